Source: an optimization exercise on an open RTL-to-GDS flow (aim: small area and a short achievable clock period). Production flows keep margins and buffers that such runs may drop.
In this exercise RTL edits were held to simulation tests only and were not proved equivalent to the original.
Runs are listed by start time; runs that overlapped did not see each other's results, and the first one shown may already differ from the original design.
Not every run is shown, and edits may drop behaviour that the tests do not exercise.

===== flow/run.sh =====
#!/bin/bash
# synth_recipe.tcl (not shown) runs the flow's synth.tcl, then flattens the netlist and writes it again
# the make line also repeats each setting of config.mk as NAME=value (left out here)
make -C /OpenROAD-flow-scripts/flow DESIGN_CONFIG=/design/flow/config.mk WORK_HOME=/design/flow/orfs CLKGATE_MAP_FILE= SYNTH_SCRIPT=/design/flow/synth_recipe.tcl finish

===== flow/config.mk =====
export PLATFORM = sky130hd
export DESIGN_NAME = NoC
export DESIGN_NICKNAME = NoC
export VERILOG_FILES = /design/flow/design.v
export SDC_FILE = /design/flow/constraint.sdc
export NUM_CORES = 8
export LEC_CHECK = 0
export CAP_MARGIN = 30
export CORE_MARGIN = 2
export CORE_UTILIZATION = 35
export PLACE_DENSITY = 0.45
export SLEW_MARGIN = 30

===== flow/constraint.sdc =====
create_clock -name core_clock -period 12.0 [get_ports {clk}]
set_input_delay 2.4000 -clock core_clock [delete_from_list [all_inputs] [get_ports {clk}]]
set_output_delay 2.4000 -clock core_clock [all_outputs]
set_load 0.01 [all_outputs]

===== flow/design.v =====
module NoC (
    input wire clk,
    input wire rst,
    input wire [3:0] in_west,
    input wire [3:0] in_south,
    input wire [3:0] in_east,
    input wire [3:0] in_north,
    input wire [1:0] west_sel,
    input wire [1:0] south_sel,
    input wire [1:0] east_sel,
    input wire [1:0] north_sel,
    input wire in_west_valid,
    input wire in_south_valid,
    input wire in_east_valid,
    input wire in_north_valid,
    input wire in_west_vc,
    input wire in_south_vc,
    input wire in_east_vc,
    input wire in_north_vc,
    output wire [3:0] out_west,
    output wire [3:0] out_south,
    output wire [3:0] out_east,
    output wire [3:0] out_north,
    output wire out_west_valid,
    output wire out_south_valid,
    output wire out_east_valid,
    output wire out_north_valid,
    output wire out_west_vc,
    output wire out_south_vc,
    output wire out_east_vc,
    output wire out_north_vc
);
    wire [3:0] s_in    [0:3];
    wire       s_valid [0:3];
    wire       s_vc    [0:3];
    wire [1:0] s_sel   [0:3];
    assign s_in[0] = in_west;  assign s_valid[0] = in_west_valid;  assign s_vc[0] = in_west_vc;  assign s_sel[0] = west_sel;
    assign s_in[1] = in_south; assign s_valid[1] = in_south_valid; assign s_vc[1] = in_south_vc; assign s_sel[1] = south_sel;
    assign s_in[2] = in_east;  assign s_valid[2] = in_east_valid;  assign s_vc[2] = in_east_vc;  assign s_sel[2] = east_sel;
    assign s_in[3] = in_north; assign s_valid[3] = in_north_valid; assign s_vc[3] = in_north_vc; assign s_sel[3] = north_sel;
    wire [63:0] de_data  [0:11];
    wire        de_valid [0:11];
    wire        de_vc    [0:11];
    wire [64:0] se_data  [0:11];
    wire        se_valid [0:11];
    wire        se_vc    [0:11];
    wire [3:0]  so_data  [0:11];
    wire        so_valid [0:11];
    wire        so_vc    [0:11];
    genvar e;
    generate
        for (e = 0; e < 12; e = e + 1) begin : edge_port
            Deserializer des (
                .clk(clk), .rst(rst),
                .data_in(s_in[e/3]), .valid_in(s_valid[e/3] && s_sel[e/3] == (e%3)), .vc_in(s_vc[e/3]),
                .data_out(de_data[e]), .valid_out(de_valid[e]), .vc_out(de_vc[e])
            );
            Serializer ser (
                .clk(clk), .rst(rst),
                .data_in(se_data[e][63:0]), .valid_in(se_valid[e]), .vc_in(se_vc[e]),
                .data_out(so_data[e]), .valid_out(so_valid[e]), .vc_out(so_vc[e])
            );
        end
    endgenerate
    wire [3:0] o_data  [0:3];
    wire       o_valid [0:3];
    wire       o_vc    [0:3];
    genvar s;
    generate
        for (s = 0; s < 4; s = s + 1) begin : side_out
            assign o_data[s]  = (s_sel[s] == 2'd0) ? so_data[s*3]  : (s_sel[s] == 2'd1) ? so_data[s*3+1]  :
                                (s_sel[s] == 2'd2) ? so_data[s*3+2]  : 4'b0;
            assign o_valid[s] = (s_sel[s] == 2'd0) ? so_valid[s*3] : (s_sel[s] == 2'd1) ? so_valid[s*3+1] :
                                (s_sel[s] == 2'd2) ? so_valid[s*3+2] : 1'b0;
            assign o_vc[s]    = (s_sel[s] == 2'd0) ? so_vc[s*3]    : (s_sel[s] == 2'd1) ? so_vc[s*3+1]    :
                                (s_sel[s] == 2'd2) ? so_vc[s*3+2]    : 1'b0;
        end
    endgenerate
    assign out_west  = o_data[0]; assign out_west_valid  = o_valid[0]; assign out_west_vc  = o_vc[0];
    assign out_south = o_data[1]; assign out_south_valid = o_valid[1]; assign out_south_vc = o_vc[1];
    assign out_east  = o_data[2]; assign out_east_valid  = o_valid[2]; assign out_east_vc  = o_vc[2];
    assign out_north = o_data[3]; assign out_north_valid = o_valid[3]; assign out_north_vc = o_vc[3];
    reg [2:0] lcred;
    always @(posedge clk or posedge rst) begin
        if (rst) lcred <= 3'd4;
        else lcred <= lcred + 3'd1;
    end
    wire lavail = (lcred != 3'd0);
    wire [259:0] r_in_data   [0:8];
    wire [3:0]   r_in_valid  [0:8];
    wire [3:0]   r_in_vc     [0:8];
    wire [7:0]   r_cred_in   [0:8];
    wire [259:0] r_out_data  [0:8];
    wire [3:0]   r_out_valid [0:8];
    wire [3:0]   r_out_vc    [0:8];
    wire [7:0]   r_cred_out  [0:8];
    genvar x, y;
    generate
        for (x = 1; x <= 3; x = x + 1) begin : col
            for (y = 1; y <= 3; y = y + 1) begin : row
                localparam integer R = (x-1)*3 + (y-1);
                Router #(.X(x), .Y(y)) router (
                    .clk(clk), .rst(rst),
                    .in_data(r_in_data[R]), .in_valid(r_in_valid[R]), .in_vc(r_in_vc[R]),
                    .cred_in(r_cred_in[R]), .lavail(lavail),
                    .out_data(r_out_data[R]), .out_valid(r_out_valid[R]), .out_vc(r_out_vc[R]),
                    .cred_out(r_cred_out[R])
                );
                if (y < 3) begin : n_in
                    assign r_in_data[R][0*65 +: 65] = r_out_data[R+1][2*65 +: 65];
                    assign r_in_valid[R][0] = r_out_valid[R+1][2];
                    assign r_in_vc[R][0]    = r_out_vc[R+1][2];
                    assign r_cred_in[R][1:0] = r_cred_out[R+1][5:4];
                end else begin : n_edge
                    assign r_in_data[R][0*65 +: 65] = {|de_data[9+x-1], de_data[9+x-1]};
                    assign r_in_valid[R][0] = de_valid[9+x-1];
                    assign r_in_vc[R][0]    = de_vc[9+x-1];
                    assign r_cred_in[R][1:0] = 2'b11;
                    assign se_data[9+x-1]  = r_out_data[R][0*65 +: 65];
                    assign se_valid[9+x-1] = r_out_valid[R][0];
                    assign se_vc[9+x-1]    = r_out_vc[R][0];
                end
                if (x < 3) begin : e_in
                    assign r_in_data[R][1*65 +: 65] = r_out_data[R+3][3*65 +: 65];
                    assign r_in_valid[R][1] = r_out_valid[R+3][3];
                    assign r_in_vc[R][1]    = r_out_vc[R+3][3];
                    assign r_cred_in[R][3:2] = r_cred_out[R+3][7:6];
                end else begin : e_edge
                    assign r_in_data[R][1*65 +: 65] = {|de_data[6+y-1], de_data[6+y-1]};
                    assign r_in_valid[R][1] = de_valid[6+y-1];
                    assign r_in_vc[R][1]    = de_vc[6+y-1];
                    assign r_cred_in[R][3:2] = 2'b11;
                    assign se_data[6+y-1]  = r_out_data[R][1*65 +: 65];
                    assign se_valid[6+y-1] = r_out_valid[R][1];
                    assign se_vc[6+y-1]    = r_out_vc[R][1];
                end
                if (y > 1) begin : s_in
                    assign r_in_data[R][2*65 +: 65] = r_out_data[R-1][0*65 +: 65];
                    assign r_in_valid[R][2] = r_out_valid[R-1][0];
                    assign r_in_vc[R][2]    = r_out_vc[R-1][0];
                    assign r_cred_in[R][5:4] = r_cred_out[R-1][1:0];
                end else begin : s_edge
                    assign r_in_data[R][2*65 +: 65] = {|de_data[3+x-1], de_data[3+x-1]};
                    assign r_in_valid[R][2] = de_valid[3+x-1];
                    assign r_in_vc[R][2]    = de_vc[3+x-1];
                    assign r_cred_in[R][5:4] = 2'b11;
                    assign se_data[3+x-1]  = r_out_data[R][2*65 +: 65];
                    assign se_valid[3+x-1] = r_out_valid[R][2];
                    assign se_vc[3+x-1]    = r_out_vc[R][2];
                end
                if (x > 1) begin : w_in
                    assign r_in_data[R][3*65 +: 65] = r_out_data[R-3][1*65 +: 65];
                    assign r_in_valid[R][3] = r_out_valid[R-3][1];
                    assign r_in_vc[R][3]    = r_out_vc[R-3][1];
                    assign r_cred_in[R][7:6] = r_cred_out[R-3][3:2];
                end else begin : w_edge
                    assign r_in_data[R][3*65 +: 65] = {|de_data[0+y-1], de_data[0+y-1]};
                    assign r_in_valid[R][3] = de_valid[0+y-1];
                    assign r_in_vc[R][3]    = de_vc[0+y-1];
                    assign r_cred_in[R][7:6] = 2'b11;
                    assign se_data[0+y-1]  = r_out_data[R][3*65 +: 65];
                    assign se_valid[0+y-1] = r_out_valid[R][3];
                    assign se_vc[0+y-1]    = r_out_vc[R][3];
                end
            end
        end
    endgenerate
endmodule
module Router #(
    parameter X = 1,
    parameter Y = 1
) (
    input  wire         clk,
    input  wire         rst,
    input  wire [259:0] in_data,     
    input  wire [3:0]   in_valid,
    input  wire [3:0]   in_vc,
    input  wire [7:0]   cred_in,     
    input  wire         lavail,      
    output wire [259:0] out_data,
    output wire [3:0]   out_valid,
    output wire [3:0]   out_vc,
    output wire [7:0]   cred_out     
);
    wire [15:0] rc_hdr [0:3];
    wire [64:0] cbs    [0:3];
    wire [3:0]  rc_nz, rc_valid, rc_vc, req, sa_vc, cgrant;
    wire [1:0]  vgrant [0:3];
    genvar p;
    generate
        for (p = 0; p < 4; p = p + 1) begin : ib
            Buffer buffer (
                .clk(clk), .rst(rst),
                .din(in_data[p*65 +: 65]), .dvalid(in_valid[p]), .dvc(in_vc[p]),
                .vgrant(vgrant[p]), .cgrant(cgrant[p]),
                .notfull(cred_out[2*p +: 2]),
                .rc_hdr(rc_hdr[p]), .rc_nz(rc_nz[p]), .rc_valid(rc_valid[p]), .rc_vc(rc_vc[p]),
                .req(req[p]), .sa_vc(sa_vc[p]), .cbs(cbs[p])
            );
        end
    endgenerate
    reg  [2:0] cred [0:7];
    wire [9:0] av;
    genvar d;
    generate
        for (d = 0; d < 8; d = d + 1) begin : cr
            assign av[d] = (cred[d] != 3'd0);
        end
    endgenerate
    assign av[9:8] = {lavail, lavail};
    function [3:0] rcomp;
        input [2:0] dy, dx;
        input [9:0] a;
        reg [2:0] prim, sec, port;
        reg [1:0] pa;
        begin
            if (dx == X && dy == Y) begin prim = 3'd4; sec = 3'd4; end
            else if (dx < X) begin
                prim = 3'd3;
                sec = (dy > Y) ? 3'd0 : (dy < Y) ? 3'd2 : 3'd3;
            end
            else if (dy > Y) begin prim = 3'd0; sec = 3'd0; end
            else if (dy < Y) begin prim = 3'd2; sec = 3'd2; end
            else begin prim = 3'd1; sec = 3'd1; end
            port = (a[2*prim +: 2] != 2'b00) ? prim : sec;
            pa = a[2*port +: 2];
            rcomp = {port, ~pa[0] & pa[1]};
        end
    endfunction
    reg  [31:0] tbl;             
    wire [3:0]  comp  [0:3];
    wire [3:0]  route [0:3];
    wire [2:0]  port  [0:3];
    wire [3:0]  rvc;
    wire [3:0]  is_head;
    generate
        for (p = 0; p < 4; p = p + 1) begin : rc
            assign is_head[p] = (rc_hdr[p][9:7] == 3'b000);
            assign comp[p]  = rcomp(rc_hdr[p][15:13], rc_hdr[p][12:10], av);
            assign route[p] = is_head[p] ? comp[p] : tbl[rc_hdr[p][2:0]*4 +: 4];
            assign port[p]  = route[p][3:1];
            assign rvc[p]   = route[p][0];
        end
    endgenerate
    integer k;
    always @(posedge clk or posedge rst) begin
        if (rst) tbl <= 32'b0;
        else begin
            for (k = 0; k < 4; k = k + 1)
                if (is_head[k] && rc_nz[k]) tbl[rc_hdr[k][2:0]*4 +: 4] <= comp[k];
        end
    end
    function [3:0] rr;
        input [1:0] last;
        input [3:0] r;
        integer j;
        reg [1:0] idx;
        reg found;
        begin
            rr = 4'b0; found = 1'b0;
            for (j = 1; j <= 4; j = j + 1) begin
                idx = last + j[1:0];
                if (!found && r[idx]) begin rr[idx] = 1'b1; found = 1'b1; end
            end
        end
    endfunction
    function [1:0] enc4;
        input [3:0] oh;
        begin
            enc4 = {oh[3] | oh[2], oh[3] | oh[1]};
        end
    endfunction
    reg  [1:0] vlast [0:4];
    wire [3:0] vwin  [0:4];
    wire [3:0] vwon;
    wire [3:0] g;
    genvar o;
    generate
        for (o = 0; o < 5; o = o + 1) begin : va
            wire [3:0] r;
            for (p = 0; p < 4; p = p + 1) begin : rq
                assign r[p] = rc_valid[p] && (port[p] == o);
            end
            assign vwin[o] = rr(vlast[o], r);
        end
        for (p = 0; p < 4; p = p + 1) begin : vg
            assign vwon[p] = vwin[0][p] | vwin[1][p] | vwin[2][p] | vwin[3][p] | vwin[4][p];
            assign g[p] = vwon[p] & av[{port[p], rvc[p]}];
            wire gv = req[p] ? sa_vc[p] : rc_vc[p];
            assign vgrant[p] = g[p] ? (gv ? 2'b10 : 2'b01) : 2'b00;
        end
    endgenerate
    always @(posedge clk or posedge rst) begin
        if (rst) begin
            for (k = 0; k < 5; k = k + 1) vlast[k] <= 2'd0;
            for (k = 0; k < 8; k = k + 1) cred[k] <= 3'd4;
        end else begin
            for (k = 0; k < 5; k = k + 1)
                if ((vwin[k] & g) != 4'b0) vlast[k] <= enc4(vwin[k]);
            for (k = 0; k < 8; k = k + 1)
                cred[k] <= cred[k] + {2'b0, cred_in[k]} - {2'b0, vgrant[k/2][k%2]};
        end
    end
    reg  [1:0] clast [0:4];
    reg  [4:0] lk;
    reg  [6:0] lid   [0:4];
    wire [3:0] cwin  [0:4];
    wire [2:0] wtype [0:4];
    wire [6:0] wid   [0:4];
    generate
        for (o = 0; o < 5; o = o + 1) begin : sa
            wire [3:0] r;
            for (p = 0; p < 4; p = p + 1) begin : rq
                assign r[p] = req[p] && (port[p] == o) &&
                              (!lk[o] || cbs[p][54:48] == lid[o]);
            end
            assign cwin[o] = rr(clast[o], r);
            assign wtype[o] = ({3{cwin[o][0]}} & cbs[0][57:55]) | ({3{cwin[o][1]}} & cbs[1][57:55]) |
                              ({3{cwin[o][2]}} & cbs[2][57:55]) | ({3{cwin[o][3]}} & cbs[3][57:55]);
            assign wid[o]   = ({7{cwin[o][0]}} & cbs[0][54:48]) | ({7{cwin[o][1]}} & cbs[1][54:48]) |
                              ({7{cwin[o][2]}} & cbs[2][54:48]) | ({7{cwin[o][3]}} & cbs[3][54:48]);
        end
        for (p = 0; p < 4; p = p + 1) begin : sg
            assign cgrant[p] = cwin[0][p] | cwin[1][p] | cwin[2][p] | cwin[3][p] | cwin[4][p];
        end
        for (o = 0; o < 4; o = o + 1) begin : xb
            assign out_data[o*65 +: 65] = ({65{cwin[o][0]}} & cbs[0]) | ({65{cwin[o][1]}} & cbs[1]) |
                                          ({65{cwin[o][2]}} & cbs[2]) | ({65{cwin[o][3]}} & cbs[3]);
            assign out_valid[o] = cwin[o] != 4'b0;
            assign out_vc[o]    = (cwin[o] & sa_vc) != 4'b0;
        end
    endgenerate
    always @(posedge clk or posedge rst) begin
        if (rst) begin
            lk <= 5'b0;
            for (k = 0; k < 5; k = k + 1) begin
                clast[k] <= 2'd0;
                lid[k] <= 7'd0;
            end
        end else begin
            for (k = 0; k < 5; k = k + 1) begin
                if (cwin[k] != 4'b0) begin
                    clast[k] <= enc4(cwin[k]);
                    if (!lk[k]) begin
                        if (wtype[k] == 3'b000) begin
                            lk[k] <= 1'b1;
                            lid[k] <= wid[k];
                        end
                    end else if (wtype[k] == 3'b010) begin
                        lk[k] <= 1'b0;
                    end
                end
            end
        end
    end
endmodule
module Buffer (
    input  wire        clk,
    input  wire        rst,
    input  wire [64:0] din,
    input  wire        dvalid,
    input  wire        dvc,
    input  wire [1:0]  vgrant,     
    input  wire        cgrant,     
    output wire [1:0]  notfull,
    output wire [15:0] rc_hdr,     
    output wire        rc_nz,      
    output wire        rc_valid,
    output wire        rc_vc,
    output wire        req,        
    output wire        sa_vc,
    output wire [64:0] cbs
);
    reg [64:0] m0 [0:3];
    reg [64:0] m1 [0:3];
    reg [1:0] hd0, tl0, hd1, tl1;
    reg [2:0] n0, n1;
    reg last, gr0, gr1, cl0, cl1;
    wire e0 = (n0 == 3'd0);
    wire e1 = (n1 == 3'd0);
    wire f0 = n0[2];
    wire f1 = n1[2];
    assign notfull = {~f1, ~f0};
    wire [64:0] h0 = m0[hd0];
    wire [64:0] h1 = m1[hd1];
    wire a0 = gr0 & ~e0;
    wire a1 = gr1 & ~e1;
    wire s0 = ~e0 & (e1 | last);
    wire s1 = ~e1 & (e0 | ~last);
    assign rc_hdr   = s0 ? h0[63:48] : h1[63:48];
    assign rc_nz    = s0 ? h0[64] : (s1 & h1[64]);
    assign rc_valid = ~e0 | ~e1;
    assign rc_vc    = ~s0;
    assign req      = a0 | a1;
    assign sa_vc    = ~a0;
    assign cbs      = a0 ? h0 : h1;
    wire dq0 = cgrant & a0;
    wire dq1 = cgrant & a1;
    wire eq0 = dvalid & ~dvc & ~f0;
    wire eq1 = dvalid &  dvc & ~f1;
    always @(posedge clk) begin
        if (eq0) m0[tl0] <= din;
        if (eq1) m1[tl1] <= din;
    end
    always @(posedge clk or posedge rst) begin
        if (rst) begin
            hd0 <= 2'd0; tl0 <= 2'd0; n0 <= 3'd0;
            hd1 <= 2'd0; tl1 <= 2'd0; n1 <= 3'd0;
            last <= 1'b0;
            gr0 <= 1'b0; gr1 <= 1'b0; cl0 <= 1'b0; cl1 <= 1'b0;
        end else begin
            if (eq0) tl0 <= tl0 + 2'd1;
            if (dq0) hd0 <= hd0 + 2'd1;
            n0 <= n0 + {2'b0, eq0} - {2'b0, dq0};
            if (eq1) tl1 <= tl1 + 2'd1;
            if (dq1) hd1 <= hd1 + 2'd1;
            n1 <= n1 + {2'b0, eq1} - {2'b0, dq1};
            gr0 <= vgrant[0] | (gr0 & ~cl0);
            cl0 <= ~vgrant[0] & dq0 & (h0[57:55] == 3'b010);
            gr1 <= vgrant[1] | (gr1 & ~cl1);
            cl1 <= ~vgrant[1] & dq1 & (h1[57:55] == 3'b010);
            if (cgrant) last <= sa_vc;
        end
    end
endmodule
module Serializer (
    input  wire        clk,
    input  wire        rst,
    input  wire [63:0] data_in,
    input  wire        valid_in,
    input  wire        vc_in,
    output wire [3:0]  data_out,
    output reg         valid_out,
    output wire        vc_out
);
    reg [63:0] s0, s1, s2, s3;
    reg [59:0] s4lo;
    reg [3:0]  s4hi;
    reg [3:0]  vcs;
    reg        vc4;
    reg [2:0]  tx, tl, fc;
    reg [3:0]  count;
    wire [2:0] hd = (tx == 3'd4) ? 3'd0 : tx + 3'd1;
    wire do_enq = valid_in && !fc[2];
    wire do_deq = (count == 4'd0) && (fc != 3'd0);
    always @(posedge clk) begin
        if (do_enq) begin
            case (tl)
                3'd0: begin s0 <= data_in; vcs[0] <= vc_in; end
                3'd1: begin s1 <= data_in; vcs[1] <= vc_in; end
                3'd2: begin s2 <= data_in; vcs[2] <= vc_in; end
                3'd3: begin s3 <= data_in; vcs[3] <= vc_in; end
                default: s4lo <= data_in[59:0];
            endcase
        end
    end
    always @(posedge clk or posedge rst) begin
        if (rst) begin
            s4hi <= 4'b0;
            vc4  <= 1'b0;
        end else if (do_enq && tl == 3'd4) begin
            s4hi <= data_in[63:60];
            vc4  <= vc_in;
        end
    end
    always @(posedge clk or posedge rst) begin
        if (rst) begin
            tx <= 3'd4; tl <= 3'd0; fc <= 3'd0; count <= 4'd0; valid_out <= 1'b0;
        end else begin
            valid_out <= do_deq || (count != 4'd0);
            if (do_deq) begin
                tx <= hd;
                count <= 4'd1;
            end else if (count != 4'd0) begin
                count <= count + 4'd1;
            end
            if (do_enq) tl <= (tl == 3'd4) ? 3'd0 : tl + 3'd1;
            case ({do_enq, do_deq})
                2'b10: fc <= fc + 3'd1;
                2'b01: fc <= fc - 3'd1;
                default: ;
            endcase
        end
    end
    wire [63:0] s4 = {s4hi, s4lo};
    reg  [63:0] cur;
    reg         cvc;
    always @(*) begin
        case (tx)
            3'd0: begin cur = s0; cvc = vcs[0]; end
            3'd1: begin cur = s1; cvc = vcs[1]; end
            3'd2: begin cur = s2; cvc = vcs[2]; end
            3'd3: begin cur = s3; cvc = vcs[3]; end
            default: begin cur = s4; cvc = vc4; end
        endcase
    end
    wire [3:0] nib = count - 4'd1;
    assign data_out = cur[nib*4 +: 4];
    assign vc_out = cvc;
endmodule
module Deserializer (
    input  wire        clk,
    input  wire        rst,
    input  wire [3:0]  data_in,
    input  wire        valid_in,
    input  wire        vc_in,
    output reg  [63:0] data_out,
    output reg         valid_out,
    output reg         vc_out
);
    reg [3:0] count;
    always @(posedge clk or posedge rst) begin
        if (rst) begin
            data_out  <= 64'b0;
            count     <= 4'b0;
            valid_out <= 1'b0;
            vc_out    <= 1'b0;
        end else begin
            valid_out <= valid_in && (count == 4'd15);
            if (valid_in) data_out[count*4 +: 4] <= data_in;
            if (valid_in && count == 4'd0) vc_out <= vc_in;
            if (valid_in || count != 4'd0) count <= count + 4'd1;
        end
    end
endmodule

==> flow_summary.yaml, run 1 <==
sta:
  slew_violations: 0
  rsz0062_at_grt: "no"
  slew_headroom: 0.141
  finalCritPeriodShare: 0.858
  fin_setup_tns_ns: 0
  max_freq_mhz: 97.1
  fin_crit_ns: 10.30
  hold_viol: 0
  fin_skew_ns: 0.180
  setup-violations-final: 0
  worst_slack_ns: 1.70
  tightest_slew_ns: 1.28
  whs_ns: 0.377
synth:
  synth_edf_count: 22600
  synth-seq-area-share: 0.667
  synth_area_mm2: 1.12
  synth_warnings: 85
  synth_area_leaders: "edfxtp_1, mux4_2, dfrtp_1"
  syn_avg_cell_area_um2: 15.9
  ys_types: 122
  syn_inst: 70600
  synth_top_area_cell: "edfxtp_1"
  synth_ff_type: "edfxtp_1"
  synth_top_area_share: 0.604
  syn-num-nets: 72400
  synth_seq_cells: 25400
  async_flop_share: 0.110
clocking:
  ctsResizeCount: 0
  htreeDepth: 8
  clock_path_buffers: 6
  path_clk_slew_ns: 0.06
  clock_latency_ns: 1.81
  clockRootBuffer: "clkbuf_16"
  cts_buffers: 2807
  clock_sinks: 25400
  cts_tree: "yes"
  cts_hold_buf: 0
  post_cts_buffers: 0
critical_path:
  arrival_ns: 7.90
  path_class: "flop to output port"
  rr_startpoint: "col[2].row[2].router.ib[3].buffer.n0[2]"
  worst_setup_path_start_kind: "flop"
  cp_max_fo: 52
  crit_required_ns: 9.60
  critPathMaxStageDelay_ns: 0.71
  r2r_cells: 18
  crit_chain: "buf_4 -> inv_1 -> buf_4 -> ha_1 -> buf_4 -> mux4_2 -> mux4_2 -> a21oi_1 -> nand3_1 -> o311ai_0 -> nand2_1 -> clkdlybuf4s50_1"
  crit_path_frequent_cell: "buf_4"
  worst_path_max_delay_cell: "a21oi_1"
  end_kind: "output port"
  r2r_slack_ns: 1.94
  r2r_end: "col[1].row[2].router.ib[1].buffer.m0[2][63]"
floorplan:
  start_util: 0.351
  coreArea_mm2: 3.20
  die_area_mm2: 3.22
  die_h_mm: 1.79
  ios: 58
  core.rowCount: 657
  die_w_mm: 1.79
drt:
  drc: 0
  drt_iter0_drc: 93500
  vias: 711000
  routed-wl-met2_mm: 2020
  routed_wl_mm: 4640
  first_pass_iters: 13
  wl_per_cell_um: 39.3
  vias_per_cell: 6.03
  highest_layer: "met5"
  ant_nets: 0
  dr_wl_met3_mm: 394
  wl_met1_mm: 1940
run:
  max_cap_viol_count: 0
placement:
  hpwl_mm: 3340
  place.gp.congestion: 0.991
  pre_cts_ws_ns: 2.09
  port_buffers: 57
run_status:
  status: "finished clean"
min_path:
  worstHoldPathType: "flop to flop"
  min_path_cells: 1
  hold_start: "col[1].row[3].router.ib[2].buffer.cl0"
  hold_end: "col[1].row[3].router.ib[2].buffer.gr0"
layout:
  utilization: 0.404
  final_nets: 74700
  drive_above_1_share: 0.213
  area_growth_pct: 15.3
global_route:
  grt_pass1_wl_mm: 6200
  antenna_found_initial: 419
  grt_overflow: 0
  grt_pass1_vias: 681000
  grt_max_degree: 128
  grtUsageTotal: 0.278
==> layout by cell type, fill, tap and decap left out, types with 989 or more instances in the layout <==
cell type	instances
edfxtp_1	22600
mux2i_1	1611
xnor2_1	1453
a21oi_1	1731
inv_1	1989
mux4_2	4926
o22ai_1	1287
a221o_1	989
o21ai_0	1374
a22oi_1	1636
mux2_2	1116
clkbuf_16	2826
ha_1	1595
dfrtp_1	2545
nand2_1	6200
nor2_1	2070
buf_4	3336
==> kinds of logic after synthesis <==
kind of cell,count (synthesis),synth area share
xor+xnor,2283,0.0178
compound gates,13500,0.0889
simple gates,13600,0.0569
flops,25400,0.667
buf+inv,6113,0.0208
mux,8107,0.129
fa+ha+maj,1742,0.0203
==> sequential cells by signal, summed over array words and instances, names as in the netlist, 90 cells and up <==
| signal | cells |
|---|---|
| edge_port.ser.s0 | 768 |
| edge_port.ser.s3 | 768 |
| edge_port.des.data_out | 768 |
| col.row.router.cred | 216 |
| col.row.router.ib.buffer.m0 | 9360 |
| edge_port.ser.s1 | 768 |
| col.row.router.tbl | 288 |
| col.row.router.ib.buffer.m1 | 9360 |
| col.row.router.ib.buffer.n0 | 108 |
| edge_port.ser.s2 | 768 |
| col.row.router.lid | 315 |
| col.row.router.vlast | 90 |
| edge_port.ser.s4lo | 720 |
| col.row.router.ib.buffer.n1 | 108 |
| col.row.router.clast | 90 |
==> worst max path at each step <==
| stage | cells after the start | start | endpoint |
|---|---|---|---|
| floorplan | 1 | rst | col[1].row[1].router.clast[0][0] |
| global placement | 19 | col[2].row[2].router.ib[1].buffer.hd0[0] | col[1].row[2].router.ib[1].buffer.m0[2][58] |
| detailed placement | 21 | col[2].row[2].router.ib[1].buffer.hd0[1] | col[1].row[2].router.ib[1].buffer.m0[2][63] |
| CTS | 12 | edge_port[5].ser.count[0] | out_south[1] |
| global route | 20 | col[2].row[2].router.ib[1].buffer.hd1[0] | col[1].row[2].router.ib[1].buffer.m0[2][53] |
| finish | 12 | edge_port[5].ser.count[0] | out_south[1] |
==> metal layers <==
layer  global-route usage  vias to the layer above
li1                     -                   290000
met4                0.136                       68
met5                    0                        -
met2                0.416                    33400
met1                0.385                   380000
met3               0.0613                     7421
==> cells in the mapped netlist, types with 130 or more instances <==
cell type,instances
a211o_1,193
a211oi_1,608
a21oi_1,1759
a221o_1,1072
a221oi_1,725
a222oi_1,189
a22o_1,203
a22oi_1,1636
a31oi_1,197
a32oi_1,130
and2_1,511
and3_1,385
buf_1,1266
buf_2,216
clkbuf_1,2568
dfrtp_1,2714
edfxtp_1,22600
fa_1,132
ha_1,1610
inv_1,1990
mux2_2,1116
mux2i_1,2026
mux4_2,4926
nand2_1,6211
nand2b_1,269
nand3_1,757
nand4_1,446
nor2_1,2096
nor2b_1,279
nor3_1,840
nor3b_1,194
nor4_1,578
o211ai_1,721
o21ai_0,1508
o221ai_1,1288
o22a_1,225
o22ai_1,1299
o31ai_1,171
or3_1,292
xnor2_1,1458
xor2_1,825
==> through the flow <==
stage | cell area, um2 | std cells
3_5_place_dp | 1200000 | 113000
6_report | 1290000 | 118000
4_1_cts | 1290000 | 118000
2_1_floorplan | 1120000 | 70600
5_1_grt | 1290000 | 118000
3_3_place_gp | 1200000 | 112000
==> layout make-up <==
type | count | area, um2
multi-input cells | 39200 | 364000
well taps | 42500 | 53200
clock inverters | 1434 | 15100
clock buffers | 3739 | 75600
fillers | 291000 | 1910000
flip-flops and latches | 25400 | 748000
inverters | 2032 | 7630
diodes | 251 | 628
repair buffers | 3577 | 28700
==> worst max-delay path: cells and delay by family, from the launching register on <==
family | cells | cell delay [ns]
flip-flops | 1 | 0.34
AO/OA/AOI/OAI | 2 | 0.93
buffers and inverters | 5 | 2.84
multiplexers | 2 | 0.91
adder cells (fa/ha/maj) | 1 | 0.31
AND/OR/NAND/NOR | 2 | 0.75
Power of run 1 is left out: the tool's default activity adds up to more than one toggle a clock period on the data nets, which glitch-free logic cannot reach.
==> run 2, diff against run 1 <==
--- a/flow/design.v
+++ b/flow/design.v
@@ -210,19 +210,26 @@
     assign av[9:8] = {lavail, lavail};
-    function [3:0] rcomp;
+    function [5:0] rcomp;
         input [2:0] dy, dx;
         input [9:0] a;
-        reg [2:0] prim, sec, port;
+        reg lx, gx, ly, gy, ey, aw;
+        reg [4:0] oh;
         reg [1:0] pa;
         begin
-            if (dx == X && dy == Y) begin prim = 3'd4; sec = 3'd4; end
-            else if (dx < X) begin
-                prim = 3'd3;
-                sec = (dy > Y) ? 3'd0 : (dy < Y) ? 3'd2 : 3'd3;
-            end
-            else if (dy > Y) begin prim = 3'd0; sec = 3'd0; end
-            else if (dy < Y) begin prim = 3'd2; sec = 3'd2; end
-            else begin prim = 3'd1; sec = 3'd1; end
-            port = (a[2*prim +: 2] != 2'b00) ? prim : sec;
-            pa = a[2*port +: 2];
-            rcomp = {port, ~pa[0] & pa[1]};
+            lx = dx < X; gx = dx > X;
+            ly = dy < Y; gy = dy > Y; ey = (dy == Y);
+            aw = a[6] | a[7];
+            oh[3] = lx & (aw | ey);
+            oh[0] = gy & ~(lx & aw);
+            oh[2] = ly & ~(lx & aw);
+            oh[1] = gx & ey;
+            oh[4] = ~lx & ~gx & ey;
+            pa = ({2{oh[0]}} & a[1:0]) | ({2{oh[1]}} & a[3:2]) | ({2{oh[2]}} & a[5:4]) |
+                 ({2{oh[3]}} & a[7:6]) | ({2{oh[4]}} & a[9:8]);
+            rcomp = {oh, ~pa[0] & pa[1]};
+        end
+    endfunction
+    function [2:0] enc5;
+        input [4:0] oh;
+        begin
+            enc5 = {oh[4], oh[3] | oh[2], oh[3] | oh[1]};
         end
@@ -230,7 +237,7 @@
     reg  [31:0] tbl;             
-    wire [3:0]  comp  [0:3];
-    wire [3:0]  route [0:3];
-    wire [2:0]  port  [0:3];
+    wire [5:0]  comp  [0:3];
+    wire [4:0]  poh   [0:3];     
     wire [3:0]  rvc;
     wire [3:0]  is_head;
+    wire [3:0]  tent  [0:3];
     generate
@@ -239,5 +246,7 @@
             assign comp[p]  = rcomp(rc_hdr[p][15:13], rc_hdr[p][12:10], av);
-            assign route[p] = is_head[p] ? comp[p] : tbl[rc_hdr[p][2:0]*4 +: 4];
-            assign port[p]  = route[p][3:1];
-            assign rvc[p]   = route[p][0];
+            assign tent[p]  = tbl[rc_hdr[p][2:0]*4 +: 4];
+            assign poh[p]   = is_head[p] ? comp[p][5:1] :
+                              {tent[p][3:1] == 3'd4, tent[p][3:1] == 3'd3, tent[p][3:1] == 3'd2,
+                               tent[p][3:1] == 3'd1, tent[p][3:1] == 3'd0};
+            assign rvc[p]   = is_head[p] ? comp[p][0] : tent[p][0];
         end
@@ -249,3 +258,3 @@
             for (k = 0; k < 4; k = k + 1)
-                if (is_head[k] && rc_nz[k]) tbl[rc_hdr[k][2:0]*4 +: 4] <= comp[k];
+                if (is_head[k] && rc_nz[k]) tbl[rc_hdr[k][2:0]*4 +: 4] <= {enc5(comp[k][5:1]), comp[k][0]};
         end
@@ -253,22 +262,14 @@
     function [3:0] rr;
-        input [1:0] last;
+        input [3:0] l;       
         input [3:0] r;
-        integer j;
-        reg [1:0] idx;
-        reg found;
-        begin
-            rr = 4'b0; found = 1'b0;
-            for (j = 1; j <= 4; j = j + 1) begin
-                idx = last + j[1:0];
-                if (!found && r[idx]) begin rr[idx] = 1'b1; found = 1'b1; end
-            end
-        end
-    endfunction
-    function [1:0] enc4;
-        input [3:0] oh;
+        integer i;
         begin
-            enc4 = {oh[3] | oh[2], oh[3] | oh[1]};
+            for (i = 0; i < 4; i = i + 1)
+                rr[i] = r[i] & (l[(i+3)%4] |
+                                (l[(i+2)%4] & ~r[(i+3)%4]) |
+                                (l[(i+1)%4] & ~r[(i+2)%4] & ~r[(i+3)%4]) |
+                                (l[i] & ~r[(i+1)%4] & ~r[(i+2)%4] & ~r[(i+3)%4]));
         end
     endfunction
-    reg  [1:0] vlast [0:4];
+    reg  [3:0] vlast [0:4];
     wire [3:0] vwin  [0:4];
@@ -281,3 +282,3 @@
             for (p = 0; p < 4; p = p + 1) begin : rq
-                assign r[p] = rc_valid[p] && (port[p] == o);
+                assign r[p] = rc_valid[p] & poh[p][o];
             end
@@ -287,3 +288,3 @@
             assign vwon[p] = vwin[0][p] | vwin[1][p] | vwin[2][p] | vwin[3][p] | vwin[4][p];
-            assign g[p] = vwon[p] & av[{port[p], rvc[p]}];
+            assign g[p] = vwon[p] & |(poh[p] & (rvc[p] ? {av[9], av[7], av[5], av[3], av[1]} : {av[8], av[6], av[4], av[2], av[0]}));
             wire gv = req[p] ? sa_vc[p] : rc_vc[p];
@@ -294,3 +295,3 @@
         if (rst) begin
-            for (k = 0; k < 5; k = k + 1) vlast[k] <= 2'd0;
+            for (k = 0; k < 5; k = k + 1) vlast[k] <= 4'b0001;
             for (k = 0; k < 8; k = k + 1) cred[k] <= 3'd4;
@@ -298,3 +299,3 @@
             for (k = 0; k < 5; k = k + 1)
-                if ((vwin[k] & g) != 4'b0) vlast[k] <= enc4(vwin[k]);
+                if ((vwin[k] & g) != 4'b0) vlast[k] <= vwin[k];
             for (k = 0; k < 8; k = k + 1)
@@ -303,3 +304,3 @@
     end
-    reg  [1:0] clast [0:4];
+    reg  [3:0] clast [0:4];
     reg  [4:0] lk;
@@ -313,3 +314,3 @@
             for (p = 0; p < 4; p = p + 1) begin : rq
-                assign r[p] = req[p] && (port[p] == o) &&
+                assign r[p] = req[p] & poh[p][o] &
                               (!lk[o] || cbs[p][54:48] == lid[o]);
@@ -336,3 +337,3 @@
             for (k = 0; k < 5; k = k + 1) begin
-                clast[k] <= 2'd0;
+                clast[k] <= 4'b0001;
                 lid[k] <= 7'd0;
@@ -342,3 +343,3 @@
                 if (cwin[k] != 4'b0) begin
-                    clast[k] <= enc4(cwin[k]);
+                    clast[k] <= cwin[k];
                     if (!lk[k]) begin
@@ -373,21 +374,20 @@
 );
-    reg [64:0] m0 [0:3];
-    reg [64:0] m1 [0:3];
-    reg [1:0] hd0, tl0, hd1, tl1;
-    reg [2:0] n0, n1;
+    wire [16:0] dh = {din[64], din[63:48]};
+    wire [47:0] dp = din[47:0];
+    reg [16:0] H0 [0:3];
+    reg [16:0] H1 [0:3];
+    reg [47:0] P0 [0:3];
+    reg [47:0] P1 [0:3];
+    reg [3:0] t0, t1;           
+    reg [3:0] hp0, tp0, hp1, tp1;   
     reg last, gr0, gr1, cl0, cl1;
-    wire e0 = (n0 == 3'd0);
-    wire e1 = (n1 == 3'd0);
-    wire f0 = n0[2];
-    wire f1 = n1[2];
-    assign notfull = {~f1, ~f0};
-    wire [64:0] h0 = m0[hd0];
-    wire [64:0] h1 = m1[hd1];
-    wire a0 = gr0 & ~e0;
-    wire a1 = gr1 & ~e1;
-    wire s0 = ~e0 & (e1 | last);
-    wire s1 = ~e1 & (e0 | ~last);
-    assign rc_hdr   = s0 ? h0[63:48] : h1[63:48];
-    assign rc_nz    = s0 ? h0[64] : (s1 & h1[64]);
-    assign rc_valid = ~e0 | ~e1;
+    wire ne0 = t0[0];
+    wire ne1 = t1[0];
+    assign notfull = {~t1[3], ~t0[3]};
+    wire a0 = gr0 & ne0;
+    wire a1 = gr1 & ne1;
+    wire s0 = ne0 & (~ne1 | last);
+    assign rc_hdr   = s0 ? H0[0][15:0] : H1[0][15:0];
+    assign rc_nz    = s0 ? H0[0][16] : (ne1 & H1[0][16]);
+    assign rc_valid = ne0 | ne1;
     assign rc_vc    = ~s0;
@@ -395,10 +395,24 @@
     assign sa_vc    = ~a0;
-    assign cbs      = a0 ? h0 : h1;
+    wire [3:0] ps0 = hp0 & {4{a0}};
+    wire [3:0] ps1 = hp1 & {4{~a0}};
+    wire [47:0] pay = ({48{ps0[0]}} & P0[0]) | ({48{ps0[1]}} & P0[1]) |
+                      ({48{ps0[2]}} & P0[2]) | ({48{ps0[3]}} & P0[3]) |
+                      ({48{ps1[0]}} & P1[0]) | ({48{ps1[1]}} & P1[1]) |
+                      ({48{ps1[2]}} & P1[2]) | ({48{ps1[3]}} & P1[3]);
+    wire [16:0] hh = a0 ? H0[0] : H1[0];
+    assign cbs = {hh, pay};
     wire dq0 = cgrant & a0;
     wire dq1 = cgrant & a1;
-    wire eq0 = dvalid & ~dvc & ~f0;
-    wire eq1 = dvalid &  dvc & ~f1;
+    wire eq0 = dvalid & ~dvc & ~t0[3];
+    wire eq1 = dvalid &  dvc & ~t1[3];
+    integer i;
     always @(posedge clk) begin
-        if (eq0) m0[tl0] <= din;
-        if (eq1) m1[tl1] <= din;
+        for (i = 0; i < 4; i = i + 1) begin
+            if (dq0 || (eq0 && !t0[i] && (i == 0 || t0[i > 0 ? i - 1 : 0])))
+                H0[i] <= (dq0 && i < 3 && t0[i < 3 ? i + 1 : 3]) ? H0[i < 3 ? i + 1 : 3] : dh;
+            if (dq1 || (eq1 && !t1[i] && (i == 0 || t1[i > 0 ? i - 1 : 0])))
+                H1[i] <= (dq1 && i < 3 && t1[i < 3 ? i + 1 : 3]) ? H1[i < 3 ? i + 1 : 3] : dh;
+            if (eq0 && tp0[i]) P0[i] <= dp;
+            if (eq1 && tp1[i]) P1[i] <= dp;
+        end
     end
@@ -406,4 +420,4 @@
         if (rst) begin
-            hd0 <= 2'd0; tl0 <= 2'd0; n0 <= 3'd0;
-            hd1 <= 2'd0; tl1 <= 2'd0; n1 <= 3'd0;
+            t0 <= 4'b0; t1 <= 4'b0;
+            hp0 <= 4'b0001; tp0 <= 4'b0001; hp1 <= 4'b0001; tp1 <= 4'b0001;
             last <= 1'b0;
@@ -411,12 +425,20 @@
         end else begin
-            if (eq0) tl0 <= tl0 + 2'd1;
-            if (dq0) hd0 <= hd0 + 2'd1;
-            n0 <= n0 + {2'b0, eq0} - {2'b0, dq0};
-            if (eq1) tl1 <= tl1 + 2'd1;
-            if (dq1) hd1 <= hd1 + 2'd1;
-            n1 <= n1 + {2'b0, eq1} - {2'b0, dq1};
+            case ({eq0, dq0})
+                2'b10: t0 <= {t0[2:0], 1'b1};
+                2'b01: t0 <= {1'b0, t0[3:1]};
+                default: ;
+            endcase
+            case ({eq1, dq1})
+                2'b10: t1 <= {t1[2:0], 1'b1};
+                2'b01: t1 <= {1'b0, t1[3:1]};
+                default: ;
+            endcase
+            if (eq0) tp0 <= {tp0[2:0], tp0[3]};
+            if (dq0) hp0 <= {hp0[2:0], hp0[3]};
+            if (eq1) tp1 <= {tp1[2:0], tp1[3]};
+            if (dq1) hp1 <= {hp1[2:0], hp1[3]};
             gr0 <= vgrant[0] | (gr0 & ~cl0);
-            cl0 <= ~vgrant[0] & dq0 & (h0[57:55] == 3'b010);
+            cl0 <= ~vgrant[0] & dq0 & (H0[0][9:7] == 3'b010);
             gr1 <= vgrant[1] | (gr1 & ~cl1);
-            cl1 <= ~vgrant[1] & dq1 & (h1[57:55] == 3'b010);
+            cl1 <= ~vgrant[1] & dq1 & (H1[0][9:7] == 3'b010);
             if (cgrant) last <= sa_vc;
@@ -431,48 +453,50 @@
     input  wire        vc_in,
-    output wire [3:0]  data_out,
+    output reg  [3:0]  data_out,
     output reg         valid_out,
-    output wire        vc_out
+    output reg         vc_out
 );
-    reg [63:0] s0, s1, s2, s3;
-    reg [59:0] s4lo;
-    reg [3:0]  s4hi;
-    reg [3:0]  vcs;
-    reg        vc4;
-    reg [2:0]  tx, tl, fc;
+    reg [63:0] s [0:4];
+    reg [4:0]  vcs;
+    reg [4:0]  hd, tl;           
+    wire [4:0] tx = {hd[0], hd[4:1]};    
+    reg [2:0]  fc;
     reg [3:0]  count;
-    wire [2:0] hd = (tx == 3'd4) ? 3'd0 : tx + 3'd1;
+    wire sending = (count != 4'd0);
     wire do_enq = valid_in && !fc[2];
-    wire do_deq = (count == 4'd0) && (fc != 3'd0);
+    wire do_deq = !sending && (fc != 3'd0);
+    integer i;
     always @(posedge clk) begin
-        if (do_enq) begin
-            case (tl)
-                3'd0: begin s0 <= data_in; vcs[0] <= vc_in; end
-                3'd1: begin s1 <= data_in; vcs[1] <= vc_in; end
-                3'd2: begin s2 <= data_in; vcs[2] <= vc_in; end
-                3'd3: begin s3 <= data_in; vcs[3] <= vc_in; end
-                default: s4lo <= data_in[59:0];
-            endcase
-        end
+        for (i = 0; i < 5; i = i + 1)
+            if (do_enq && tl[i]) begin
+                s[i]   <= data_in;
+                vcs[i] <= vc_in;
+            end
     end
-    always @(posedge clk or posedge rst) begin
-        if (rst) begin
-            s4hi <= 4'b0;
-            vc4  <= 1'b0;
-        end else if (do_enq && tl == 3'd4) begin
-            s4hi <= data_in[63:60];
-            vc4  <= vc_in;
+    reg  [63:0] cur;
+    reg         nvc;
+    always @(*) begin
+        cur = 64'b0;
+        nvc = 1'b0;
+        for (i = 0; i < 5; i = i + 1) begin
+            cur = cur | ({64{hd[i] & do_deq | tx[i] & ~do_deq}} & s[i]);
+            nvc = nvc | (hd[i] & vcs[i]);
         end
     end
+    wire [3:0] nib = cur[count*4 +: 4];
     always @(posedge clk or posedge rst) begin
         if (rst) begin
-            tx <= 3'd4; tl <= 3'd0; fc <= 3'd0; count <= 4'd0; valid_out <= 1'b0;
+            hd <= 5'b00001; tl <= 5'b00001;
+            fc <= 3'd0; count <= 4'd0;
+            data_out <= 4'b0; valid_out <= 1'b0; vc_out <= 1'b0;
         end else begin
-            valid_out <= do_deq || (count != 4'd0);
+            valid_out <= do_deq || sending;
+            if (do_deq || sending) data_out <= nib;
             if (do_deq) begin
-                tx <= hd;
+                hd <= {hd[3:0], hd[4]};
+                vc_out <= nvc;
                 count <= 4'd1;
-            end else if (count != 4'd0) begin
+            end else if (sending) begin
                 count <= count + 4'd1;
             end
-            if (do_enq) tl <= (tl == 3'd4) ? 3'd0 : tl + 3'd1;
+            if (do_enq) tl <= {tl[3:0], tl[4]};
             case ({do_enq, do_deq})
@@ -484,17 +508,2 @@
     end
-    wire [63:0] s4 = {s4hi, s4lo};
-    reg  [63:0] cur;
-    reg         cvc;
-    always @(*) begin
-        case (tx)
-            3'd0: begin cur = s0; cvc = vcs[0]; end
-            3'd1: begin cur = s1; cvc = vcs[1]; end
-            3'd2: begin cur = s2; cvc = vcs[2]; end
-            3'd3: begin cur = s3; cvc = vcs[3]; end
-            default: begin cur = s4; cvc = vc4; end
-        endcase
-    end
-    wire [3:0] nib = count - 4'd1;
-    assign data_out = cur[nib*4 +: 4];
-    assign vc_out = cvc;
 endmodule
--- a/flow/config.mk
+++ b/flow/config.mk
@@ -11,2 +11,3 @@
 export PLACE_DENSITY = 0.45
+export SETUP_SLACK_MARGIN = 5
 export SLEW_MARGIN = 30
==> flow_summary.yaml, run 2 <==
run_status:
  status: "finished clean"
synth:
  synth-seq-area-share: 0.683
  syn_inst: 77700
  synth_top_area_cell: "edfxtp_1"
  synth_warnings: 90
  async_flop_share: 0.130
  synth_common_cells: "edfxtp_1, a22oi_1, mux2_2, nand2_1, clkbuf_1"
  synth_area_leaders: "edfxtp_1, dfrtp_1, a22oi_1"
  ys_types: 151
  yosysMostFrequentCell: "edfxtp_1"
  synth_area_mm2: 1.12
  synth_ff_type: "edfxtp_1"
  synth_edf_count: 22600
  syn_avg_cell_area_um2: 14.4
  synth_seq_cells: 26000
  syn-num-nets: 78300
  synth_top_area_share: 0.607
placement:
  port_buffers: 57
  placedInstanceArea_mm2: 1.18
  hpwl_mm: 3200
  place.gp.congestion: 0.988
clocking:
  clock_path_buffers: 6
  cts_tree: "yes"
  clock_sinks: 26000
  clock_latency_ns: 1.92
  clockRootBuffer: "clkbuf_16"
  cts_buffers: 2873
  htreeDepth: 8
  path_clk_slew_ns: 0.07
layout:
  area_growth_pct: 14.1
  final_nets: 79300
  drive_above_1_share: 0.181
  reg_top3: "col.row.router.ib.buffer.P0 x6912, col.row.router.ib.buffer.P1 x6912, edge_port.ser.s x3840"
  mostFrequentLayoutCells: "edfxtp_1, a22oi_1, mux2_2, nand2_1, dfrtp_1"
  fin_area_mm2: 1.28
  final_common_cell: "edfxtp_1"
drt:
  ant_nets: 0
  drc: 0
  vias_per_cell: 6.13
  drt_iter0_drc: 110000
  wl_per_cell_um: 37.8
  vias: 757000
  first_pass_iters: 14
  routed_wl_mm: 4670
critical_path:
  rr_startpoint: "col[3].row[3].router.ib[3].buffer.t0[0]"
  r2r_slack_ns: 4.97
  cp_max_fo: 40
  path_class: "flop to flop"
  r2r_cells: 15
  r2r_end: "col[3].row[2].router.ib[0].buffer.P0[0][42]"
  arrival_ns: 8.58
  end_kind: "flop"
  worst_setup_path_start_kind: "flop"
  crit_required_ns: 13.55
min_path:
  hold_end: "col[1].row[3].router.ib[0].buffer.gr0"
  min_path_cells: 1
  hold_start: "col[1].row[3].router.ib[0].buffer.cl0"
  worstHoldPathType: "flop to flop"
floorplan:
  start_util: 0.351
  die_w_mm: 1.79
  core.rowCount: 656
  die_h_mm: 1.79
  coreArea_mm2: 3.19
  die_area_mm2: 3.21
  ios: 58
sta:
  setup-violations-final: 0
  slew_headroom: 0.212
  slew_violations: 0
  rsz0062_at_grt: "yes"
  tightest_slew_ns: 1.15
  finalCritPeriodShare: 0.586
  fin_crit_ns: 7.03
  max_freq_mhz: 142
  fin_skew_ns: 0.0987
  fin_setup_tns_ns: 0
  hold_viol: 0
global_route:
  grt_pass1_wl_mm: 6290
  grt_pass1_vias: 718000
  grt_max_degree: 142
  antenna_found_initial: 354
  grt_overflow: 0
  grtUsageTotal: 0.278
run:
  max_cap_viol_count: 0
-- run 2: changes by cell type after synthesis, sizes merged, moves of 1466 or more --
cell,before,now
a22oi,1638,8360
mux4,4926,205
mux2,1142,4796
a222oi,189,1974
nand2,6211,4735
o21ai,1591,3057
-- run 2: cell type report --
type,instances,area (um2)
antenna,185,463
clock buffer,3891,78200
clock inverter,1395,13800
fill,295000,1910000
inverter,1877,7060
multi-input combinational,44900,335000
sequential,26000,764000
tap,42400,53100
timing repair buffer,2947,24300
-- run 2: how the worst max path moves through the flow --
| stage | startpoint | endpoint | slack, ns |
|---|---|---|---|
| global route | col[2].row[3].router.ib[2].buffer.t1[0] | col[3].row[3].router.ib[3].buffer.P1[2][4] | 4.96 |
| finish | col[3].row[3].router.ib[3].buffer.t0[0] | col[3].row[2].router.ib[0].buffer.P0[0][42] | 4.97 |
| CTS | col[2].row[1].router.ib[3].buffer.t0[0] | col[2].row[1].router.ib[2].buffer.H0[2][7] | 4.96 |
| global placement | col[2].row[3].router.ib[1].buffer.t1[0] | col[1].row[3].router.ib[1].buffer.P1[0][2] | 3.96 |
| floorplan | rst | col[1].row[1].router.clast[0][1] | -37.29 |
| detailed placement | col[2].row[1].router.ib[1].buffer.t0[0] | col[3].row[1].router.ib[3].buffer.P1[1][3] | 4.16 |
-- run 2: timing repair --
action                      CTS  global route
pin swaps                    15             6
hold buffers                  0             0
buffers inserted             23            17
resized for setup           123           184
gates cloned                  7             1
setup endpoints to repair  7098          8348
-- run 2: metal layers --
| metal | share of wire | GRT usage | up-vias | wire (um) |
|---|---|---|---|---|
| met2 | 0.44 | 0.419 | 36900 | 2030000 |
| li1 | - | - | 316000 | - |
| met3 | 0.087 | 0.0609 | 7327 | 407000 |
| met4 | 0.054 | 0.123 | 48 | 252000 |
| met1 | 0.42 | 0.388 | 397000 | 1970000 |
| met5 | 0.000096 | 0 | - | 448 |
-- run 2: cells by family after synthesis --
group           Yosys count  share of synthesized area
flops                 26000                      0.683
compound gates        21600                      0.143
simple gates          15400                     0.0703
buf+inv                6768                     0.0238
mux                    6135                     0.0627
xor+xnor               1203                    0.00942
fa+ha+maj               619                    0.00733
-- run 2: critical path: stages, from the launching register on --
cell and delay [ns]:
dfrtp_1 0.32, buf_4 0.45, inv_2 0.40, nor3_1 0.93, nor4_1 0.16, a2bb2oi_1 0.54, o2111ai_1 0.34, nor2_1 0.18
a31oi_1 0.10, and3_2 0.23, buf_4 0.22, a222oi_1 0.69, o21a_1 0.60, nand2_2 0.53, nor2_4 0.39, buf_4 0.49
-- run 2: metrics by stage --
stage / cells / setup slack [ns] / hold slack, ns / util
3_3_place_gp: 118000 / 3.96 / 0.402 / 0.369
4_1_cts: 123000 / 4.96 / 0.405 / 0.399
5_1_grt: 123000 / 4.96 / 0.419 / 0.400
3_5_place_dp: 118000 / 4.16 / 0.407 / 0.370
2_1_floorplan: 77700 / -37.29 / 0.400 / -
6_report: 124000 / 4.97 / 0.396 / 0.400
Power of run 2 is not shown: the default activity estimate is doubtful for this run.
==> run 3, diff against run 2 <==
==> flow/flow/run.sh (new file) <==
#!/bin/bash
# The standard ORFS layout (standard.sh, standard synthesis included),
# with timing repair aimed at a 6.5 ns setup margin instead of the default:
# the design's paths are far shorter than the 12 ns clock, and the default
# margin stops the repair long before they are as fast as they can be made.
set -euo pipefail
bash standard.sh SETUP_SLACK_MARGIN=6.5 finish > standard_flow.log 2>&1
==> flow/standard.sh (new file) <==
#!/bin/bash
# synth_recipe.tcl (not shown) runs the flow's synth.tcl, then flattens the netlist and writes it again
# the make line also repeats each setting of config.mk as NAME=value (left out here)
make -C /OpenROAD-flow-scripts/flow DESIGN_CONFIG=/design/flow/config.mk WORK_HOME=/design/flow/orfs CLKGATE_MAP_FILE= SYNTH_SCRIPT=/design/flow/synth_recipe.tcl "${@:-finish}"
--- a/flow/config.mk
+++ b/flow/config.mk
@@ -11,3 +11,2 @@
 export PLACE_DENSITY = 0.45
-export SETUP_SLACK_MARGIN = 5
 export SLEW_MARGIN = 30
removed: flow/run.sh
==> flow_summary.yaml, run 3 <==
placement:
  pre_cts_ws_ns: 4.16
  port_buffers: 57
  placedInstanceArea_mm2: 1.18
  hpwl_mm: 3200
  place.gp.congestion: 0.988
synth:
  syn-num-nets: 78300
  synth_seq_cells: 26000
  synth-seq-area-share: 0.683
  syn_avg_cell_area_um2: 14.4
  yosysMostFrequentCell: "edfxtp_1"
  synth_top_area_share: 0.607
  synth_warnings: 90
  synth_ff_type: "edfxtp_1"
  synth_area_leaders: "edfxtp_1, dfrtp_1, a22oi_1"
  syn_inst: 77700
  synth_edf_count: 22600
  synth_common_cells: "edfxtp_1, a22oi_1, mux2_2, nand2_1, clkbuf_1"
  async_flop_share: 0.130
  synth_top_area_cell: "edfxtp_1"
  synth_area_mm2: 1.12
  ys_types: 151
drt:
  drc: 0
  first_pass_iters: 15
  vias_per_cell: 6.13
  routed_wl_mm: 4730
  vias: 764000
  ant_nets: 0
  wl_per_cell_um: 37.9
  drt_iter0_drc: 111000
sta:
  fin_setup_tns_ns: 0
  fin_skew_ns: 0.108
  slew_headroom: 0.193
  rsz0062_at_grt: "yes"
  fin_crit_ns: 5.77
  tightest_slew_ns: 1.21
  slew_violations: 0
  hold_viol: 0
  max_freq_mhz: 173
  worst_slack_ns: 6.23
  setup-violations-final: 0
  finalCritPeriodShare: 0.481
global_route:
  grt_pass1_wl_mm: 6350
  grtUsageTotal: 0.281
  grt_pass1_vias: 723000
  grt_overflow: 0
  antenna_found_initial: 354
  grt_max_degree: 142
floorplan:
  die_w_mm: 1.79
  ios: 58
  coreArea_mm2: 3.19
  die_h_mm: 1.79
  die_area_mm2: 3.21
  core.rowCount: 656
  start_util: 0.351
layout:
  reg_top3: "col.row.router.ib.buffer.P0 x6912, col.row.router.ib.buffer.P1 x6912, edge_port.ser.s x3840"
  final_common_cell: "edfxtp_1"
  fin_area_mm2: 1.30
  area_growth_pct: 16.2
  mostFrequentLayoutCells: "edfxtp_1, a22oi_1, mux2_2, nand2_1, buf_4"
  final_nets: 80300
  drive_above_1_share: 0.208
min_path:
  worstHoldPathType: "flop to flop"
critical_path:
  path_delay_family: "buffers and inverters"
  path_class: "input pin to output port"
  crit_chain: "buf_16 -> buf_12 -> mux2i_4 -> o21ai_4 -> buf_6"
  cp_max_fo: 5
  arrival_ns: 3.37
  worst_setup_path_start_kind: "input pin"
  end_kind: "output port"
  critPathMaxStageDelay_ns: 0.33
  r2r_slack_ns: 6.37
  path_buf_inv: 3
  worst_path_max_delay_cell: "o21ai_4"
  crit_required_ns: 9.60
clocking:
  clock_sinks: 26000
  cts_tree: "yes"
  clock_latency_ns: 1.93
  path_clk_slew_ns: 0.06
  clockRootBuffer: "clkbuf_16"
  clock_path_buffers: 6
  htreeDepth: 8
  cts_buffers: 2873
  cts_hold_buf: 0
run_status:
  status: "finished clean"
run:
  max_cap_viol_count: 0
## run 3: final timing paths
path                            cells past startpoint                               startpoint                                     endpoint
worst max register to register                     14  col[2].row[3].router.ib[2].buffer.t0[0]  col[3].row[3].router.ib[3].buffer.P1[2][26]
worst min register to register                      1    col[1].row[3].router.ib[1].buffer.cl0        col[1].row[3].router.ib[1].buffer.gr0
max in group asynchronous                           6                                      rst                edge_port[8].des.data_out[14]
worst max-delay path                                5                             south_sel[0]                                 out_south[3]
worst min-delay path                                1    col[1].row[3].router.ib[1].buffer.cl0        col[1].row[3].router.ib[1].buffer.gr0
min in group asynchronous                           3                                      rst                edge_port[1].des.data_out[63]
## run 3: stage by stage
step / cells / utilization / hold WS [ns]
floorplan: 77700 / - / 0.400
detailed placement: 118000 / 0.370 / 0.407
global placement: 118000 / 0.369 / 0.402
CTS: 124000 / 0.404 / 0.401
finish: 125000 / 0.407 / 0.409
global route: 124000 / 0.407 / 0.419
## run 3: cells by family (layout without fill, tap and decap cells)
family | Yosys count | after routing | share of synthesized area
buffers and inverters | 6768 | 11100 | 0.0238
flip-flops | 26000 | 26000 | 0.683
AO/OA/AOI/OAI | 21600 | 21600 | 0.143
AND/OR/NAND/NOR | 15400 | 15400 | 0.0703
other | 0 | 168 | 0
multiplexers | 6135 | 6135 | 0.0627
adder cells (fa/ha/maj) | 619 | 619 | 0.00733
XOR/XNOR | 1203 | 1203 | 0.00942
## run 3: final cells by class
class | count | area, um2
inverter | 1877 | 7320
fill | 294000 | 1890000
antenna | 168 | 420
sequential | 26000 | 765000
timing repair buffer | 3938 | 37800
tap | 42400 | 53100
multi-input combinational | 44900 | 344000
clock buffer | 3891 | 78200
clock inverter | 1395 | 13800
## run 3: metal layers
layer  vias to the layer above  wire (um)  global-route usage
met5                         -        380           0.0000884
met4                        54     263000               0.127
met3                      7562     423000              0.0627
met2                     37800    2050000               0.422
met1                    401000    1990000               0.390
li1                     318000          -                   -
## run 3: worst register-to-register path, cell delays in order (launching register included)
cell,delay [ns]
dfrtp_1,0.37
buf_8,0.23
clkinvlp_4,0.19
buf_4,0.18
nor2_4,0.24
o21ai_0,0.27
nor4_1,0.42
a221oi_1,0.16
buf_4,0.20
nor4_2,0.37
nor3_1,0.14
o311a_2,0.40
buf_4,0.38
a222oi_1,0.89
nand2_1,0.69
## run 3: repair_timing
action,in CTS,in global routing
gates cloned,67,35
setup buffers,562,411
pin swaps,228,210
resized for setup,2585,1084
endpoints found under the hold margin,0,0
setup endpoints to repair,36500,20700
Power of run 3 is not shown: the default activity estimate is doubtful for this run.
==> run 4, diff against run 3 <==
--- a/flow/design.v
+++ b/flow/design.v
@@ -336,6 +336,3 @@
             lk <= 5'b0;
-            for (k = 0; k < 5; k = k + 1) begin
-                clast[k] <= 4'b0001;
-                lid[k] <= 7'd0;
-            end
+            for (k = 0; k < 5; k = k + 1) clast[k] <= 4'b0001;
         end else begin
@@ -345,6 +342,3 @@
                     if (!lk[k]) begin
-                        if (wtype[k] == 3'b000) begin
-                            lk[k] <= 1'b1;
-                            lid[k] <= wid[k];
-                        end
+                        if (wtype[k] == 3'b000) lk[k] <= 1'b1;
                     end else if (wtype[k] == 3'b010) begin
@@ -356,2 +350,6 @@
     end
+    always @(posedge clk) begin
+        for (k = 0; k < 5; k = k + 1)
+            if (cwin[k] != 4'b0 && !lk[k] && wtype[k] == 3'b000) lid[k] <= wid[k];
+    end
 endmodule
@@ -407,2 +405,22 @@
     wire eq1 = dvalid &  dvc & ~t1[3];
+    wire [3:0] sh0, ld0, sh1, ld1;
+    genvar g;
+    generate
+        for (g = 0; g < 4; g = g + 1) begin : hq
+            if (g < 3) begin : mid
+                assign sh0[g] = dq0 & t0[g+1];
+                assign sh1[g] = dq1 & t1[g+1];
+            end else begin : top
+                assign sh0[g] = 1'b0;
+                assign sh1[g] = 1'b0;
+            end
+            if (g > 0) begin : up
+                assign ld0[g] = ~sh0[g] & ((dq0 & t0[g]) | (eq0 & ~t0[g] & t0[g-1]));
+                assign ld1[g] = ~sh1[g] & ((dq1 & t1[g]) | (eq1 & ~t1[g] & t1[g-1]));
+            end else begin : bot
+                assign ld0[g] = ~sh0[g] & ((dq0 & t0[g]) | (eq0 & ~t0[g]));
+                assign ld1[g] = ~sh1[g] & ((dq1 & t1[g]) | (eq1 & ~t1[g]));
+            end
+        end
+    endgenerate
     integer i;
@@ -410,6 +428,6 @@
         for (i = 0; i < 4; i = i + 1) begin
-            if (dq0 || (eq0 && !t0[i] && (i == 0 || t0[i > 0 ? i - 1 : 0])))
-                H0[i] <= (dq0 && i < 3 && t0[i < 3 ? i + 1 : 3]) ? H0[i < 3 ? i + 1 : 3] : dh;
-            if (dq1 || (eq1 && !t1[i] && (i == 0 || t1[i > 0 ? i - 1 : 0])))
-                H1[i] <= (dq1 && i < 3 && t1[i < 3 ? i + 1 : 3]) ? H1[i < 3 ? i + 1 : 3] : dh;
+            H0[i] <= ({17{sh0[i]}} & H0[i < 3 ? i + 1 : 3]) | ({17{ld0[i]}} & dh) |
+                     ({17{~sh0[i] & ~ld0[i]}} & H0[i]);
+            H1[i] <= ({17{sh1[i]}} & H1[i < 3 ? i + 1 : 3]) | ({17{ld1[i]}} & dh) |
+                     ({17{~sh1[i] & ~ld1[i]}} & H1[i]);
             if (eq0 && tp0[i]) P0[i] <= dp;
--- a/flow/config.mk
+++ b/flow/config.mk
@@ -10,2 +10,4 @@
 export CORE_UTILIZATION = 35
+export CTS_CLUSTER_DIAMETER = 100
+export CTS_CLUSTER_SIZE = 20
 export PLACE_DENSITY = 0.45
==> flow_summary.yaml, run 4 <==
run_status:
  status: "finished clean"
drt:
  routed_wl_mm: 4900
  first_pass_iters: 15
  drt_iter0_drc: 119000
  wl_per_cell_um: 38.5
  drc: 0
  ant_nets: 0
  vias_per_cell: 6.30
  vias: 801000
critical_path:
  worst_setup_path_start_kind: "input pin"
  cp_max_fo: 5
  cp-startpoint: "south_sel[0]"
  r2r_slack_ns: 6.39
  cp-endpoint: "out_south_valid"
  r2r_cells: 15
  crit_required_ns: 9.60
  r2r_end: "col[3].row[3].router.ib[2].buffer.P0[3][0]"
  rr_startpoint: "col[3].row[2].router.ib[3].buffer.t0[0]"
  arrival_ns: 3.41
  end_kind: "output port"
  path_class: "input pin to output port"
global_route:
  grt_pass1_wl_mm: 6570
  grtUsageTotal: 0.295
  grt_max_degree: 127
  antenna_found_initial: 363
  grt_pass1_vias: 742000
  grt_overflow: 0
synth:
  synth_edf_count: 19300
  synth_top_area_cell: "edfxtp_1"
  ys_types: 153
  synth_warnings: 90
  synth_area_mm2: 1.10
  synth_common_cells: "edfxtp_1, a22oi_1, nand2_1, clkbuf_1, o21ai_0"
  synth_area_leaders: "edfxtp_1, a22oi_1, dfxtp_1"
  syn_avg_cell_area_um2: 13.1
  async_flop_share: 0.118
  synth_seq_cells: 26000
  synth_top_area_share: 0.526
  yosysMostFrequentCell: "edfxtp_1"
  syn_inst: 83800
  synth_ff_type: "edfxtp_1"
  syn-num-nets: 84500
  synth-seq-area-share: 0.663
sta:
  tightest_slew_ns: 1.21
  max_freq_mhz: 172
  setup-violations-final: 0
  hold_viol: 0
  rsz0062_at_grt: "yes"
  fin_crit_ns: 5.81
  slew_violations: 0
  slew_headroom: 0.168
  fin_setup_tns_ns: 0
  finalCritPeriodShare: 0.484
  fin_skew_ns: 0.115
floorplan:
  die_w_mm: 1.78
  ios: 58
  die_area_mm2: 3.16
  die_h_mm: 1.78
  coreArea_mm2: 3.14
  core.rowCount: 651
  start_util: 0.351
layout:
  nFillCells: 296000
  instances_no_fill: 127000
  drive_above_1_share: 0.140
  final_common_cell: "edfxtp_1"
  reg_top3: "col.row.router.ib.buffer.P0 x6912, col.row.router.ib.buffer.P1 x6912, edge_port.ser.s x3840"
  seqCellArea_mm2: 0.730
  mostFrequentLayoutCells: "edfxtp_1, a22oi_1, nand2_1, dfxtp_1, o21ai_0"
  final_nets: 84500
  area_growth_pct: 12.3
  multi_input_area_mm2: 0.355
placement:
  hpwl_mm: 3370
  port_buffers: 57
  place_inst: 123000
  place.gp.congestion: 0.983
clocking:
  cts_buffers: 1530
  cts_tree: "yes"
  htreeDepth: 7
  clockRootBuffer: "clkbuf_16"
  clock_latency_ns: 1.72
  clock_sinks: 26000
  clock_path_buffers: 6
  path_clk_slew_ns: 0.09
min_path:
  worstHoldPathType: "flop to flop"
  min_path_cells: 1
run:
  max_cap_viol_count: 0
run 4: cell types whose count changed after synthesis, moves of 488 or more:
cell,previous run,this run
a21o_1,504,1219
a221o_1,552,1164
a22oi_1,8359,9860
clkbuf_1,3401,4334
dfxtp_1,0,3672
edfxtp_1,22620,19263
inv_1,1747,2925
mux2_2,4687,999
nand2_1,4671,5280
nor2_1,2198,2861
o21ai_0,2856,4258
o221ai_1,274,786
o22ai_1,868,1356
run 4: repair_timing:
action,CTS,global route
endpoints found under the hold margin,0,0
resized for setup,2797,1086
gates cloned,71,24
buffers inserted,474,366
pin swaps,263,200
endpoints found under the setup margin,33400,19300
hold buffers,0,0
run 4: worst max-delay path: stages:
cell	delay (ns)
buf_16	0.13
mux2i_4	0.51
o21ai_4	0.15
buf_6	0.15
run 4: cell type report:
class | count | share of cell area
clock buffers | 2544 | 0.0347
multi-input cells | 49000 | 0.287
well taps | 41800 | 0.0423
repair inverters | 4 | 0.0000192
flip-flops and latches | 26000 | 0.590
inverters | 3064 | 0.00953
repair buffers | 4291 | 0.0324
clock inverters | 241 | 0.00288
diodes | 233 | 0.000472
run 4: metrics by stage:
step	util	setup WS [ns]	hold WS (ns)	instance area, um2
global placement	0.369	3.90	0.397	1160000
finish	0.394	6.19	0.413	1240000
detailed placement	0.371	4.08	0.406	1160000
floorplan	-	-32.89	0.395	1100000
global route	0.394	6.20	0.429	1240000
CTS	0.391	6.19	0.410	1230000
run 4: worst min-delay path by stage:
stage                                                 end                                   from  slack (ns)
floorplan           col[3].row[3].router.ib[2].buffer.gr1  col[3].row[3].router.ib[2].buffer.cl1        0.40
global placement    col[3].row[3].router.ib[2].buffer.gr1  col[3].row[3].router.ib[2].buffer.cl1        0.40
detailed placement  col[2].row[3].router.ib[0].buffer.gr0  col[2].row[3].router.ib[0].buffer.cl0        0.41
CTS                 col[1].row[2].router.ib[3].buffer.gr0  col[1].row[2].router.ib[3].buffer.cl0        0.41
global route        col[3].row[1].router.ib[1].buffer.gr1  col[3].row[1].router.ib[1].buffer.cl1        0.43
finish              col[3].row[3].router.ib[1].buffer.gr0  col[3].row[3].router.ib[1].buffer.cl0        0.41
run 4: cells by family after synthesis:
| family | share of synthesized area |
|---|---|
| compound gates | 0.185 |
| flops | 0.663 |
| simple gates | 0.0763 |
| buf+inv | 0.0316 |
| mux | 0.0255 |
| xor+xnor | 0.0112 |
| fa+ha+maj | 0.00747 |
run 4: per-layer routing:
metal	track usage	up-vias	part of all wire
met4	0.137	68	0.058
met5	0	-	0.00018
met2	0.437	40600	0.43
li1	-	334000	-
met3	0.0596	7292	0.090
met1	0.417	420000	0.42
Power of run 4 is not shown: the default activity estimate is doubtful for this run.
==> run 5, diff against run 4 <==
--- a/flow/design.v
+++ b/flow/design.v
@@ -308,2 +308,3 @@
     wire [3:0] cwin  [0:4];
+    wire [4:0] cany;             
     wire [2:0] wtype [0:4];
@@ -318,2 +319,3 @@
             assign cwin[o] = rr(clast[o], r);
+            assign cany[o] = r != 4'b0;
             assign wtype[o] = ({3{cwin[o][0]}} & cbs[0][57:55]) | ({3{cwin[o][1]}} & cbs[1][57:55]) |
@@ -329,3 +331,3 @@
                                           ({65{cwin[o][2]}} & cbs[2]) | ({65{cwin[o][3]}} & cbs[3]);
-            assign out_valid[o] = cwin[o] != 4'b0;
+            assign out_valid[o] = cany[o];
             assign out_vc[o]    = (cwin[o] & sa_vc) != 4'b0;
@@ -339,3 +341,3 @@
             for (k = 0; k < 5; k = k + 1) begin
-                if (cwin[k] != 4'b0) begin
+                if (cany[k]) begin
                     clast[k] <= cwin[k];
@@ -352,3 +354,3 @@
         for (k = 0; k < 5; k = k + 1)
-            if (cwin[k] != 4'b0 && !lk[k] && wtype[k] == 3'b000) lid[k] <= wid[k];
+            if (cany[k] && !lk[k] && wtype[k] == 3'b000) lid[k] <= wid[k];
     end
@@ -479,7 +481,8 @@
     wire [4:0] tx = {hd[0], hd[4:1]};    
-    reg [2:0]  fc;
     reg [3:0]  count;
     wire sending = (count != 4'd0);
-    wire do_enq = valid_in && !fc[2];
-    wire do_deq = !sending && (fc != 3'd0);
+    wire empty = (tl & hd) != 5'b0;
+    wire full  = (tl & tx) != 5'b0;
+    wire do_enq = valid_in && !full;
+    wire do_deq = !sending && !empty;
     integer i;
@@ -506,3 +509,3 @@
             hd <= 5'b00001; tl <= 5'b00001;
-            fc <= 3'd0; count <= 4'd0;
+            count <= 4'd0;
             data_out <= 4'b0; valid_out <= 1'b0; vc_out <= 1'b0;
@@ -519,7 +522,2 @@
             if (do_enq) tl <= {tl[3:0], tl[4]};
-            case ({do_enq, do_deq})
-                2'b10: fc <= fc + 3'd1;
-                2'b01: fc <= fc - 3'd1;
-                default: ;
-            endcase
         end
==> flow/flow/run.sh (replaced) <==
#!/bin/bash
# The standard ORFS layout (standard.sh, standard synthesis included),
# with timing repair aimed at a 6.5 ns setup margin instead of the default and
# allowed to resize cells to other footprints: the design's paths are far
# shorter than the 12 ns clock, and the default repair stops long before they
# are as fast as they can be made.
set -euo pipefail
bash standard.sh SETUP_SLACK_MARGIN=6.5 MATCH_CELL_FOOTPRINT=0 finish > standard_flow.log 2>&1
==> flow_summary.yaml, run 5 <==
run_status:
  status: "finished clean"
synth:
  synth_top_area_cell: "edfxtp_1"
  ys_types: 162
  synth_common_cells: "edfxtp_1, a22oi_1, nand2_1, o21ai_0, clkbuf_1"
  syn_avg_cell_area_um2: 13.1
  synth_ff_type: "edfxtp_1"
  syn-num-nets: 84900
  synth_area_mm2: 1.10
  synth_edf_count: 19300
  yosysMostFrequentCell: "edfxtp_1"
  synth_warnings: 90
  synth_seq_cells: 26000
  async_flop_share: 0.117
  synth-seq-area-share: 0.662
  syn_inst: 84200
  synth_top_area_share: 0.526
  synth_area_leaders: "edfxtp_1, a22oi_1, dfxtp_1"
global_route:
  grtUsageTotal: 0.290
  grt_pass1_wl_mm: 6480
  grt_overflow: 0
  grtUsageMet1: 0.407
  grt_pass1_vias: 743000
  grt_max_degree: 134
  met2_usage: 0.430
  use_met3: 0.0583
  top_usage_layer: "met2"
  antenna_found_initial: 305
clocking:
  htreeDepth: 7
  cts_tree: "yes"
  path_clk_slew_ns: 0.09
  clock_path_buffers: 6
  cts_hold_buf: 0
  cts_buffers: 1528
  clock_latency_ns: 1.75
  clock_sinks: 26000
  clockRootBuffer: "clkbuf_16"
layout:
  area_growth_pct: 12.1
  fin_area_mm2: 1.23
  reg_top3: "col.row.router.ib.buffer.P0 x6912, col.row.router.ib.buffer.P1 x6912, edge_port.ser.s x3840"
  mostFrequentLayoutCells: "edfxtp_1, a22oi_1, nand2_1, o21ai_0, dfxtp_1"
  final_common_cell: "edfxtp_1"
  nFillCells: 296000
  instances_no_fill: 127000
  final_nets: 84800
  drive_above_1_share: 0.138
placement:
  placedInstanceArea_mm2: 1.16
  port_buffers: 57
  place_inst: 124000
  place.gp.congestion: 0.986
  hpwl_mm: 3310
critical_path:
  cp-startpoint: "north_sel[0]"
  rr_startpoint: "col[1].row[1].router.ib[1].buffer.t0[0]"
  cp_max_fo: 7
  arrival_ns: 3.33
  r2r_cells: 14
  end_kind: "output port"
  cp-endpoint: "out_north[3]"
  worst_setup_path_start_kind: "input pin"
  r2r_slack_ns: 6.32
  crit_required_ns: 9.60
  path_class: "input pin to output port"
  r2r_end: "edge_port[0].ser.s[1][18]"
sta:
  finalCritPeriodShare: 0.477
  max_freq_mhz: 175
  fin_setup_tns_ns: 0
  slew_headroom: 0.164
  fin_crit_ns: 5.73
  hold_viol: 0
  fin_skew_ns: 0.176
  rsz0062_at_grt: "yes"
  tightest_slew_ns: 1.25
  slew_violations: 0
  setup-violations-final: 0
drt:
  wl_per_cell_um: 37.8
  routed_wl_mm: 4810
  ant_nets: 0
  vias_per_cell: 6.25
  first_pass_iters: 17
  drt_iter0_drc: 113000
  vias: 796000
  drc: 0
floorplan:
  die_area_mm2: 3.16
  coreArea_mm2: 3.14
  start_util: 0.351
  core.rowCount: 651
  die_h_mm: 1.78
  ios: 58
  die_w_mm: 1.78
min_path:
  min_path_cells: 2
  worstHoldPathType: "flop to flop"
run:
  max_cap_viol_count: 0
## run 5: cell types whose count changed after synthesis, sizes merged, moves of 101 or more
cell / change
o21ai: +338
xnor2: -109
o22ai: -101
nand3: -351
inv: -241
a221o: -337
a222oi: -222
o221ai: +130
nand2: +445
nor2: +496
a32oi: +104
nand2b: +142
a21o: -155
## run 5: repair_timing
item,4_1_cts,5_1_grt
gates cloned,42,25
gates resized for setup,2641,1072
pin swaps,238,179
buffers inserted,465,329
endpoints found under the setup margin,33200,18200
## run 5: kinds of logic (layout without fill, tap and decap cells)
kind of cell	count (synthesis)	after routing	synth area share
AOI/OAI and AO/OA	27600	27600	0.184
buffers and inverters	8642	9763	0.0307
other	0	151	0
xor gates and xnor gates	1236	1236	0.00984
and+or+nand+nor	17700	17700	0.0794
adders and majority gates	599	599	0.00714
DFF	26000	26000	0.662
muxes	2519	2519	0.0267
## run 5: metal layers
metal,part of all wire,routed length (um)
met1,0.42,2040000
met2,0.43,2060000
met3,0.088,423000
met4,0.061,296000
met5,0.00010,486
## run 5: final cells by class
cell class	count	area, um2	area share
sequential	26000	729000	0.591
multi-input combinational	49700	357000	0.289
tap	41800	52300	0.0424
clock buffer	2519	42600	0.0346
timing repair buffer	4157	37200	0.0302
inverter	2824	10900	0.00881
clock inverter	256	4110	0.00333
antenna	151	378	0.000307
timing repair inverter	7	40.0	0.0000325
## run 5: per-stage QoR
| stage | hold WS [ns] | utilization | worst slack (ns) |
|---|---|---|---|
| floorplan | 0.400 | - | -32.39 |
| global placement | 0.403 | 0.369 | 4.05 |
| detailed placement | 0.409 | 0.370 | 4.05 |
| CTS | 0.378 | 0.390 | 6.29 |
| global route | 0.399 | 0.393 | 6.29 |
| finish | 0.376 | 0.393 | 6.27 |
## run 5: worst min-delay path by stage
stage,from,to,slack [ns]
floorplan,col[1].row[1].router.ib[0].buffer.cl1,col[1].row[1].router.ib[0].buffer.gr1,0.40
global placement,col[1].row[3].router.ib[2].buffer.cl1,col[1].row[3].router.ib[2].buffer.gr1,0.40
detailed placement,col[2].row[1].router.ib[2].buffer.cl1,col[2].row[1].router.ib[2].buffer.gr1,0.41
CTS,flop,col[2].row[3].router.ib[0].buffer.H1[2][7],0.38
global route,flop,col[2].row[3].router.ib[0].buffer.H1[2][7],0.40
finish,col[1].row[1].router.ib[3].buffer.H1[1][13],col[1].row[1].router.ib[3].buffer.H1[0][13],0.38
## run 5: critical path, cell delays in order
cell and delay [ns]:
buf_16 0.13, buf_12 0.14, mux2i_4 0.21, o21ai_4 0.26
buf_6 0.15
Power of run 5 is not shown: the default activity estimate is doubtful for this run.
==> run 6, diff against run 5 <==
--- a/flow/design.v
+++ b/flow/design.v
@@ -273,3 +273,9 @@
     endfunction
-    reg  [3:0] vlast [0:4];
+    function [1:0] enc4;
+        input [3:0] oh;
+        begin
+            enc4 = {oh[3] | oh[2], oh[3] | oh[1]};
+        end
+    endfunction
+    reg  [1:0] vlast [0:4];      
     wire [3:0] vwin  [0:4];
@@ -284,3 +290,3 @@
             end
-            assign vwin[o] = rr(vlast[o], r);
+            assign vwin[o] = rr(4'b0001 << vlast[o], r);
         end
@@ -295,3 +301,3 @@
         if (rst) begin
-            for (k = 0; k < 5; k = k + 1) vlast[k] <= 4'b0001;
+            for (k = 0; k < 5; k = k + 1) vlast[k] <= 2'd0;
             for (k = 0; k < 8; k = k + 1) cred[k] <= 3'd4;
@@ -299,3 +305,3 @@
             for (k = 0; k < 5; k = k + 1)
-                if ((vwin[k] & g) != 4'b0) vlast[k] <= vwin[k];
+                if ((vwin[k] & g) != 4'b0) vlast[k] <= enc4(vwin[k]);
             for (k = 0; k < 8; k = k + 1)
@@ -304,3 +310,3 @@
     end
-    reg  [3:0] clast [0:4];
+    reg  [1:0] clast [0:4];      
     reg  [4:0] lk;
@@ -318,3 +324,3 @@
             end
-            assign cwin[o] = rr(clast[o], r);
+            assign cwin[o] = rr(4'b0001 << clast[o], r);
             assign cany[o] = r != 4'b0;
@@ -338,3 +344,3 @@
             lk <= 5'b0;
-            for (k = 0; k < 5; k = k + 1) clast[k] <= 4'b0001;
+            for (k = 0; k < 5; k = k + 1) clast[k] <= 2'd0;
         end else begin
@@ -342,3 +348,3 @@
                 if (cany[k]) begin
-                    clast[k] <= cwin[k];
+                    clast[k] <= enc4(cwin[k]);
                     if (!lk[k]) begin
@@ -479,8 +485,11 @@
     reg [4:0]  vcs;
-    reg [4:0]  hd, tl;           
-    wire [4:0] tx = {hd[0], hd[4:1]};    
+    reg [2:0]  hb, tb;           
+    wire [2:0] xb = (hb == 3'd0) ? 3'd4 : hb - 3'd1;    
+    wire [4:0] hd = 5'b00001 << hb;
+    wire [4:0] tl = 5'b00001 << tb;
+    wire [4:0] tx = 5'b00001 << xb;
     reg [3:0]  count;
     wire sending = (count != 4'd0);
-    wire empty = (tl & hd) != 5'b0;
-    wire full  = (tl & tx) != 5'b0;
+    wire empty = (tb == hb);
+    wire full  = (tb == xb);
     wire do_enq = valid_in && !full;
@@ -508,3 +517,3 @@
         if (rst) begin
-            hd <= 5'b00001; tl <= 5'b00001;
+            hb <= 3'd0; tb <= 3'd0;
             count <= 4'd0;
@@ -515,3 +524,3 @@
             if (do_deq) begin
-                hd <= {hd[3:0], hd[4]};
+                hb <= (hb == 3'd4) ? 3'd0 : hb + 3'd1;
                 vc_out <= nvc;
@@ -521,3 +530,3 @@
             end
-            if (do_enq) tl <= {tl[3:0], tl[4]};
+            if (do_enq) tb <= (tb == 3'd4) ? 3'd0 : tb + 3'd1;
         end
==> flow_summary.yaml, run 6 <==
layout:
  area_growth_pct: 12.2
  final_common_cell: "edfxtp_1"
  reg_top3: "col.row.router.ib.buffer.P0 x6912, col.row.router.ib.buffer.P1 x6912, edge_port.ser.s x3840"
  mostFrequentLayoutCells: "edfxtp_1, a22oi_1, nand2_1, dfxtp_1, o21ai_0"
  final_nets: 83600
  drive_above_1_share: 0.135
floorplan:
  die_area_mm2: 3.12
  start_util: 0.350
  die_h_mm: 1.77
  ios: 58
  core.rowCount: 648
  die_w_mm: 1.77
  coreArea_mm2: 3.11
global_route:
  grt_pass1_wl_mm: 6440
  antenna_found_initial: 387
  grt_pass1_vias: 734000
  grt_max_degree: 121
  grtUsageTotal: 0.291
  grt_overflow: 0
sta:
  setup-violations-final: 0
  hold_viol: 0
  tightest_slew_ns: 1.25
  rsz0062_at_grt: "yes"
  max_freq_mhz: 177
  slew_violations: 0
  slew_headroom: 0.168
  fin_setup_tns_ns: 0
  fin_crit_ns: 5.66
  fin_skew_ns: 0.140
  finalCritPeriodShare: 0.471
critical_path:
  r2r_end: "col[3].row[3].router.ib[3].buffer.P1[2][3]"
  arrival_ns: 6.94
  path_class: "flop to flop"
  worst_setup_path_start_kind: "flop"
  crit_required_ns: 13.29
  r2r_slack_ns: 6.34
  rr_startpoint: "col[2].row[3].router.tbl[3]"
  end_kind: "flop"
  cp-startpoint: "col[2].row[3].router.tbl[3]"
  cp_max_fo: 47
  cp-endpoint: "col[3].row[3].router.ib[3].buffer.P1[2][3]"
  r2r_cells: 12
synth:
  syn-num-nets: 83600
  synth_seq_cells: 25700
  synth_top_area_share: 0.531
  synth_area_mm2: 1.09
  synth_edf_count: 19300
  syn_inst: 82800
  synth_area_leaders: "edfxtp_1, dfxtp_1, a22oi_1"
  syn_avg_cell_area_um2: 13.1
  synth_ff_type: "edfxtp_1"
  synth_warnings: 90
  synth-seq-area-share: 0.664
  yosysMostFrequentCell: "edfxtp_1"
  async_flop_share: 0.109
  ys_types: 155
  synth_top_area_cell: "edfxtp_1"
  synth_common_cells: "edfxtp_1, a22oi_1, nand2_1, clkbuf_1, o21ai_0"
drt:
  routed_wl_mm: 4780
  drt_iter0_drc: 114000
  drc: 0
  vias: 787000
  vias_per_cell: 6.26
  first_pass_iters: 14
  ant_nets: 0
  wl_per_cell_um: 38.0
clocking:
  clock_sinks: 25700
  htreeDepth: 7
  clockRootBuffer: "clkbuf_16"
  cts_hold_buf: 0
  cts_buffers: 1513
  cts_tree: "yes"
  path_clk_slew_ns: 0.10
  clock_latency_ns: 1.72
  clock_path_buffers: 6
min_path:
  worstHoldPathType: "flop to flop"
placement:
  port_buffers: 57
  place.gp.congestion: 0.985
  hpwl_mm: 3290
run_status:
  status: "finished clean"
run:
  max_cap_viol_count: 0
[run 6: critical path, cell delays in order, from the launching register on]
cell and delay [ns]:
dfrtp_1 1.01, mux4_2 0.40, nor2_1 0.05, o21ai_0 0.26, o221ai_2 0.22, a41oi_2 0.52
a211o_1 0.27, o31ai_4 0.19, a221oi_4 0.25, buf_4 0.33, buf_4 0.66, a22o_1 0.23
a221o_1 0.76
[run 6: timing repair]
item                                   4_1_cts  5_1_grt
setup endpoints to repair                33000    16500
gates resized for setup                   2882     1009
pin swaps                                  253      127
endpoints found under the hold margin        0        0
setup buffers                              454      285
gates cloned                                71        9
[run 6: area by class of cell]
cell class / count / area, um2
multi-input cells: 48700 / 352000
inverters: 2641 / 10200
well taps: 41300 / 51600
fillers: 293000 / 1890000
clock buffers: 2503 / 42400
repair buffers: 4223 / 38200
clock inverters: 230 / 3760
repair inverters: 5 / 30.0
flip-flops and latches: 25700 / 723000
diodes: 241 / 603
[run 6: how the worst min path moves through the flow]
stage                                                     start                                     to  slack (ns)  depth (start not counted)
after floorplan           col[3].row[2].router.ib[3].buffer.cl1  col[3].row[2].router.ib[3].buffer.gr1        0.40                          1
after global placement    col[2].row[3].router.ib[0].buffer.cl0  col[2].row[3].router.ib[0].buffer.gr0        0.40                          1
after detailed placement  col[3].row[2].router.ib[3].buffer.cl1  col[3].row[2].router.ib[3].buffer.gr1        0.41                          1
after CTS                 col[3].row[2].router.ib[0].buffer.cl0  col[3].row[2].router.ib[0].buffer.gr0        0.36                          1
after global routing      col[3].row[2].router.ib[0].buffer.cl0  col[3].row[2].router.ib[0].buffer.gr0        0.40                          1
final                     col[3].row[2].router.ib[0].buffer.cl0  col[3].row[2].router.ib[0].buffer.gr0        0.35                          1
[run 6: metal layers]
metal | up-vias | track usage | share of wire
met4 | 68 | 0.131 | 0.055
met5 | - | 0 | 0.00010
met2 | 38000 | 0.439 | 0.44
met3 | 7141 | 0.0567 | 0.085
li1 | 330000 | - | -
met1 | 412000 | 0.407 | 0.42
[run 6: metrics by stage]
step | worst slack [ns] | area, um2 | hold slack [ns] | utilization | cells
after floorplan | -29.29 | 1090000 | 0.395 | - | 82800
after global placement | 3.99 | 1150000 | 0.403 | 0.369 | 122000
after detailed placement | 4.08 | 1150000 | 0.405 | 0.371 | 122000
after CTS | 6.30 | 1210000 | 0.360 | 0.390 | 125000
after global routing | 6.32 | 1220000 | 0.396 | 0.393 | 125000
final | 6.34 | 1220000 | 0.354 | 0.393 | 126000
[run 6: cell families after synthesis]
family / share of synthesized area
compound gates: 0.185
xor+xnor: 0.0112
fa+ha+maj: 0.00892
buf+inv: 0.0300
flops: 0.664
mux: 0.0250
simple gates: 0.0761
Power of run 6 is not shown: the default activity estimate is doubtful for this run.
==> run 7, diff against run 6 <==
--- a/flow/config.mk
+++ b/flow/config.mk
@@ -9,6 +9,6 @@
 export CORE_MARGIN = 2
-export CORE_UTILIZATION = 35
+export CORE_UTILIZATION = 40
 export CTS_CLUSTER_DIAMETER = 100
 export CTS_CLUSTER_SIZE = 20
-export PLACE_DENSITY = 0.45
+export PLACE_DENSITY = 0.5
 export SLEW_MARGIN = 30
==> flow_summary.yaml, run 7 <==
min_path:
  worstHoldPathType: "flop to flop"
sta:
  max_freq_mhz: 177
  fin_setup_tns_ns: 0
  hold_viol: 0
  slew_headroom: 0.159
  slew_violations: 0
  tightest_slew_ns: 1.25
  fin_crit_ns: 5.66
  fin_skew_ns: 0.123
  finalCritPeriodShare: 0.472
  rsz0062_at_grt: "yes"
  setup-violations-final: 0
synth:
  synth_area_mm2: 1.09
  synth_common_cells: "edfxtp_1, a22oi_1, nand2_1, clkbuf_1, o21ai_0"
  synth_seq_cells: 25700
  synth_area_leaders: "edfxtp_1, dfxtp_1, a22oi_1"
  synth_top_area_share: 0.531
  ys_types: 155
  synth_top_area_cell: "edfxtp_1"
  syn_inst: 82800
  synth-seq-area-share: 0.664
  async_flop_share: 0.109
  syn-num-nets: 83600
  synth_edf_count: 19300
  yosysMostFrequentCell: "edfxtp_1"
  synth_ff_type: "edfxtp_1"
  syn_avg_cell_area_um2: 13.1
  synth_warnings: 90
critical_path:
  worst_setup_path_start_kind: "input pin"
  worst_path_max_delay_cell: "nor2b_4"
  crit_path_frequent_cell: "buf_6"
  crit_chain: "buf_16 -> nor2b_4 -> buf_6 -> buf_6 -> buf_6 -> nand2_4 -> o21ai_4 -> buf_6"
  cp_max_fo: 4
  path_buf_inv: 5
  path_delay_family: "buffers and inverters"
  crit_required_ns: 9.60
  path_class: "input pin to output port"
  arrival_ns: 3.26
  critPathMaxStageDelay_ns: 0.17
  end_kind: "output port"
clocking:
  clock_latency_ns: 1.84
  clockRootBuffer: "clkbuf_16"
  cts_buffers: 1496
  clock_sinks: 25700
  cts_hold_buf: 0
  path_clk_slew_ns: 0.09
  cts_tree: "yes"
  htreeDepth: 7
  clock_path_buffers: 6
placement:
  port_buffers: 57
  hpwl_mm: 3100
  place.gp.congestion: 1.01
floorplan:
  core.rowCount: 606
  die_w_mm: 1.65
  start_util: 0.400
  coreArea_mm2: 2.72
  die_area_mm2: 2.73
  die_h_mm: 1.65
  ios: 58
layout:
  drive_above_1_share: 0.129
  mostFrequentLayoutCells: "edfxtp_1, a22oi_1, nand2_1, dfxtp_1, o21ai_0"
  area_growth_pct: 11.1
  reg_top3: "col.row.router.ib.buffer.P0 x6912, col.row.router.ib.buffer.P1 x6912, edge_port.ser.s x3840"
  final_common_cell: "edfxtp_1"
  final_nets: 83400
drt:
  wl_per_cell_um: 37.8
  vias_per_cell: 6.53
  drc: 0
  drt_iter0_drc: 121000
  first_pass_iters: 17
  ant_nets: 0
  vias: 785000
  routed_wl_mm: 4540
global_route:
  grtUsageTotal: 0.317
  grt_overflow: 0
  grt_pass1_wl_mm: 6150
  grt_pass1_vias: 727000
  grt_max_degree: 137
  antenna_found_initial: 309
run_status:
  status: "finished clean"
run:
  max_cap_viol_count: 0
## run 7: metal layers
layer	routed length, um	up-vias	track usage
li1	-	329000	-
met1	1850000	407000	0.438
met2	1960000	41600	0.470
met3	444000	7594	0.0705
met4	281000	78	0.158
met5	659	-	0.000208
## run 7: repair_timing
action | in CTS | in global routing
pin swaps | 219 | 135
setup endpoints to repair | 33000 | 18300
buffers inserted | 409 | 262
gates resized for setup | 2695 | 913
gates cloned | 43 | 14
## run 7: cell families (layout without fill, tap and decap cells)
group,count (synthesis),count (layout),share of synthesized area
AO/OA/AOI/OAI,27300,27300,0.185
flip-flops,25700,25700,0.664
AND/OR/NAND/NOR,16900,16900,0.0761
buffers and inverters,8408,9349,0.0300
multiplexers,2404,2404,0.0250
XOR/XNOR,1396,1396,0.0112
adder cells (fa/ha/maj),747,747,0.00892
other,0,149,0
## run 7: worst paths after layout
kind                                                          endpoint                               startpoint  slack [ns]  cells past startpoint
setup / recovery                                           out_west[1]                              west_sel[0]        6.34                      8
min in group asynchronous                edge_port[6].des.data_out[16]                                      rst        0.93                      2
hold reg to reg             col[1].row[2].router.ib[3].buffer.H1[2][4]                                     flop        0.40                      2
max in group asynchronous                 edge_port[9].ser.data_out[0]                                      rst        8.12                      5
hold / removal              col[1].row[2].router.ib[3].buffer.H1[2][4]                                     flop        0.40                      2
setup reg to reg           col[1].row[1].router.ib[1].buffer.P0[3][26]  col[2].row[1].router.ib[0].buffer.t0[0]        6.39                     15
## run 7: worst reg2reg max path, cell delays in order, from the launching register on
cell and delay [ns]:
dfrtp_1 0.39, buf_12 0.25, and2_1 0.21, buf_8 0.27, mux2i_4 0.37, xnor2_1 0.16, nand4_1 0.17, or4_1 0.61
a211oi_4 0.40, a211oi_1 0.10, o31a_2 0.37, buf_4 0.29, buf_8 0.38, a222oi_1 0.95, o21ai_0 0.22, buf_4 0.24
## run 7: final cells by class
class / count / area [um2]
inverter: 2641 / 10100
clock inverter: 200 / 3410
sequential: 25700 / 723000
antenna: 149 / 373
clock buffer: 2524 / 41600
timing repair inverter: 4 / 25.0
multi-input combinational: 48700 / 350000
tap: 36200 / 45300
fill: 246000 / 1510000
timing repair buffer: 3980 / 35600
## run 7: metrics by stage
stage                      util  hold WS (ns)  instance area, um2  setup slack (ns)  instances
after global placement    0.419         0.403             1140000              4.00     116000
after floorplan               -         0.395             1090000            -29.29      82800
final                     0.445         0.403             1210000              6.34     120000
after CTS                 0.442         0.408             1200000              6.29     120000
after global routing      0.445         0.425             1210000              6.28     120000
after detailed placement  0.420         0.407             1140000              4.02     116000
Power of run 7 is not shown: the default activity estimate is doubtful for this run.

==> static timing again, ports no longer ideal <==
How much do the figures lean on ideal ports? The routed layouts below were timed once more, with nothing changed but the port constraints.
Step 1 sets driving cells, clkbuf_16 on the clock port and buf_2 on the other inputs (assumed; they add their load-dependent delay and slew).
Step 2, shift: input delay + t, output delay - t, t = (earliest + latest rising clock arrival at the registers) / 2. This alone moves slack from input paths to output paths.
Three values: ideal, step 1, step 2; two values: the first two.
run | t, ns | setup slack, ns | hold WS [ns]
run 1 | 1.962 | 1.704 / 1.459 / 1.939 | 0.377 / 0.377 / 0.377
run 2 | 2.023 | 4.966 / 4.966 / 4.966 | 0.396 / 0.396 / 0.396
run 3 | 2.026 | 6.229 / 6.152 / 6.152 | 0.409 / 0.409 / 0.409
run 4 | 1.881 | 6.193 / 5.823 / 5.699 | 0.413 / 0.413 / 0.413
run 5 | 1.891 | 6.272 / 6.202 / 5.991 | 0.376 / 0.376 / 0.376
run 6 | 1.908 | 6.344 / 6.287 / 6.209 | 0.354 / 0.354 / 0.354
run 7 | 1.932 | 6.338 / 6.232 / 6.232 | 0.403 / 0.403 / 0.403
After both steps every run listed still meets setup and hold. The setup slack of run 4, which loses most, moves by -0.370 ns with the drivers and by -0.494 ns with both steps. Setup slack includes reset recovery checks.
